This design comes from an exercise in tuning for small area, a short achievable clock period and few clock cycles on the open sky130 flow, not from production work. RTL that was checked went through simulation tests only; none was proved equivalent to the original. The runs stand in the order in which they began. Some may have run side by side, so a run need not build on the results above it, and the first need not be the original design. Not every run is shown, and edits may drop behaviour that the tests do not exercise. The RTL of runs 1 and 2 was laid out without a check of its function.

--- design/flow/constraint.sdc ---
create_clock -name core_clock -period 14.0 [get_ports {clk}]
set_input_delay 2.8000 -clock core_clock [delete_from_list [all_inputs] [get_ports {clk}]]
set_output_delay 2.8000 -clock core_clock [all_outputs]
set_load 0.01 [all_outputs]
--- design/flow/config.mk ---
export PLATFORM = sky130hd
export DESIGN_NAME = bin_ext_gcd
export DESIGN_NICKNAME = bin_ext_gcd
export VERILOG_FILES = /design/flow/design.v
export SDC_FILE = /design/flow/constraint.sdc
export NUM_CORES = 8
export LEC_CHECK = 0
export CAP_MARGIN = 30
export CORE_MARGIN = 2
export CORE_UTILIZATION = 40
export PLACE_DENSITY = 0.6
export SETUP_SLACK_MARGIN = 0.6
export SLEW_MARGIN = 30
--- design/flow/design.v ---
module bin_ext_gcd #(
  parameter NBITS = 256) (
  input               clk,
  input               rst_n,
  input               enable_p,
  input  [NBITS-1 :0] x,
  input  [NBITS-1 :0] y,
  output [NBITS+2 :0] a,
  output [NBITS+2 :0] b,
  output [NBITS-1 :0] gcd,
  output              done_irq_p
);
localparam CW = NBITS + 3;    
localparam AW = NBITS + 4;    
reg              busy;
reg              done_r;
reg              fin;         
reg              phase;       
reg  [7:0]       k;           
reg  [NBITS-1:0] u;
reg  [NBITS:0]   vs;          
reg              woff;        
reg  [CW-1:0]    Au, Bu, An, Bn;
wire uodd  = u[0];
wire vodd  = vs[0] ^ woff;
wire both_odd = uodd & vodd;
wire eq    = both_odd & (&(u[NBITS-1:1] ^ vs[NBITS-1:1]));
wire selU   = ~phase & (~uodd | vodd);
wire selV   = phase | uodd;
wire tforce = phase | (~uodd & ~vodd);
wire [NBITS:0] opu = selU ? {1'b0, u} : {(NBITS+1){1'b0}};
wire [NBITS:0] opv = selV ? vs : {(NBITS+1){1'b0}};
wire [NBITS:0] s   = opu + opv + {{NBITS{1'b0}}, selV & woff};
wire           t2  = ~tforce & ~s[1];
wire [NBITS:0] res = t2 ? {{2{s[NBITS]}}, s[NBITS:2]} : {s[NBITS], s[NBITS:1]};
wire           dest_v = s[NBITS];
wire [CW-1:0] opa1 = selU ? Au : {CW{1'b0}};
wire [CW-1:0] opa2 = selV ? An : {CW{1'b0}};
wire [CW-1:0] opb1 = selU ? Bu : {CW{1'b0}};
wire [CW-1:0] opb2 = selV ? Bn : {CW{1'b0}};
wire [1:0] alo = opa1[1:0] + opa2[1:0];
wire [1:0] blo = opb1[1:0] + opb2[1:0];
wire       sgna = selU ? Au[CW-1] : An[CW-1];
wire       sgnb = selU ? Bu[CW-1] : Bn[CW-1];
reg  [1:0] m4;
reg        mz, mp1, mp2, mm1;
always @(*) begin
  if (y[0]) begin
    if (t2) m4 = y[1] ? alo : (2'd0 - alo);
    else    m4 = ~alo[0] ? 2'd0 : (sgna ? 2'd1 : 2'd3);
  end else begin
    if (t2) m4 = x[1] ? (2'd0 - blo) : blo;
    else    m4 = ~blo[0] ? 2'd0 : (sgnb ? 2'd3 : 2'd1);
  end
  mz  = (m4 == 2'd0);
  mp1 = (m4 == 2'd1);
  mp2 = (m4 == 2'd2);
  mm1 = (m4 == 2'd3);
end
wire [AW-1:0] yx = {{(AW-NBITS){1'b0}}, y};
wire [AW-1:0] xx = {{(AW-NBITS){1'b0}}, x};
wire [AW-1:0] ta = ({AW{mp1}} & yx) | ({AW{mp2}} & {yx[AW-2:0], 1'b0}) | ({AW{mm1}} & ~yx);
wire [AW-1:0] tb = ({AW{mm1}} & xx) | ({AW{mp1}} & ~xx) | ({AW{mp2}} & ~{xx[AW-2:0], 1'b0});
wire          ia = mm1;
wire          ib = mp1 | mp2;
wire [AW-1:0] a1 = {opa1[CW-1], opa1};
wire [AW-1:0] a2 = {opa2[CW-1], opa2};
wire [AW-1:0] b1 = {opb1[CW-1], opb1};
wire [AW-1:0] b2 = {opb2[CW-1], opb2};
wire [AW-1:0] sa_s = a1 ^ a2 ^ ta;
wire [AW-1:0] sa_c = {(a1[AW-2:0] & a2[AW-2:0]) | (a1[AW-2:0] & ta[AW-2:0]) | (a2[AW-2:0] & ta[AW-2:0]), ia};
wire [AW-1:0] sb_s = b1 ^ b2 ^ tb;
wire [AW-1:0] sb_c = {(b1[AW-2:0] & b2[AW-2:0]) | (b1[AW-2:0] & tb[AW-2:0]) | (b2[AW-2:0] & tb[AW-2:0]), ib};
wire [AW-1:0] sa = sa_s + sa_c;
wire [AW-1:0] sb = sb_s + sb_c;
wire [CW-1:0] ra = t2 ? {sa[AW-1], sa[AW-1:2]} : sa[CW:1];
wire [CW-1:0] rb = t2 ? {sb[AW-1], sb[AW-1:2]} : sb[CW:1];
wire step = busy & ~fin & (phase | ~eq);
always @(posedge clk or negedge rst_n) begin
  if (!rst_n) begin
    busy   <= 1'b0;
    done_r <= 1'b0;
    fin    <= 1'b0;
    phase  <= 1'b0;
    k      <= 8'd0;
  end else begin
    done_r <= 1'b0;
    if (enable_p) begin
      busy  <= 1'b1;
      fin   <= 1'b0;
      phase <= 1'b0;
      k     <= 8'd0;
    end else if (busy) begin
      if (fin) begin
        if (k == 8'd0) begin
          busy   <= 1'b0;
          fin    <= 1'b0;
          done_r <= 1'b1;
        end else begin
          k <= k - 8'd1;
        end
      end else if (phase) begin
        phase <= 1'b0;
        k     <= k + 8'd1;
      end else if (eq) begin
        if (k == 8'd0) begin
          busy   <= 1'b0;
          done_r <= 1'b1;
        end else begin
          fin <= 1'b1;
        end
      end else if (tforce) begin
        phase <= 1'b1;
      end
    end
  end
end
always @(posedge clk) begin
  if (enable_p) begin
    u    <= x;
    vs   <= {1'b1, ~y};
    woff <= 1'b1;
    Au   <= {{(CW-1){1'b0}}, 1'b1};
    Bu   <= {CW{1'b0}};
    An   <= {CW{1'b0}};
    Bn   <= {CW{1'b1}};
  end else if (busy & fin) begin
    if (k != 8'd0) u <= {u[NBITS-2:0], 1'b0};
  end else if (step) begin
    if (dest_v) begin
      vs   <= res;
      woff <= 1'b0;
      An   <= ra;
      Bn   <= rb;
    end else begin
      u    <= res[NBITS-1:0];
      Au   <= ra;
      Bu   <= rb;
    end
  end
end
assign a          = Au;
assign b          = Bu;
assign gcd        = u;
assign done_irq_p = done_r;
endmodule
--- design/flow/run.sh ---
#!/bin/bash
# synth_recipe.tcl (not shown) runs the flow's synth.tcl, then flattens the netlist and writes it again
# the make line also repeats each setting of config.mk as NAME=value (left out here)
make -C /OpenROAD-flow-scripts/flow DESIGN_CONFIG=/design/flow/config.mk WORK_HOME=/design/flow/orfs CLKGATE_MAP_FILE= SYNTH_SCRIPT=/design/flow/synth_recipe.tcl finish
==> results.toml, run 1 <==
[outcome]
outcome = "failed layout checks"
check_fails = "slew limit"

[clock_tree]
cts.repair_timing.setup_buffer_count = 0
clockBufferDepth = 4
htreeDepth = 4
holdBufCountCts = 0
cts_buffers = 205
clk-insertion-delay-late_ps = 1040
cts_tree = "yes"
cts-resized-gates = 0
clkSinkCount = 1562
cts.root.buffer_cell = "clkbuf_16"
clk_transition_reported_paths_ps = 70

[floorplanning]
placeableCoreArea_um2 = 395000
die_w_um = 634
start_util_pct = 40.1
design.die.area_um2 = 402000
io_pins = 1290
core.rowCount = 231
die_height_um = 634

[detailed_routing]
drt_pre_antenna_iters = 9
drc_errors = 0
postRouteAntennaNets = 0
vias = 181000
vias_per_cell = 6.56
post_drt_wl_per_cell_um = 36.5
detail_route.iter0.violations = 26000
postRouteWirelength_mm = 1010

[worst_setup_path]
regToRegStartpoint = "u[0]$_DFFE_PP_"
crit_cells = 34
critical_path_s_slowest_cell = "a31oi_1"
crit_path_end_kind = "register"
crit_path_dat_ps = 12860
cp_common_cell = "a21oi_1"
timing.rr.end = "Bn[202]$_SDFFE_PP1P_"
critical_path.top_delay_family = "compound AO/OA/AOI/OAI gates"
timing.reg2reg.worst_path_depth = 34
crit_buf_inv = 4
timing.reg2reg.setup_slack_ps = 1960
slowest_delay_ps = 790
cp_max_fo = 89
worstSetupStartpointType = "register"
timing_worst_setup_path_type = "register to register"
required_ps = 14820

[timing]
setup_tns_ps = 0
finalWorstPathRequiredPeriod_ps = 12040
setup-violations-final = 0
achievable-frequency_mhz = 83.0
clock-skew-final_ps = 107
slew_violations = 41
rsz0062_at_grt = "false"
relSlewSlack_pct = -4.69
tightest_slew_ps = 1570
min_period_over_period_pct = 86.0
finalHoldViolCount = 0

[global_route]
globalRoute.totalOverflow = 0
grt_start_max_net_pins = 200
grt_first_pass_wirelength_mm = 1360
grt_use_total_pct = 48.1
antenna_found_initial = 205
first_global_vias = 166000

[yosys]
ys_async_sr_fraction_pct = 0.768
yosys_register_bits = 1562
synth-warning-count = 1
synth_nets = 23500
synthesized_area_um2 = 159000
synthesis.area_per_instance_um2 = 7.33
distinct_cell_type_count_of_the_synthesized_netlist = 112
syn-instance-count = 21600
synth.yosys.seq_area_share_pct = 23.0
post_synth_edffs = 512
ys_flop_type = "dfxtp_1"

[cells_and_area]
mostFrequentLayoutCells = "3467 x nand2_1, 2066 x a21oi_1, 1947 x nor2_1, 1597 x o21ai_0, 1288 x clkdlybuf4s50_1"
nets = 23900
area_growth_syn_to_layout_pct = 15.4
layout.cells.non_filler = 27700
drive_gt1_share_pct = 4.79
layout.cells.most_common = "nand2_1"

[worst_hold_path]
worstHoldStart = "An[257]$_SDFFE_PP0P_"
hold_path_depth = 2
capture_endpoint_of_the_worst_hold_path = "An[257]$_SDFFE_PP0P_"
hp-class = "register to register"

[placement]
dpl.hpwl_mm = 833
place.gp.congestion = 1.12
port_buffers = 1289
post_placement_cell_count = 27100

[job]
cap_violations = 0
[worst max-delay path by stage]
stage / from / end
CTS: u[0]$_DFFE_PP_ / Bn[202]$_SDFFE_PP1P_
floorplan: fin$_DFFE_PN0P_ / u[0]$_DFFE_PP_
global route: u[0]$_DFFE_PP_ / Bn[215]$_SDFFE_PP1P_
global placement: vs[0]$_DFFE_PP_ / Au[245]$_SDFFE_PP0P_
detailed placement: x[1] / An[244]$_SDFFE_PP0P_
finish: u[0]$_DFFE_PP_ / Bn[202]$_SDFFE_PP1P_
[per-layer routing]
| layer | vias to the layer above | share of wire (%) | track usage [%] |
|---|---|---|---|
| met3 | 2213 | 13 | 16.2 |
| li1 | 77900 | - | - |
| met4 | 42 | 8.9 | 35.0 |
| met1 | 88900 | 39 | 62.6 |
| met2 | 12200 | 39 | 65.5 |
| met5 | - | 0.054 | 0.556 |
[logic make-up (layout without fill, tap and decap cells)]
kind of cell	after synthesis	in the layout	share of synthesized area [%]
multiplexers	528	528	3.34
other	0	162	0
AND/OR/NAND/NOR	8180	8180	23.3
adder cells (fa/ha/maj)	1307	1307	12.8
AO/OA/AOI/OAI	6524	6524	26.0
buffers and inverters	2609	3217	6.42
flip-flops	1562	1562	23.0
XOR/XNOR	928	928	5.13
[per-stage QoR]
step / hold WS [ps] / utilization (%) / area [um2] / setup WS, ps
floorplan: 415 / - / 159000 / 128
global placement: 432 / 44.4 / 175000 / 610
detailed placement: 431 / 44.4 / 176000 / 2070
CTS: 448 / 46.2 / 183000 / 2240
global route: 468 / 46.3 / 183000 / 1680
finish: 452 / 46.3 / 183000 / 1960
[tightest hold or removal path, stage by stage (launching register included)]
cell,delay [ps]
dfxtp_1,310
nand2_1,50
a21oi_1,50
[Yosys cell counts (all sizes together), types with 298 or more instances]
cell type,count,area (um2)
a211oi,528,3980
ha,785,9820
xnor2,504,4410
o21ai,1657,8300
edfxtp,512,15400
a221oi,329,2910
and2,742,4640
xor2,424,3720
nand2,3470,13000
clkbuf,1103,4140
nor2,1951,7320
dfxtp,1038,20800
inv,1229,4610
nand4,497,3110
a21o,298,2240
fa,522,10500
a21oi,2069,10400
nor2b,304,1900
mux2i,512,5120
nor3,448,2250
[sequential cells by signal (all words and copies together), names as in the netlist, 8 cells and up]
signal  cells
vs        257
Bu        259
Au        259
Bn        259
An        259
k           8
u         256
[cell type report]
type | count | area, um2
fill | 40700 | 212000
multi-input combinational | 17500 | 112000
sequential | 1562 | 36500
timing repair buffer | 1606 | 15600
tap | 5242 | 6560
clock buffer | 262 | 5620
inverter | 1229 | 4640
clock inverter | 120 | 1370
antenna | 162 | 405
Power of run 1 is not shown: default switching activity piles up to over one toggle a cycle in this logic, so the estimate is an artifact.
==> inputs of run 2 (changes only) <==
--- a/design/flow/design.v
+++ b/design/flow/design.v
@@ -23,6 +23,7 @@
 reg  [CW-1:0]    Au, Bu, An, Bn;
-wire uodd  = u[0];
-wire vodd  = vs[0] ^ woff;
+reg              yodd, y1, x1;   
+wire uodd     = u[0];
+wire vodd     = vs[0] ^ woff;
 wire both_odd = uodd & vodd;
-wire eq    = both_odd & (&(u[NBITS-1:1] ^ vs[NBITS-1:1]));
+wire eq       = both_odd & (&(u[NBITS-1:1] ^ vs[NBITS-1:1]));
 wire selU   = ~phase & (~uodd | vodd);
@@ -30,6 +31,11 @@
 wire tforce = phase | (~uodd & ~vodd);
+wire s1_u  = u[1];
+wire s1_v  = vs[1] ^ (vs[0] & woff);
+wire s1_uv = u[1] ^ vs[1] ^ (vs[0] | woff);
+wire s1    = selU ? (selV ? s1_uv : s1_u) : s1_v;
+wire t2    = ~tforce & ~s1;
 wire [NBITS:0] opu = selU ? {1'b0, u} : {(NBITS+1){1'b0}};
 wire [NBITS:0] opv = selV ? vs : {(NBITS+1){1'b0}};
-wire [NBITS:0] s   = opu + opv + {{NBITS{1'b0}}, selV & woff};
-wire           t2  = ~tforce & ~s[1];
+wire [NBITS:0] s;
+skl_add #(.W(NBITS+1)) add_uv (.a(opu), .b(opv), .cin(selV & woff), .s(s));
 wire [NBITS:0] res = t2 ? {{2{s[NBITS]}}, s[NBITS:2]} : {s[NBITS], s[NBITS:1]};
@@ -40,20 +46,30 @@
 wire [CW-1:0] opb2 = selV ? Bn : {CW{1'b0}};
-wire [1:0] alo = opa1[1:0] + opa2[1:0];
-wire [1:0] blo = opb1[1:0] + opb2[1:0];
-wire       sgna = selU ? Au[CW-1] : An[CW-1];
-wire       sgnb = selU ? Bu[CW-1] : Bn[CW-1];
-reg  [1:0] m4;
-reg        mz, mp1, mp2, mm1;
+wire a0 = opa1[0] ^ opa2[0];
+wire a1 = opa1[1] ^ opa2[1] ^ (opa1[0] & opa2[0]);
+wire b0 = opb1[0] ^ opb2[0];
+wire b1 = opb1[1] ^ opb2[1] ^ (opb1[0] & opb2[0]);
+wire sgna = selU ? Au[CW-1] : An[CW-1];
+wire sgnb = selU ? Bu[CW-1] : Bn[CW-1];
+reg mp1, mp2, mm1;
 always @(*) begin
-  if (y[0]) begin
-    if (t2) m4 = y[1] ? alo : (2'd0 - alo);
-    else    m4 = ~alo[0] ? 2'd0 : (sgna ? 2'd1 : 2'd3);
+  mp1 = 1'b0; mp2 = 1'b0; mm1 = 1'b0;
+  if (yodd) begin
+    if (t2) begin
+      mp2 = a1 & ~a0;
+      mp1 = a0 & (a1 ^ y1);
+      mm1 = a0 & ~(a1 ^ y1);
+    end else begin
+      mp1 = a0 & sgna;
+      mm1 = a0 & ~sgna;
+    end
   end else begin
-    if (t2) m4 = x[1] ? (2'd0 - blo) : blo;
-    else    m4 = ~blo[0] ? 2'd0 : (sgnb ? 2'd3 : 2'd1);
+    if (t2) begin
+      mp2 = b1 & ~b0;
+      mp1 = b0 & ~(b1 ^ x1);
+      mm1 = b0 & (b1 ^ x1);
+    end else begin
+      mp1 = b0 & ~sgnb;
+      mm1 = b0 & sgnb;
+    end
   end
-  mz  = (m4 == 2'd0);
-  mp1 = (m4 == 2'd1);
-  mp2 = (m4 == 2'd2);
-  mm1 = (m4 == 2'd3);
 end
@@ -65,12 +81,13 @@
 wire          ib = mp1 | mp2;
-wire [AW-1:0] a1 = {opa1[CW-1], opa1};
-wire [AW-1:0] a2 = {opa2[CW-1], opa2};
-wire [AW-1:0] b1 = {opb1[CW-1], opb1};
-wire [AW-1:0] b2 = {opb2[CW-1], opb2};
-wire [AW-1:0] sa_s = a1 ^ a2 ^ ta;
-wire [AW-1:0] sa_c = {(a1[AW-2:0] & a2[AW-2:0]) | (a1[AW-2:0] & ta[AW-2:0]) | (a2[AW-2:0] & ta[AW-2:0]), ia};
-wire [AW-1:0] sb_s = b1 ^ b2 ^ tb;
-wire [AW-1:0] sb_c = {(b1[AW-2:0] & b2[AW-2:0]) | (b1[AW-2:0] & tb[AW-2:0]) | (b2[AW-2:0] & tb[AW-2:0]), ib};
-wire [AW-1:0] sa = sa_s + sa_c;
-wire [AW-1:0] sb = sb_s + sb_c;
+wire [AW-1:0] a1x = {opa1[CW-1], opa1};
+wire [AW-1:0] a2x = {opa2[CW-1], opa2};
+wire [AW-1:0] b1x = {opb1[CW-1], opb1};
+wire [AW-1:0] b2x = {opb2[CW-1], opb2};
+wire [AW-1:0] sa_s = a1x ^ a2x ^ ta;
+wire [AW-1:0] sa_c = {(a1x[AW-2:0] & a2x[AW-2:0]) | (a1x[AW-2:0] & ta[AW-2:0]) | (a2x[AW-2:0] & ta[AW-2:0]), ia};
+wire [AW-1:0] sb_s = b1x ^ b2x ^ tb;
+wire [AW-1:0] sb_c = {(b1x[AW-2:0] & b2x[AW-2:0]) | (b1x[AW-2:0] & tb[AW-2:0]) | (b2x[AW-2:0] & tb[AW-2:0]), ib};
+wire [AW-1:0] sa, sb;
+skl_add #(.W(AW)) add_a (.a(sa_s), .b(sa_c), .cin(1'b0), .s(sa));
+skl_add #(.W(AW)) add_b (.a(sb_s), .b(sb_c), .cin(1'b0), .s(sb));
 wire [CW-1:0] ra = t2 ? {sa[AW-1], sa[AW-1:2]} : sa[CW:1];
@@ -126,2 +143,5 @@
     Bn   <= {CW{1'b1}};
+    yodd <= y[0];
+    y1   <= y[1];
+    x1   <= x[1];
   end else if (busy & fin) begin
@@ -146 +166,28 @@
 endmodule
+module skl_add #(parameter W = 260) (
+  input  [W-1:0] a,
+  input  [W-1:0] b,
+  input          cin,
+  output [W-1:0] s
+);
+  localparam L = $clog2(W + 1);
+  wire [W:0] G [0:L];
+  wire [W:0] P [0:L];
+  assign G[0] = {a & b, cin};
+  assign P[0] = {a ^ b, 1'b0};
+  genvar l, i;
+  generate
+    for (l = 0; l < L; l = l + 1) begin : lv
+      for (i = 0; i <= W; i = i + 1) begin : bt
+        if ((i >> l) & 1) begin : m
+          assign G[l+1][i] = G[l][i] | (P[l][i] & G[l][((i >> l) << l) - 1]);
+          assign P[l+1][i] = P[l][i] & P[l][((i >> l) << l) - 1];
+        end else begin : p
+          assign G[l+1][i] = G[l][i];
+          assign P[l+1][i] = P[l][i];
+        end
+      end
+    end
+  endgenerate
+  assign s = P[0][W:1] ^ G[L][W-1:0];
+endmodule
--- a/design/flow/config.mk
+++ b/design/flow/config.mk
@@ -12,2 +12,2 @@
 export SETUP_SLACK_MARGIN = 0.6
-export SLEW_MARGIN = 30
+export SLEW_MARGIN = 50
==> run 2 against run 1 <==
  * Now clean on timing, DRC and antenna
  * Worst setup slack improved by 1200 ps
  * Worst hold slack improved by 2.6 ps
  * Non-clock buffer count fell by 102
  * Flip-flop and latch count rose by 3
  * First-iteration DRC count fell by 24%
  * Routed wire length fell by 22%
  * Largest cell class unchanged
  * Highest routed layer unchanged
==> results.toml, run 2 <==
[floorplanning]
design.die.area_um2 = 357000
start_util_pct = 40.3
io_pins = 1290
placeableCoreArea_um2 = 350000
die_height_um = 598
core.rowCount = 217
die_w_um = 598

[timing]
achievable-frequency_mhz = 92.1
min_period_over_period_pct = 77.5
setup-violations-final = 0
relSlewSlack_pct = 37.1
finalWorstPathRequiredPeriod_ps = 10850
finalHoldViolCount = 0
tightest_slew_ps = 941
slew_violations = 0
rsz0062_at_grt = "false"
setup_tns_ps = 0
clock-skew-final_ps = 84.6

[yosys]
ys_flop_type = "dfxtp_1"
synth.yosys.seq_area_share_pct = 25.9
synth-warning-count = 3
yosys_register_bits = 1565
synthDominantCellAreaShare_pct = 14.7
syn-instance-count = 18500
post_synth_edffs = 515
distinct_cell_type_count_of_the_synthesized_netlist = 111
synth_nets = 20300
netlist.top_cell.by_area = "dfxtp_1"
ys_async_sr_fraction_pct = 0.767
synth_common_cells = "2486 x nand2_1, 1746 x a21oi_1, 1641 x nor2_1"
synthMostInstantiatedCell = "nand2_1"
synthesis.area_per_instance_um2 = 7.63
post_synth_main_area_contributors = "dfxtp_1 15%, edfxtp_1 11%, fa_1 7.7%"
synthesized_area_um2 = 141000

[clock_tree]
cts_tree = "yes"
cts.repair_timing.setup_buffer_count = 0
cts.root.buffer_cell = "clkbuf_16"
holdBufCountCts = 0
cts_buffers = 214
clk_transition_reported_paths_ps = 60
cts-resized-gates = 0
clk-insertion-delay-late_ps = 980
clockBufferDepth = 4
clkSinkCount = 1565
htreeDepth = 4

[cells_and_area]
register_area_um2 = 36500
area_growth_syn_to_layout_pct = 16.8
area_of_combinational_cells_with_multiple_inputs_um2 = 95400
final_core_util_pct = 47.1
nets = 20700
mostFrequentLayoutCells = "2477 x nand2_1, 1746 x a21oi_1, 1631 x nor2_1, 1244 x o21ai_0, 1213 x inv_1"
drive_gt1_share_pct = 5.27
fillers = 35300
layout.cells.most_common = "nand2_1"

[global_route]
grt_first_pass_wirelength_mm = 1070
antenna_found_initial = 183
grt_use_total_pct = 42.3
first_global_vias = 135000
grt_start_max_net_pins = 149
globalRoute.totalOverflow = 0

[worst_setup_path]
regToRegStartpoint = "vs[0]$_DFFE_PP_"
crit_path_dat_ps = 11640
timing.reg2reg.worst_path_depth = 35
crit_path_end_kind = "register"
slowest_delay_ps = 580
timing.reg2reg.setup_slack_ps = 3150
required_ps = 14790
worstSetupStartpointType = "register"
timing.rr.end = "Bu[254]$_SDFFE_PP0P_"
timing_worst_setup_path_type = "register to register"
cp_max_fo = 71
critical_path_s_slowest_cell = "buf_4"

[outcome]
outcome = "complete, no violations"

[detailed_routing]
detail_route.iter0.violations = 19800
drt_pre_antenna_iters = 9
postRouteAntennaNets = 0
post_drt_wl_per_cell_um = 33.2
postRouteWirelength_mm = 788
vias_per_cell = 6.31
drc_errors = 0
vias = 150000

[job]
cap_violations = 0

[placement]
dpl.hpwl_mm = 603
port_buffers = 1289
place.gp.congestion = 1.04

[worst_hold_path]
hold_path_depth = 2
worstHoldStart = "An[121]$_SDFFE_PP0P_"
hp-class = "register to register"
capture_endpoint_of_the_worst_hold_path = "An[121]$_SDFFE_PP0P_"
==> run 2: cell types whose count changed after synthesis, sizes merged, moves of 135 or more <==
cell | previous run | this run
a211oi | 528 | 242
a21oi | 2069 | 1748
and2 | 742 | 345
and3 | 76 | 390
mux2i | 512 | 262
nand2 | 3470 | 2486
nand4 | 497 | 175
nor2 | 1951 | 1643
nor2b | 304 | 72
o21ai | 1657 | 1280
o221a | 213 | 9
o22ai | 59 | 366
or3 | 40 | 175
==> run 2: cell families (layout without fill, tap and decap cells) <==
group	Yosys count	count (layout)	share of synthesized area (%)
and+or+nand+nor	6255	6255	20.1
buffers and inverters	2553	3117	6.85
muxes	282	282	2.02
AOI/OAI and AO/OA	5726	5726	25.8
DFF	1565	1565	25.9
other	0	133	0
adders and majority gates	1326	1326	14.7
xor gates and xnor gates	751	751	4.67
==> run 2: per-stage QoR <==
stage | worst slack [ps] | cell area [um2] | std cells | hold WS, ps
after floorplan | 3720 | 141000 | 18500 | 415
after global placement | 2810 | 156000 | 23200 | 434
after detailed placement | 3080 | 157000 | 23200 | 437
after CTS | 3050 | 164000 | 23600 | 449
after global routing | 2840 | 164000 | 23700 | 468
final | 3150 | 165000 | 23800 | 455
==> run 2: how the worst max path moves through the flow <==
stage	startpoint	end	depth (start not counted)	slack, ps
finish	vs[0]$_DFFE_PP_	Bu[254]$_SDFFE_PP0P_	35	3150
global placement	u[0]$_DFFE_PP_	Bu[254]$_SDFFE_PP0P_	30	2810
floorplan	vs[0]$_DFFE_PP_	u[0]$_DFFE_PP_	29	3720
global route	vs[0]$_DFFE_PP_	Bu[254]$_SDFFE_PP0P_	35	2840
detailed placement	phase$_DFFE_PN0P_	Bu[254]$_SDFFE_PP0P_	33	3080
CTS	phase$_DFFE_PN0P_	Bu[254]$_SDFFE_PP0P_	33	3050
==> run 2: final cells by class <==
cell class                      count  area share, %
Sequential cell                  1565           22.2
Antenna cell                      133          0.202
Inverter                         1217           2.80
Tap cell                         4599           3.49
Timing Repair Buffer             1504           8.96
Clock buffer                      306           3.78
Clock inverter                     90          0.623
Multi-Input combinational cell  14300           57.9
==> run 2: critical path, delay by kind of cell (launching register included) <==
family / cells / cell delay (ps)
AOI/OAI and AO/OA: 14 / 4150
adders and majority gates: 5 / 2090
and+or+nand+nor: 7 / 1480
buffers and inverters: 5 / 1350
xor gates and xnor gates: 3 / 830
DFF: 1 / 370
muxes: 1 / 220
==> run 2: layer usage <==
| layer | GRT usage, % | vias to the layer above | share of wire, % |
|---|---|---|---|
| met5 | 0 | - | 0.046 |
| met4 | 41.6 | 48 | 12 |
| met3 | 13.6 | 1906 | 13 |
| met2 | 58.4 | 8578 | 40 |
| met1 | 50.9 | 72700 | 36 |
| li1 | - | 66500 | - |
Power of run 2 is left out for the same reason.
==> inputs of run 3 (changes only) <==
--- a/design/flow/design.v
+++ b/design/flow/design.v
@@ -23,15 +23,42 @@
 reg  [CW-1:0]    Au, Bu, An, Bn;
-reg              yodd, y1, x1;   
-wire uodd     = u[0];
-wire vodd     = vs[0] ^ woff;
-wire both_odd = uodd & vodd;
-wire eq       = both_odd & (&(u[NBITS-1:1] ^ vs[NBITS-1:1]));
-wire selU   = ~phase & (~uodd | vodd);
-wire selV   = phase | uodd;
-wire tforce = phase | (~uodd & ~vodd);
-wire s1_u  = u[1];
-wire s1_v  = vs[1] ^ (vs[0] & woff);
-wire s1_uv = u[1] ^ vs[1] ^ (vs[0] | woff);
-wire s1    = selU ? (selV ? s1_uv : s1_u) : s1_v;
-wire t2    = ~tforce & ~s1;
+reg  [NBITS-1:0] xr, yr;      
+reg              selU, selV, tforce, t2, mp1, mp2, mm1;
+function [6:0] ctl;
+  input ph, u0, u1, v0, v1, wo;
+  input au0, au1, an0, an1, bu0, bu1, bn0, bn1;
+  input sga, sgb;
+  input yo, yb1, xb1;
+  reg uo, vo, su, sv, tf, s1, tt, a0, a1, b0, b1, p1, p2, n1, od;
+  begin
+    uo = u0;
+    vo = v0 ^ wo;
+    su = ~ph & (~uo | vo);
+    sv = ph | uo;
+    tf = ph | (~uo & ~vo);
+    s1 = su ? (sv ? (u1 ^ v1 ^ (v0 | wo)) : u1) : (v1 ^ (v0 & wo));
+    tt = ~tf & ~s1;
+    a0 = (su & au0) ^ (sv & an0);
+    a1 = (su & au1) ^ (sv & an1) ^ (su & au0 & sv & an0);
+    b0 = (su & bu0) ^ (sv & bn0);
+    b1 = (su & bu1) ^ (sv & bn1) ^ (su & bu0 & sv & bn0);
+    if (yo) begin
+      p2 = tt & a1 & ~a0;
+      p1 = tt & a0 & (a1 ^ yb1);
+      n1 = tt & a0 & ~(a1 ^ yb1);
+      od = ~tt & a0;
+      p1 = p1 | (od & sga);
+      n1 = n1 | (od & ~sga);
+    end else begin
+      p2 = tt & b1 & ~b0;
+      p1 = tt & b0 & ~(b1 ^ xb1);
+      n1 = tt & b0 & (b1 ^ xb1);
+      od = ~tt & b0;
+      p1 = p1 | (od & ~sgb);
+      n1 = n1 | (od & sgb);
+    end
+    ctl = {su, sv, tf, tt, p1, p2, n1};
+  end
+endfunction
+wire vodd = vs[0] ^ woff;
+wire eq   = u[0] & vodd & (&(u[NBITS-1:1] ^ vs[NBITS-1:1]));
 wire [NBITS:0] opu = selU ? {1'b0, u} : {(NBITS+1){1'b0}};
@@ -46,33 +73,4 @@
 wire [CW-1:0] opb2 = selV ? Bn : {CW{1'b0}};
-wire a0 = opa1[0] ^ opa2[0];
-wire a1 = opa1[1] ^ opa2[1] ^ (opa1[0] & opa2[0]);
-wire b0 = opb1[0] ^ opb2[0];
-wire b1 = opb1[1] ^ opb2[1] ^ (opb1[0] & opb2[0]);
-wire sgna = selU ? Au[CW-1] : An[CW-1];
-wire sgnb = selU ? Bu[CW-1] : Bn[CW-1];
-reg mp1, mp2, mm1;
-always @(*) begin
-  mp1 = 1'b0; mp2 = 1'b0; mm1 = 1'b0;
-  if (yodd) begin
-    if (t2) begin
-      mp2 = a1 & ~a0;
-      mp1 = a0 & (a1 ^ y1);
-      mm1 = a0 & ~(a1 ^ y1);
-    end else begin
-      mp1 = a0 & sgna;
-      mm1 = a0 & ~sgna;
-    end
-  end else begin
-    if (t2) begin
-      mp2 = b1 & ~b0;
-      mp1 = b0 & ~(b1 ^ x1);
-      mm1 = b0 & (b1 ^ x1);
-    end else begin
-      mp1 = b0 & ~sgnb;
-      mm1 = b0 & sgnb;
-    end
-  end
-end
-wire [AW-1:0] yx = {{(AW-NBITS){1'b0}}, y};
-wire [AW-1:0] xx = {{(AW-NBITS){1'b0}}, x};
+wire [AW-1:0] yx = {{(AW-NBITS){1'b0}}, yr};
+wire [AW-1:0] xx = {{(AW-NBITS){1'b0}}, xr};
 wire [AW-1:0] ta = ({AW{mp1}} & yx) | ({AW{mp2}} & {yx[AW-2:0], 1'b0}) | ({AW{mm1}} & ~yx);
@@ -94,3 +92,19 @@
 wire [CW-1:0] rb = t2 ? {sb[AW-1], sb[AW-1:2]} : sb[CW:1];
-wire step = busy & ~fin & (phase | ~eq);
+wire step    = busy & ~fin & (phase | ~eq);
+wire phase_n = ~phase & tforce;    
+wire [6:0] ctl_u = ctl(phase_n, res[0], res[1], vs[0], vs[1], woff,
+                       ra[0], ra[1], An[0], An[1], rb[0], rb[1], Bn[0], Bn[1],
+                       An[CW-1], Bn[CW-1], yr[0], yr[1], xr[1]);
+wire [6:0] ctl_v = ctl(phase_n, u[0], u[1], res[0], res[1], 1'b0,
+                       Au[0], Au[1], ra[0], ra[1], Bu[0], Bu[1], rb[0], rb[1],
+                       Au[CW-1], Bu[CW-1], yr[0], yr[1], xr[1]);
+wire [6:0] ctl_l = ctl(1'b0, x[0], x[1], ~y[0], ~y[1], 1'b1,
+                       1'b1, 1'b0, 1'b0, 1'b0, 1'b0, 1'b0, 1'b1, 1'b1,
+                       1'b0, 1'b0, y[0], y[1], x[1]);
+always @(posedge clk) begin
+  if (enable_p)
+    {selU, selV, tforce, t2, mp1, mp2, mm1} <= ctl_l;
+  else if (step)
+    {selU, selV, tforce, t2, mp1, mp2, mm1} <= dest_v ? ctl_v : ctl_u;
+end
 always @(posedge clk or negedge rst_n) begin
@@ -143,5 +157,4 @@
     Bn   <= {CW{1'b1}};
-    yodd <= y[0];
-    y1   <= y[1];
-    x1   <= x[1];
+    xr   <= x;
+    yr   <= y;
   end else if (busy & fin) begin
@@ -172,3 +185,3 @@
 );
-  localparam L = $clog2(W + 1);
+  localparam L = 9;             
   wire [W:0] G [0:L];
--- a/design/flow/config.mk
+++ b/design/flow/config.mk
@@ -11,3 +11,3 @@
 export PLACE_DENSITY = 0.6
-export SETUP_SLACK_MARGIN = 0.6
+export SETUP_SLACK_MARGIN = 5
 export SLEW_MARGIN = 50
==> run 3 against run 2 <==
  * Critical path depth fell by 9
  * Count of clock-buffer cells in the layout is 53 higher
  * Global-route usage is 3.1 points lower
  * Worst setup slack improved by 2000 ps
  * Die area grew 8.5%
  * Non-clock buffer count up 35
  * Still clean on timing, DRC and antenna
  * First-iteration DRC count decreased by 2.9%
  * Worst hold slack worse by 14 ps
==> results.toml, run 3 <==
[outcome]
outcome = "complete, no violations"

[placement]
place.gp.congestion = 1.04
post_placement_cell_count = 23400
port_buffers = 1289
dpl.hpwl_mm = 612

[global_route]
grt_use_total_pct = 39.2
antenna_found_initial = 277
first_global_vias = 135000
globalRoute.totalOverflow = 0
grt_start_max_net_pins = 152
grt_first_pass_wirelength_mm = 1070

[worst_setup_path]
worstSetupStartpointType = "register"
critical_path.top_delay_family = "compound AO/OA/AOI/OAI gates"
cp_max_fo = 88
slowest_delay_ps = 550
critical_path_s_slowest_cell = "edfxtp_1"
timing_worst_setup_path_type = "register to register"
cp_common_cell = "buf_4"
required_ps = 14590
crit_path_dat_ps = 9390
crit_path_end_kind = "register"
crit_buf_inv = 6

[yosys]
ys_async_sr_fraction_pct = 0.577
netlist.top_cell.by_area = "edfxtp_1"
synth_nets = 19800
synth_common_cells = "2475 x nand2_1, 1478 x a21oi_1, 1400 x nor2_1"
synth.yosys.seq_area_share_pct = 34.0
post_synth_main_area_contributors = "edfxtp_1 20%, dfxtp_1 14%, fa_1 7.1%"
synthDominantCellAreaShare_pct = 20.2
synth-warning-count = 3
distinct_cell_type_count_of_the_synthesized_netlist = 107
syn-instance-count = 17900
synthesized_area_um2 = 153000
synthMostInstantiatedCell = "nand2_1"
synthesis.area_per_instance_um2 = 8.52
yosys_register_bits = 2081
ys_flop_type = "dfxtp_1"
post_synth_edffs = 1031

[timing]
setup_tns_ps = 0
slew_violations = 0
setup-violations-final = 0
finalWorstPathRequiredPeriod_ps = 8810
clock-skew-final_ps = 79.1
tightest_slew_ps = 900
min_period_over_period_pct = 62.9
finalHoldViolCount = 0
achievable-frequency_mhz = 114
rsz0062_at_grt = "false"
relSlewSlack_pct = 39.8

[floorplanning]
die_w_um = 622
die_height_um = 622
io_pins = 1290
start_util_pct = 40.1
core.rowCount = 227
placeableCoreArea_um2 = 381000
design.die.area_um2 = 387000

[cells_and_area]
nets = 20500
final_core_util_pct = 47.6
register_area_um2 = 52000
layout.cells.most_common = "nand2_1"
mostFrequentLayoutCells = "2463 x nand2_1, 1475 x a21oi_1, 1386 x nor2_1, 1240 x clkdlybuf4s50_1, 1105 x o21ai_0"
area_of_combinational_cells_with_multiple_inputs_um2 = 93400
fillers = 37100
area_growth_syn_to_layout_pct = 18.7
layout.cells.non_filler = 24100
drive_gt1_share_pct = 5.56

[detailed_routing]
detail_route.iter0.violations = 19200
vias_per_cell = 6.19
post_drt_wl_per_cell_um = 32.7
vias = 149000
postRouteWirelength_mm = 789
drt_pre_antenna_iters = 8
drc_errors = 0
postRouteAntennaNets = 0

[worst_hold_path]
hp-class = "register to register"

[clock_tree]
cts.root.buffer_cell = "clkbuf_16"
clockBufferDepth = 4
clk-insertion-delay-late_ps = 970
cts_buffers = 271
holdBufCountCts = 0
htreeDepth = 5
cts_tree = "yes"
clkSinkCount = 2081
clk_transition_reported_paths_ps = 60

[job]
cap_violations = 0
-- run 3: cell count changes after synthesis, moves of 215 or more --
cell      before   now
and2_1       344   910
and3_1       390   103
a21oi_1     1746  1478
clkbuf_1    1182   967
edfxtp_1     515  1031
nor2_1      1641  1400
-- run 3: path summary, 6_finish.rpt --
path,cells past startpoint,slack [ps],endpoint,from
setup / recovery,26,5190,u[37]$_DFFE_PP_,selV$_DFFE_PP_
hold / removal,2,440,An[188]$_SDFFE_PP0P_,An[188]$_SDFFE_PP0P_
setup reg to reg,26,5190,u[37]$_DFFE_PP_,selV$_DFFE_PP_
hold reg to reg,2,440,An[188]$_SDFFE_PP0P_,An[188]$_SDFFE_PP0P_
max in group asynchronous,1,11340,fin$_DFFE_PN0P_,rst_n
min in group asynchronous,1,2220,k[5]$_DFFE_PN0P_,rst_n
-- run 3: metrics by stage --
stage / hold WS, ps / instance area, um2 / setup slack (ps)
floorplan: 415 / 153000 / 108
global placement: 426 / 170000 / 4300
detailed placement: 428 / 171000 / 4570
CTS: 439 / 181000 / 5000
global route: 471 / 181000 / 4980
finish: 441 / 182000 / 5190
-- run 3: worst register-to-register path: stages (launching register included) --
cell and delay, ps:
edfxtp_1 550, buf_4 220, buf_12 230, buf_16 410, and2_1 290, ha_1 300, a21oi_1 150, o21ai_0 160
a221o_1 450, o31ai_2 520, o211a_1 390, o21ai_0 200, a22oi_1 290, a21boi_2 150, o211ai_1 390, nand3_1 300
nand3_1 160, a41o_1 250, nand2_1 80, a21o_1 190, fa_1 530, xnor2_4 280, or3_4 540, buf_4 200
o211ai_1 210, buf_4 400, clkbuf_8 570
-- run 3: routing by layer --
metal / part of all wire, % / routed length [um] / GRT usage [%] / up-vias
met2: 40 / 314000 / 53.7 / 8259
met3: 12 / 98700 / 13.2 / 1634
met5: 0.072 / 570 / 0 / -
met4: 8.2 / 64400 / 27.9 / 84
li1: - / - / - / 65700
met1: 40 / 312000 / 51.1 / 73400
-- run 3: logic make-up after synthesis --
family	count (synthesis)	share of synthesized area, %
flip-flops	2081	34.0
multiplexers	450	3.00
XOR/XNOR	639	3.66
AND/OR/NAND/NOR	6041	18.2
buffers and inverters	2125	5.24
adder cells (fa/ha/maj)	1322	13.5
AO/OA/AOI/OAI	5281	22.4
-- run 3: layout make-up --
class	instances	area share, %
clock buffer	359	4.26
inverter	1064	2.23
multi-input combinational	13700	51.5
clock inverter	138	0.974
timing repair buffer	1539	8.71
tap	5038	3.47
sequential	2081	28.7
antenna	153	0.211
-- run 3: timing repair --
item | in CTS | in global routing
pin swaps | 2 | 1
setup buffers | 0 | 10
setup endpoints to repair | 383 | 830
gates resized for setup | 6 | 22
hold endpoints to repair | 0 | 0
cloned | 1 | 0
Testbench counts for the RTL of run 3, summed over its fixed seeds: cycles 67,681.
Power of run 3 is not shown: the default activity estimate is doubtful for this run.
==> inputs of run 4 (changes only) <==
--- a/design/flow/design.v
+++ b/design/flow/design.v
@@ -21,8 +21,7 @@
 reg  [NBITS:0]   vs;          
-reg              woff;        
 reg  [CW-1:0]    Au, Bu, An, Bn;
 reg  [NBITS-1:0] xr, yr;      
-reg              selU, selV, tforce, t2, mp1, mp2, mm1;
-function [6:0] ctl;
-  input ph, u0, u1, v0, v1, wo;
+reg              sub, shu, shv, selU, selV, tforce, t2, mp1, mp2, mm1;
+function [9:0] ctl;
+  input ph, u0, u1, v0, v1;             
   input au0, au1, an0, an1, bu0, bu1, bn0, bn1;
@@ -30,11 +29,12 @@
   input yo, yb1, xb1;
-  reg uo, vo, su, sv, tf, s1, tt, a0, a1, b0, b1, p1, p2, n1, od;
+  reg su, sv, sb, hu, hv, tf, d1, tt, a0, a1, b0, b1, p1, p2, n1, od;
   begin
-    uo = u0;
-    vo = v0 ^ wo;
-    su = ~ph & (~uo | vo);
-    sv = ph | uo;
-    tf = ph | (~uo & ~vo);
-    s1 = su ? (sv ? (u1 ^ v1 ^ (v0 | wo)) : u1) : (v1 ^ (v0 & wo));
-    tt = ~tf & ~s1;
+    hv = ph | (u0 & ~v0);
+    hu = ~ph & ~u0;
+    sb = ~ph & u0 & v0;
+    tf = ph | (~u0 & ~v0);
+    su = hu | sb;
+    sv = hv | sb;
+    d1 = sb ? (u1 ^ v1) : (hu ? u1 : v1);
+    tt = ~tf & ~d1;
     a0 = (su & au0) ^ (sv & an0);
@@ -58,13 +58,13 @@
     end
-    ctl = {su, sv, tf, tt, p1, p2, n1};
+    ctl = {sb, hu, hv, su, sv, tf, tt, p1, p2, n1};
   end
 endfunction
-wire vodd = vs[0] ^ woff;
-wire eq   = u[0] & vodd & (&(u[NBITS-1:1] ^ vs[NBITS-1:1]));
-wire [NBITS:0] opu = selU ? {1'b0, u} : {(NBITS+1){1'b0}};
-wire [NBITS:0] opv = selV ? vs : {(NBITS+1){1'b0}};
-wire [NBITS:0] s;
-skl_add #(.W(NBITS+1)) add_uv (.a(opu), .b(opv), .cin(selV & woff), .s(s));
-wire [NBITS:0] res = t2 ? {{2{s[NBITS]}}, s[NBITS:2]} : {s[NBITS], s[NBITS:1]};
-wire           dest_v = s[NBITS];
+wire eq = &(u ^ vs[NBITS-1:0]);           
+wire [NBITS:0] s0, s1;
+cmp_add #(.W(NBITS+1)) add_uv (.a({1'b0, u}), .b(vs), .s0(s0), .s1(s1));
+wire           dest_v = s0[NBITS];        
+wire [NBITS-1:0] u_sub = t2 ? {1'b0, s1[NBITS:2]} : s1[NBITS:1];
+wire [NBITS:0]   v_sub = t2 ? {{2{s0[NBITS]}}, s0[NBITS:2]} : {s0[NBITS], s0[NBITS:1]};
+wire [NBITS-1:0] u_sh  = t2 ? {2'b00, u[NBITS-1:2]} : {1'b0, u[NBITS-1:1]};
+wire [NBITS:0]   v_sh  = t2 ? {{2{vs[NBITS]}}, vs[NBITS:2]} : {vs[NBITS], vs[NBITS:1]};
 wire [CW-1:0] opa1 = selU ? Au : {CW{1'b0}};
@@ -93,10 +93,13 @@
 wire step    = busy & ~fin & (phase | ~eq);
-wire phase_n = ~phase & tforce;    
-wire [6:0] ctl_u = ctl(phase_n, res[0], res[1], vs[0], vs[1], woff,
+wire wr_u    = step & (shu | (sub & ~dest_v));    
+wire phase_n = ~phase & tforce;                    
+wire [NBITS-1:0] u_n  = sub ? u_sub : u_sh;        
+wire [NBITS:0]   vs_n = sub ? v_sub : v_sh;        
+wire [9:0] ctl_u = ctl(phase_n, u_n[0], u_n[1], ~vs[0], ~vs[1],
                        ra[0], ra[1], An[0], An[1], rb[0], rb[1], Bn[0], Bn[1],
                        An[CW-1], Bn[CW-1], yr[0], yr[1], xr[1]);
-wire [6:0] ctl_v = ctl(phase_n, u[0], u[1], res[0], res[1], 1'b0,
+wire [9:0] ctl_v = ctl(phase_n, u[0], u[1], ~vs_n[0], ~vs_n[1],
                        Au[0], Au[1], ra[0], ra[1], Bu[0], Bu[1], rb[0], rb[1],
                        Au[CW-1], Bu[CW-1], yr[0], yr[1], xr[1]);
-wire [6:0] ctl_l = ctl(1'b0, x[0], x[1], ~y[0], ~y[1], 1'b1,
+wire [9:0] ctl_l = ctl(1'b0, x[0], x[1], y[0], y[1],
                        1'b1, 1'b0, 1'b0, 1'b0, 1'b0, 1'b0, 1'b1, 1'b1,
@@ -104,6 +107,10 @@
 always @(posedge clk) begin
+  xr <= x;
+  yr <= y;
+end
+always @(posedge clk) begin
   if (enable_p)
-    {selU, selV, tforce, t2, mp1, mp2, mm1} <= ctl_l;
+    {sub, shu, shv, selU, selV, tforce, t2, mp1, mp2, mm1} <= ctl_l;
   else if (step)
-    {selU, selV, tforce, t2, mp1, mp2, mm1} <= dest_v ? ctl_v : ctl_u;
+    {sub, shu, shv, selU, selV, tforce, t2, mp1, mp2, mm1} <= wr_u ? ctl_u : ctl_v;
 end
@@ -152,3 +159,2 @@
     vs   <= {1'b1, ~y};
-    woff <= 1'b1;
     Au   <= {{(CW-1){1'b0}}, 1'b1};
@@ -157,4 +163,2 @@
     Bn   <= {CW{1'b1}};
-    xr   <= x;
-    yr   <= y;
   end else if (busy & fin) begin
@@ -162,11 +166,10 @@
   end else if (step) begin
-    if (dest_v) begin
-      vs   <= res;
-      woff <= 1'b0;
+    if (wr_u) begin
+      u    <= u_n;
+      Au   <= ra;
+      Bu   <= rb;
+    end else begin
+      vs   <= vs_n;
       An   <= ra;
       Bn   <= rb;
-    end else begin
-      u    <= res[NBITS-1:0];
-      Au   <= ra;
-      Bu   <= rb;
     end
@@ -186,21 +189,53 @@
   localparam L = 9;             
-  wire [W:0] G [0:L];
-  wire [W:0] P [0:L];
-  assign G[0] = {a & b, cin};
-  assign P[0] = {a ^ b, 1'b0};
-  genvar l, i;
-  generate
-    for (l = 0; l < L; l = l + 1) begin : lv
-      for (i = 0; i <= W; i = i + 1) begin : bt
-        if ((i >> l) & 1) begin : m
-          assign G[l+1][i] = G[l][i] | (P[l][i] & G[l][((i >> l) << l) - 1]);
-          assign P[l+1][i] = P[l][i] & P[l][((i >> l) << l) - 1];
-        end else begin : p
-          assign G[l+1][i] = G[l][i];
-          assign P[l+1][i] = P[l][i];
+  reg [W:0] g, p, gn, pn;
+  integer l, i, j;
+  always @(*) begin
+    j = 0;
+    g = {a & b, cin};
+    p = {a ^ b, 1'b0};
+    for (l = 0; l < L; l = l + 1) begin
+      gn = g;
+      pn = p;
+      for (i = 0; i <= W; i = i + 1) begin
+        if ((i >> l) & 1) begin
+          j = ((i >> l) << l) - 1;
+          gn[i] = g[i] | (p[i] & g[j]);
+          pn[i] = p[i] & p[j];
         end
       end
-    end
-  endgenerate
-  assign s = P[0][W:1] ^ G[L][W-1:0];
+      g = gn;
+      p = pn;
+    end
+  end
+  assign s = a ^ b ^ g[W-1:0];
 endmodule
+module cmp_add #(parameter W = 257) (
+  input  [W-1:0] a,
+  input  [W-1:0] b,
+  output [W-1:0] s0,
+  output [W-1:0] s1
+);
+  localparam L = 9;             
+  reg [W-1:0] g, p, gn, pn;
+  integer l, i, j;
+  always @(*) begin
+    j = 0;
+    g = a & b;
+    p = a ^ b;
+    for (l = 0; l < L; l = l + 1) begin
+      gn = g;
+      pn = p;
+      for (i = 0; i < W; i = i + 1) begin
+        if ((i >> l) & 1) begin
+          j = ((i >> l) << l) - 1;
+          gn[i] = g[i] | (p[i] & g[j]);
+          pn[i] = p[i] & p[j];
+        end
+      end
+      g = gn;
+      p = pn;
+    end
+  end
+  assign s0 = a ^ b ^ {g[W-2:0], 1'b0};
+  assign s1 = a ^ b ^ {g[W-2:0] | p[W-2:0], 1'b1};
+endmodule
==> design/flow/flow/run.sh (new file) <==
#!/bin/bash
set -euo pipefail
bash standard.sh SETUP_SLACK_MARGIN=8 \
  "BUFFER_PORTS_ARGS=-buffer_cell sky130_fd_sc_hd__buf_1" finish > make_finish.log 2>&1
==> design/flow/standard.sh (new file) <==
#!/bin/bash
# synth_recipe.tcl (not shown) runs the flow's synth.tcl, then flattens the netlist and writes it again
# the make line also repeats each setting of config.mk as NAME=value (left out here)
make -C /OpenROAD-flow-scripts/flow DESIGN_CONFIG=/design/flow/config.mk WORK_HOME=/design/flow/orfs CLKGATE_MAP_FILE= SYNTH_SCRIPT=/design/flow/synth_recipe.tcl "${@:-finish}"
--- a/design/flow/config.mk
+++ b/design/flow/config.mk
@@ -11,3 +11,3 @@
 export PLACE_DENSITY = 0.6
-export SETUP_SLACK_MARGIN = 5
 export SLEW_MARGIN = 50
+export TNS_END_PERCENT = 5
removed: design/flow/run.sh
==> run 4 against run 3 <==
  * Worst hold slack gained 9.9 ps
  * Cell count grew 5.0%
  * Count of clock-buffer cells in the layout grew 24
  * Worst setup slack better by 2700 ps
  * Critical endpoint is now u[181]$_DFFE_PP_
  * Die area rose by 1.7%
  * Final area grew 0.39%
  * Utilization is 0.41 points lower
  * Non-clock buffer count is 236 higher
  * Register-to-register slack better by 2700 ps
  * Via count rose by 6.1%
  * Global-route usage down 0.27 points
==> results.toml, run 4 <==
[worst_setup_path]
critical_path.top_delay_family = "compound AO/OA/AOI/OAI gates"
cp_max_fo = 36
crit_buf_inv = 5
crit_path_dat_ps = 6780
worstSetupStartpointType = "register"
required_ps = 14630
critical_path_s_slowest_cell = "edfxtp_1"
crit_path_end_kind = "register"
cp_common_cell = "buf_4"
crit_path_cell_chain = "ha_1, and4_1, and2_1, a221oi_2, nor3_4, o311ai_2, buf_4, a211oi_4, o311ai_4, nand3_4, a21oi_4, mux2i_4, o21bai_4, o211ai_1, buf_4, buf_12, buf_16, clkbuf_16"
slowest_delay_ps = 520
timing_worst_setup_path_type = "register to register"

[timing]
achievable-frequency_mhz = 163
finalWorstPathRequiredPeriod_ps = 6140
min_period_over_period_pct = 43.9
relSlewSlack_pct = 38.8
clock-skew-final_ps = 66.5
slew_violations = 0
setup_tns_ps = 0
setup-violations-final = 0
rsz0062_at_grt = "true"
finalHoldViolCount = 0
setup_slack_ps = 7860
tightest_slew_ps = 919

[yosys]
synth_common_cells = "2459 x nand2_1, 1748 x a21oi_1, 1650 x nor2_1"
synthMostInstantiatedCell = "nand2_1"
synth.yosys.seq_area_share_pct = 30.2
post_synth_main_area_contributors = "dfxtp_1 20%, edfxtp_1 10%, fa_1 7.0%"
ys_async_sr_fraction_pct = 0.576
ys_flop_type = "dfxtp_1"
synthDominantCellAreaShare_pct = 19.9
synthesized_area_um2 = 155000
yosys_register_bits = 2082
synth-warning-count = 3
synthesis.area_per_instance_um2 = 8.22
synth_nets = 20700
post_synth_edffs = 521
distinct_cell_type_count_of_the_synthesized_netlist = 115
syn-instance-count = 18900
netlist.top_cell.by_area = "dfxtp_1"

[floorplanning]
die_w_um = 627
io_pins = 1290
die_height_um = 627
core.rowCount = 228
design.die.area_um2 = 394000
start_util_pct = 40.3
placeableCoreArea_um2 = 386000

[clock_tree]
clk-insertion-delay-late_ps = 970
clkSinkCount = 2082
clockBufferDepth = 4
cts.root.buffer_cell = "clkbuf_16"
htreeDepth = 5
clk_transition_reported_paths_ps = 60
cts_buffers = 275
cts_tree = "yes"

[placement]
place.gp.congestion = 1.01
port_buffers = 1289
dpl.hpwl_mm = 575
place_area_um2 = 165000
detailedPlace.worstSlack_ps = 6190

[worst_hold_path]
hp-class = "register to register"

[global_route]
globalRoute.totalOverflow = 0
first_global_vias = 141000
grt_first_pass_wirelength_mm = 1090
grt_start_max_net_pins = 116
grt_use_total_pct = 38.9
antenna_found_initial = 248

[cells_and_area]
final_core_util_pct = 47.2
layout.cells.most_common = "nand2_1"
mostFrequentLayoutCells = "2438 x nand2_1, 1695 x a21oi_1, 1612 x nor2_1, 1542 x dfxtp_1, 1105 x buf_1"
fillers = 38100
post-route-cell-area_um2 = 182000
nets = 21500
area_growth_syn_to_layout_pct = 17.2
drive_gt1_share_pct = 9.64

[detailed_routing]
postRouteWirelength_mm = 817
post_drt_wl_per_cell_um = 32.3
vias = 158000
postRouteAntennaNets = 0
detail_route.iter0.violations = 21200
drc_errors = 0
drt_pre_antenna_iters = 7
vias_per_cell = 6.26

[outcome]
outcome = "complete, no violations"

[job]
cap_violations = 0
## run 4: cell count changes after synthesis, sizes merged, moves of 164 or more
cell    before   now
dfxtp     1038  1549
nor2      1401  1653
a21oi     1487  1754
and2       910   418
buf         92   256
edfxtp    1031   521
a211oi     195   376
o21ai     1167   976
## run 4: logic make-up (layout without fill, tap and decap cells)
kind of cell | after synthesis | count (layout) | share of synthesized area, %
AND/OR/NAND/NOR | 6031 | 6032 | 17.3
AO/OA/AOI/OAI | 5655 | 5656 | 23.8
buffers and inverters | 2368 | 3367 | 6.07
flip-flops | 2082 | 2082 | 30.2
adder cells (fa/ha/maj) | 1322 | 1322 | 13.3
XOR/XNOR | 859 | 859 | 4.84
multiplexers | 593 | 593 | 4.55
other | 0 | 217 | 0
## run 4: per-stage QoR
step	std cells	hold slack [ps]
6_report	25300	451
3_5_place_dp	24300	443
3_3_place_gp	24300	439
4_1_cts	25000	451
5_1_grt	25200	471
2_1_floorplan	18900	429
## run 4: metal layers
layer | GRT usage, % | up-vias | wire [um]
met4 | 30.6 | 80 | 76700
met3 | 15.6 | 2109 | 116000
met5 | 0 | - | 608
met1 | 48.7 | 76800 | 307000
met2 | 52.6 | 9778 | 317000
li1 | - | 69600 | -
## run 4: worst min-delay path: cells and delay by family, from the launching register on
family / cells / cell delay, ps
and+or+nand+nor: 1 / 50
AOI/OAI and AO/OA: 1 / 50
DFF: 1 / 300
## run 4: cell type report
cell class | count | area [um2] | area share [%]
inverter | 1089 | 4180 | 2.29
sequential | 2082 | 47000 | 25.8
clock buffer | 383 | 8050 | 4.42
tap | 5175 | 6470 | 3.55
clock inverter | 110 | 1120 | 0.612
timing repair buffer | 1775 | 12400 | 6.83
multi-input combinational | 14500 | 102000 | 56.2
timing repair inverter | 10 | 130 | 0.0714
antenna | 217 | 543 | 0.298
## run 4: repair_timing
| item | in CTS | in global routing |
|---|---|---|
| pin swaps | 57 | 96 |
| hold buffers | 0 | 0 |
| gates cloned | 65 | 32 |
| setup buffers | 95 | 61 |
| setup endpoints to repair | 1529 | 1080 |
| resized for setup | 411 | 335 |
## run 4: final timing paths
path	slack, ps	from	endpoint	depth (start not counted)
hold reg to reg	450	An[66]$_SDFFE_PP0P_	An[66]$_SDFFE_PP0P_	2
setup reg to reg	7860	u[17]$_DFFE_PP_	u[181]$_DFFE_PP_	18
hold / removal	450	An[66]$_SDFFE_PP0P_	An[66]$_SDFFE_PP0P_	2
min in group asynchronous	1770	rst_n	done_r$_DFF_PN0_	1
max in group asynchronous	11940	rst_n	fin$_DFFE_PN0P_	1
setup / recovery	7860	u[17]$_DFFE_PP_	u[181]$_DFFE_PP_	18
Testbench counts for the RTL of run 4, summed over its fixed seeds: cycles 67,681.
Power of run 4 is not shown: the default activity estimate is doubtful for this run.
==> inputs of run 5 (changes only) <==
--- a/design/flow/design.v
+++ b/design/flow/design.v
@@ -20,4 +20,5 @@
 reg  [NBITS-1:0] u;
-reg  [NBITS:0]   vs;          
+reg  [NBITS-1:0] vs;          
 reg  [CW-1:0]    Au, Bu, An, Bn;
+reg              ninit;       
 reg  [NBITS-1:0] xr, yr;      
@@ -61,14 +62,15 @@
 endfunction
-wire eq = &(u ^ vs[NBITS-1:0]);           
 wire [NBITS:0] s0, s1;
-cmp_add #(.W(NBITS+1)) add_uv (.a({1'b0, u}), .b(vs), .s0(s0), .s1(s1));
-wire           dest_v = s0[NBITS];        
+cmp_add #(.W(NBITS+1)) add_uv (.a({1'b0, u}), .b({1'b1, vs}), .s0(s0), .s1(s1), .pall());
+wire           gt, eq;
+cmp4 #(.W(NBITS)) cmp_uv (.u(u), .vs(vs), .gt(gt), .eq(eq));
+wire           dest_v = ~gt;              
 wire [NBITS-1:0] u_sub = t2 ? {1'b0, s1[NBITS:2]} : s1[NBITS:1];
-wire [NBITS:0]   v_sub = t2 ? {{2{s0[NBITS]}}, s0[NBITS:2]} : {s0[NBITS], s0[NBITS:1]};
+wire [NBITS-1:0] v_sub = t2 ? {s0[NBITS], s0[NBITS:2]} : s0[NBITS:1];
 wire [NBITS-1:0] u_sh  = t2 ? {2'b00, u[NBITS-1:2]} : {1'b0, u[NBITS-1:1]};
-wire [NBITS:0]   v_sh  = t2 ? {{2{vs[NBITS]}}, vs[NBITS:2]} : {vs[NBITS], vs[NBITS:1]};
+wire [NBITS-1:0] v_sh  = t2 ? {2'b11, vs[NBITS-1:2]} : {1'b1, vs[NBITS-1:1]};
 wire [CW-1:0] opa1 = selU ? Au : {CW{1'b0}};
-wire [CW-1:0] opa2 = selV ? An : {CW{1'b0}};
+wire [CW-1:0] opa2 = (selV & ~ninit) ? An : {CW{1'b0}};
 wire [CW-1:0] opb1 = selU ? Bu : {CW{1'b0}};
-wire [CW-1:0] opb2 = selV ? Bn : {CW{1'b0}};
+wire [CW-1:0] opb2 = selV ? (ninit ? {CW{1'b1}} : Bn) : {CW{1'b0}};
 wire [AW-1:0] yx = {{(AW-NBITS){1'b0}}, yr};
@@ -96,6 +98,10 @@
 wire [NBITS-1:0] u_n  = sub ? u_sub : u_sh;        
-wire [NBITS:0]   vs_n = sub ? v_sub : v_sh;        
+wire [NBITS-1:0] vs_n = sub ? v_sub : v_sh;        
+wire [1:0] an_lo = ninit ? 2'b00 : An[1:0];
+wire [1:0] bn_lo = ninit ? 2'b11 : Bn[1:0];
+wire       an_sg = ~ninit & An[CW-1];
+wire       bn_sg = ninit | Bn[CW-1];
 wire [9:0] ctl_u = ctl(phase_n, u_n[0], u_n[1], ~vs[0], ~vs[1],
-                       ra[0], ra[1], An[0], An[1], rb[0], rb[1], Bn[0], Bn[1],
-                       An[CW-1], Bn[CW-1], yr[0], yr[1], xr[1]);
+                       ra[0], ra[1], an_lo[0], an_lo[1], rb[0], rb[1], bn_lo[0], bn_lo[1],
+                       an_sg, bn_sg, yr[0], yr[1], xr[1]);
 wire [9:0] ctl_v = ctl(phase_n, u[0], u[1], ~vs_n[0], ~vs_n[1],
@@ -158,7 +164,6 @@
     u    <= x;
-    vs   <= {1'b1, ~y};
+    vs   <= ~y;
     Au   <= {{(CW-1){1'b0}}, 1'b1};
     Bu   <= {CW{1'b0}};
-    An   <= {CW{1'b0}};
-    Bn   <= {CW{1'b1}};
+    ninit <= 1'b1;
   end else if (busy & fin) begin
@@ -172,2 +177,3 @@
       vs   <= vs_n;
+      ninit <= 1'b0;
       An   <= ra;
@@ -215,3 +221,4 @@
   output [W-1:0] s0,
-  output [W-1:0] s1
+  output [W-1:0] s1,
+  output         pall           
 );
@@ -240,2 +247,25 @@
   assign s1 = a ^ b ^ {g[W-2:0] | p[W-2:0], 1'b1};
-endmodule
+  assign pall = p[W-2];
+endmodule
+module cmp4 #(parameter W = 256) (
+  input  [W-1:0] u,
+  input  [W-1:0] vs,
+  output         gt,
+  output         eq
+);
+  reg [W-1:0] g, e;
+  integer l, i;
+  always @(*) begin
+    g = u & vs;               
+    e = u ^ vs;               
+    for (l = 1; (W >> (2 * l)) > 0; l = l + 1) begin
+      for (i = 0; i < (W >> (2 * l)); i = i + 1) begin
+        g[i] = g[4*i+3] | (e[4*i+3] & g[4*i+2]) | (e[4*i+3] & e[4*i+2] & g[4*i+1])
+             | (e[4*i+3] & e[4*i+2] & e[4*i+1] & g[4*i]);
+        e[i] = e[4*i+3] & e[4*i+2] & e[4*i+1] & e[4*i];
+      end
+    end
+  end
+  assign gt = g[0];
+  assign eq = e[0];
+endmodule
--- a/design/flow/config.mk
+++ b/design/flow/config.mk
@@ -9,4 +9,5 @@
 export CORE_MARGIN = 2
-export CORE_UTILIZATION = 40
-export PLACE_DENSITY = 0.6
+export CORE_UTILIZATION = 55
+export CTS_BUF_LIST = sky130_fd_sc_hd__clkbuf_8
+export PLACE_DENSITY = 0.7
 export SLEW_MARGIN = 50
==> run 5 against run 4 <==
  * Still clean
  * Register-to-register slack got worse by 260 ps
  * Fmax decreased by 4.1%
  * Area after synthesis decreased by 0.48%
  * Cell count decreased by 11%
  * Synthesized cell count decreased by 7.9%
==> results.toml, run 5 <==
[yosys]
synthesized_area_um2 = 155000
combinational_family_with_the_most_area_after_synthesis = "compound AO/OA/AOI/OAI gates"
yosys.area_share.adder_pct = 13.3
synthesis.area_per_instance_um2 = 8.88
netlist.top_cell.by_area = "edfxtp_1"
syn-instance-count = 17400
post_synth_main_area_contributors = "edfxtp_1 20%, dfxtp_1 13%, fa_1 7.0%"
synth.yosys.seq_area_share_pct = 33.7
synth_compound_area_share_pct = 23.3
share_of_synthesized_area_spent_on_multiplexers_pct = 4.35
yosys_register_bits = 2082
distinct_cell_type_count_of_the_synthesized_netlist = 102
synth-warning-count = 4
synth-xor-area-share_pct = 4.44
synth_nets = 19300
synthDominantCellAreaShare_pct = 20.2
post_synth_edffs = 1039
synthMostInstantiatedCell = "nand2_1"
post_synth_and_or_nand_nor_area_fraction_pct = 16.4
ys_flop_type = "edfxtp_1"
synth_common_cells = "2154 x nand2_1, 1420 x a21oi_1, 1261 x nor2_1"
ys_async_sr_fraction_pct = 0.576

[worst_setup_path]
crit_path_dat_ps = 7320
slowest_delay_ps = 710
timing.reg2reg.setup_slack_ps = 7600
crit_path_cell_chain = "ha_1, inv_1, fa_1, nor2b_1, o21ai_0, a21oi_1, o21ai_0, a21o_1, a21oi_1, buf_4, o21ai_4, a21oi_1, buf_4, nor3_4, o21ai_0, xor2_1, mux2i_1, mux2i_1, a221o_1"
cp_max_fo = 11
crit_path_end_kind = "register"
worstSetupStartpointType = "register"
critical_path_s_slowest_cell = "mux2i_1"
required_ps = 14910
timing_worst_setup_path_type = "register to register"

[cells_and_area]
mostFrequentLayoutCells = "2131 x nand2_1, 1387 x a21oi_1, 1229 x nor2_1, 1151 x buf_1, 1039 x edfxtp_1"
drive_gt1_share_pct = 9.79
register_area_um2 = 52200
area_growth_syn_to_layout_pct = 14.0
area_of_combinational_cells_with_multiple_inputs_um2 = 97300
post-route-cell-area_um2 = 176000
nets = 20200
layout.cells.most_common = "nand2_1"
fillers = 24500

[global_route]
grt_use_total_pct = 49.9
grt_first_pass_wirelength_mm = 1020
antenna_found_initial = 155
first_global_vias = 139000
globalRoute.totalOverflow = 0
grt_start_max_net_pins = 136

[detailed_routing]
vias_per_cell = 6.80
postRouteWirelength_mm = 746
post_drt_wl_per_cell_um = 33.0
drc_errors = 0
drt_pre_antenna_iters = 9
postRouteAntennaNets = 0
vias = 153000
detail_route.iter0.violations = 21700

[floorplanning]
die_w_um = 534
design.die.area_um2 = 286000
start_util_pct = 55.3
die_height_um = 534
core.rowCount = 194
io_pins = 1290
placeableCoreArea_um2 = 280000

[timing]
setup_tns_ps = 0
min_period_over_period_pct = 45.7
clock-skew-final_ps = 89.4
rsz0062_at_grt = "true"
slew_violations = 0
tightest_slew_ps = 961
achievable-frequency_mhz = 156
relSlewSlack_pct = 36.0
smallest_hold_slack_ps = 464
finalHoldViolCount = 0
finalWorstPathRequiredPeriod_ps = 6400
setup-violations-final = 0

[placement]
port_buffers = 1289
dpl.hpwl_mm = 536
place_area_um2 = 163000
place.gp.congestion = 1.06

[clock_tree]
htreeDepth = 5
cts.root.buffer_cell = "clkbuf_8"
holdBufCountCts = 0
clockBufferDepth = 4
cts_buffers = 380
clkSinkCount = 2082
cts_tree = "yes"
clk_transition_reported_paths_ps = 60
clk-insertion-delay-late_ps = 1180

[outcome]
outcome = "complete, no violations"

[worst_hold_path]
hp-class = "register to register"

[job]
cap_violations = 0
## run 5: through the flow
step | instances | setup WS [ps] | utilization (%)
finish | 22600 | 7600 | 63.1
global route | 22400 | 7540 | 63.0
CTS | 22400 | 7860 | 62.5
detailed placement | 21500 | 6130 | 58.3
global placement | 21500 | 5820 | 57.9
floorplan | 17400 | 112 | -
## run 5: metal layers
| metal | wire [um] | part of all wire [%] | global-route usage (%) |
|---|---|---|---|
| met5 | 284 | 0.038 | 0 |
| met4 | 74900 | 10 | 41.0 |
| met2 | 285000 | 38 | 66.2 |
| met1 | 256000 | 34 | 59.9 |
| met3 | 130000 | 17 | 25.2 |
## run 5: kinds of logic after synthesis
family,Yosys count
flops,2082
xor+xnor,785
simple gates,5472
mux,536
buf+inv,1849
fa+ha+maj,1322
compound gates,5372
## run 5: worst paths after layout
| path | start | end | cells after the start |
|---|---|---|---|
| setup / recovery | u[0]$_DFFE_PP_ | u[195]$_DFFE_PP_ | 19 |
| hold / removal | Bu[25]$_SDFFE_PP0P_ | Bu[25]$_SDFFE_PP0P_ | 2 |
| setup reg to reg | u[0]$_DFFE_PP_ | u[195]$_DFFE_PP_ | 19 |
| hold reg to reg | Bu[25]$_SDFFE_PP0P_ | Bu[25]$_SDFFE_PP0P_ | 2 |
| max in group asynchronous | rst_n | fin$_DFFE_PN0P_ | 1 |
| min in group asynchronous | rst_n | k[4]$_DFFE_PN0P_ | 1 |
## run 5: timing repair
item / CTS / global route
gates resized for setup: 301 / 120
endpoints found under the hold margin: 0 / 0
pin swaps: 88 / 47
gates cloned: 52 / 8
endpoints found under the setup margin: 1796 / 1230
setup buffers: 88 / 37
## run 5: area by class of cell
cell class                      count  area share [%]
Antenna cell                      149           0.211
Sequential cell                  2082            29.6
Clock inverter                    244           0.918
Timing Repair inverter              6          0.0341
Inverter                          711            1.55
Clock buffer                      467            3.64
Tap cell                         3724            2.64
Timing Repair Buffer             1689            6.24
Multi-Input combinational cell  13500            55.2
## run 5: worst max-delay path, delay by kind of cell (launching register included)
kind	cells	cell delay (ps)
XOR/XNOR	1	190
AO/OA/AOI/OAI	9	2850
buffers and inverters	3	620
AND/OR/NAND/NOR	2	510
adder cells (fa/ha/maj)	2	560
multiplexers	2	920
flip-flops	1	510
Testbench counts for the RTL of run 5, summed over its fixed seeds: cycles 67,681.
Power of run 5 is not shown: the default activity estimate is doubtful for this run.
==> inputs of run 6 (changes only) <==
--- a/design/flow/design.v
+++ b/design/flow/design.v
@@ -24,3 +24,3 @@
 reg  [NBITS-1:0] xr, yr;      
-reg              sub, shu, shv, selU, selV, tforce, t2, mp1, mp2, mm1;
+reg              sub, shu, shv, selU, gVa, gVo, tforce, t2, mp1, mp2, mm1;
 function [9:0] ctl;
@@ -72,5 +72,5 @@
 wire [CW-1:0] opa1 = selU ? Au : {CW{1'b0}};
-wire [CW-1:0] opa2 = (selV & ~ninit) ? An : {CW{1'b0}};
+wire [CW-1:0] opa2 = gVa ? An : {CW{1'b0}};
 wire [CW-1:0] opb1 = selU ? Bu : {CW{1'b0}};
-wire [CW-1:0] opb2 = selV ? (ninit ? {CW{1'b1}} : Bn) : {CW{1'b0}};
+wire [CW-1:0] opb2 = ({CW{gVa}} & Bn) | {CW{gVo}};
 wire [AW-1:0] yx = {{(AW-NBITS){1'b0}}, yr};
@@ -99,2 +99,9 @@
 wire [NBITS-1:0] vs_n = sub ? v_sub : v_sh;        
+function [10:0] gv;
+  input [9:0] c;
+  input       ni;
+  begin
+    gv = {c[9:6], c[5] & ~ni, c[5] & ni, c[4:0]};
+  end
+endfunction
 wire [1:0] an_lo = ninit ? 2'b00 : An[1:0];
@@ -118,5 +125,5 @@
   if (enable_p)
-    {sub, shu, shv, selU, selV, tforce, t2, mp1, mp2, mm1} <= ctl_l;
+    {sub, shu, shv, selU, gVa, gVo, tforce, t2, mp1, mp2, mm1} <= gv(ctl_l, 1'b1);
   else if (step)
-    {sub, shu, shv, selU, selV, tforce, t2, mp1, mp2, mm1} <= wr_u ? ctl_u : ctl_v;
+    {sub, shu, shv, selU, gVa, gVo, tforce, t2, mp1, mp2, mm1} <= wr_u ? gv(ctl_u, ninit) : gv(ctl_v, 1'b0);
 end
==> run 6 against run 5 <==
  * Still clean on timing, DRC and antenna
  * Clock skew is 17 ps lower
  * Global-route usage increased by 1.8 points
  * Worst hold slack improved by 3.9 ps
  * Critical path type unchanged
  * Non-clock buffer count shrank 5
  * Cell count grew 0.84%
  * Area after synthesis is 1.2% lower
  * Fmax up 2.7%
  * Critical endpoint is now vs[190]$_DFFE_PP_
  * Routed wire length up 3.5%
  * Highest routed layer unchanged
  * Largest cell class unchanged
  * First-iteration DRC count is 9.0% higher
  * Utilization grew 0.65 points
==> results.toml, run 6 <==
[outcome]
outcome = "complete, no violations"

[yosys]
post_synth_and_or_nand_nor_area_fraction_pct = 15.6
synthMostInstantiatedCell = "nand2_1"
netlist.top_cell.by_area = "edfxtp_1"
synth_compound_area_share_pct = 23.0
synth_common_cells = "2317 x nand2_1, 1621 x a21oi_1, 1267 x nor2_1"
post_synth_main_area_contributors = "edfxtp_1 20%, dfxtp_1 14%, fa_1 7.1%"
yosys_register_bits = 2083
synth_nets = 19200
ys_async_sr_fraction_pct = 0.576
yosys.area_share.adder_pct = 13.5
synthesis.area_per_instance_um2 = 8.79
syn-instance-count = 17400
synthesized_area_um2 = 153000
combinational_family_with_the_most_area_after_synthesis = "compound AO/OA/AOI/OAI gates"
share_of_synthesized_area_spent_on_multiplexers_pct = 4.09
synth-xor-area-share_pct = 4.52
post_synth_edffs = 1039
synth.yosys.seq_area_share_pct = 34.1
synth-warning-count = 4
distinct_cell_type_count_of_the_synthesized_netlist = 109
synthDominantCellAreaShare_pct = 20.4
ys_flop_type = "edfxtp_1"

[worst_setup_path]
crit_path_end_kind = "register"
cp_max_fo = 8
slowest_delay_ps = 550
crit_path_dat_ps = 7200
required_ps = 14960
critical_path.top_delay_family = "compound AO/OA/AOI/OAI gates"
crit_buf_inv = 3
critical_path_s_slowest_cell = "edfxtp_1"
crit_path_cell_chain = "ha_1, inv_1, fa_1, nor2b_1, o21ai_0, nand2b_1, a21bo_2, o2bb2ai_1, buf_4, a21o_1, inv_2, nor2_2, o21ai_4, nand2_2, a21o_1, a21oi_1, o21ai_0, xor2_1, mux4_2, o21a_1"
worstSetupStartpointType = "register"
timing_worst_setup_path_type = "register to register"

[placement]
dpl.hpwl_mm = 556
port_buffers = 1289
place.gp.congestion = 1.08

[detailed_routing]
vias = 155000
drt_pre_antenna_iters = 10
postRouteWirelength_mm = 772
post_drt_wl_per_cell_um = 33.9
detail_route.iter0.violations = 23600
vias_per_cell = 6.81
postRouteAntennaNets = 0
drc_errors = 0

[worst_hold_path]
hp-class = "register to register"

[floorplanning]
die_height_um = 531
placeableCoreArea_um2 = 276000
start_util_pct = 55.3
core.rowCount = 193
io_pins = 1290
design.die.area_um2 = 282000
die_w_um = 531

[clock_tree]
clk-insertion-delay-late_ps = 1200
cts_buffers = 382
holdBufCountCts = 0
clockBufferDepth = 4
htreeDepth = 5
clkSinkCount = 2083
clk_transition_reported_paths_ps = 70
cts_tree = "yes"
cts.root.buffer_cell = "clkbuf_8"

[cells_and_area]
mostFrequentLayoutCells = "2303 x nand2_1, 1557 x a21oi_1, 1237 x nor2_1, 1124 x buf_1, 1082 x inv_1"
fillers = 24100
layout.cells.most_common = "nand2_1"
drive_gt1_share_pct = 10.0
nets = 20200
area_growth_syn_to_layout_pct = 15.2

[timing]
min_period_over_period_pct = 44.6
clock-skew-final_ps = 72.0
relSlewSlack_pct = 36.1
setup_tns_ps = 0
finalHoldViolCount = 0
tightest_slew_ps = 959
setup-violations-final = 0
slew_violations = 0
rsz0062_at_grt = "true"
finalWorstPathRequiredPeriod_ps = 6240
achievable-frequency_mhz = 160

[job]
cap_violations = 0

[global_route]
grt_start_max_net_pins = 133
grt_use_total_pct = 51.7
grt_first_pass_wirelength_mm = 1040
antenna_found_initial = 285
first_global_vias = 137000
globalRoute.totalOverflow = 0
-- run 6: cell types whose count changed after synthesis, moves of 116 or more --
cell      delta
a21o_1     +126
a21oi_1    +201
a221oi_1   +116
and2_1     -244
inv_1      +257
nand2_1    +163
o211ai_1   -131
o21a_1     -211
o21ai_0    -204
-- run 6: logic make-up (layout without fill, tap and decap cells) --
family	Yosys count	in the layout
simple gates	5312	5312
compound gates	5243	5243
buf+inv	2089	3380
flops	2083	2083
fa+ha+maj	1322	1322
xor+xnor	790	790
mux	556	556
other cells	0	359
-- run 6: stage by stage --
step | cell area [um2] | instances | setup slack, ps | hold WS [ps] | utilization, %
2_1_floorplan | 153000 | 17400 | 2590 | 484 | -
3_3_place_gp | 160000 | 21500 | 5690 | 453 | 57.9
3_5_place_dp | 161000 | 21500 | 6020 | 458 | 58.3
4_1_cts | 173000 | 22300 | 7850 | 467 | 62.7
5_1_grt | 176000 | 22500 | 7650 | 480 | 63.5
6_report | 176000 | 22800 | 7760 | 467 | 63.7
-- run 6: tightest hold or removal path: cells and delay by family (launching register included) --
kind             cells  cell delay, ps
AO/OA/AOI/OAI        1              50
AND/OR/NAND/NOR      1              50
flip-flops           1             320
-- run 6: what timing repair did --
item | in CTS | in global routing
gates resized for setup | 322 | 248
setup endpoints to repair | 1598 | 1537
cloned | 68 | 14
setup buffers | 76 | 30
pin swaps | 40 | 35
-- run 6: layer usage --
| layer | global-route usage [%] | share of wire (%) |
|---|---|---|
| met1 | 61.7 | 34 |
| met2 | 66.1 | 38 |
| met3 | 26.3 | 18 |
| met4 | 47.7 | 11 |
| met5 | 1.16 | 0.080 |
-- run 6: area by class of cell --
| class | count | area (um2) | area share (%) |
|---|---|---|---|
| multi-input combinational | 13200 | 95000 | 53.9 |
| sequential | 2083 | 52200 | 29.6 |
| timing repair buffer | 1684 | 11400 | 6.45 |
| clock buffer | 475 | 6540 | 3.71 |
| tap | 3705 | 4640 | 2.63 |
| inverter | 971 | 3730 | 2.12 |
| clock inverter | 240 | 1690 | 0.957 |
| antenna | 359 | 898 | 0.510 |
| timing repair inverter | 10 | 121 | 0.0689 |
-- run 6: path summary, 6_finish.rpt --
kind / from / to / slack, ps / cells after the start
max: u[0]$_DFFE_PP_ / vs[190]$_DFFE_PP_ / 7760 / 20
min: Bu[11]$_SDFFE_PP0P_ / Bu[11]$_SDFFE_PP0P_ / 470 / 2
max reg2reg: u[0]$_DFFE_PP_ / vs[190]$_DFFE_PP_ / 7760 / 20
min reg2reg: Bu[11]$_SDFFE_PP0P_ / Bu[11]$_SDFFE_PP0P_ / 470 / 2
max in group asynchronous: rst_n / k[0]$_DFFE_PN0P_ / 12250 / 1
min in group asynchronous: rst_n / k[2]$_DFFE_PN0P_ / 1500 / 1
Testbench counts for the RTL of run 6, summed over its fixed seeds: cycles 67,681.
Power of run 6 is not shown: the default activity estimate is doubtful for this run.
==> inputs of run 7 (changes only) <==
--- a/design/flow/config.mk
+++ b/design/flow/config.mk
@@ -9,5 +9,4 @@
 export CORE_MARGIN = 2
-export CORE_UTILIZATION = 55
-export CTS_BUF_LIST = sky130_fd_sc_hd__clkbuf_8
-export PLACE_DENSITY = 0.7
+export CORE_UTILIZATION = 40
+export PLACE_DENSITY = 0.6
 export SLEW_MARGIN = 50
==> run 7 against run 6 <==
  * Critical path type unchanged
  * Non-clock buffer count increased by 87
  * Synthesized cell count unchanged
  * Cell count increased by 4.7%
  * Clock skew increased by 5.7 ps
==> results.toml, run 7 <==
[floorplanning]
die_height_um = 622
core.rowCount = 227
start_util_pct = 40.1
placeableCoreArea_um2 = 381000
design.die.area_um2 = 387000
io_pins = 1290
die_w_um = 622

[clock_tree]
cts.root.buffer_cell = "clkbuf_16"
clk_transition_reported_paths_ps = 70
clkSinkCount = 2083
htreeDepth = 5
clk-insertion-delay-late_ps = 960
holdBufCountCts = 0
cts_buffers = 272
cts_tree = "yes"
clockBufferDepth = 4

[yosys]
ys_flop_type = "edfxtp_1"
post_synth_main_area_contributors = "edfxtp_1 20%, dfxtp_1 14%, fa_1 7.1%"
synthesis.area_per_instance_um2 = 8.79
netlist.top_cell.by_area = "edfxtp_1"
ys_async_sr_fraction_pct = 0.576
post_synth_edffs = 1039
syn-instance-count = 17400
synth_common_cells = "2317 x nand2_1, 1621 x a21oi_1, 1267 x nor2_1"
synthMostInstantiatedCell = "nand2_1"
distinct_cell_type_count_of_the_synthesized_netlist = 109
yosys_register_bits = 2083
synth-warning-count = 4
synth.yosys.seq_area_share_pct = 34.1
synthesized_area_um2 = 153000
synth_nets = 19200
synthDominantCellAreaShare_pct = 20.4

[timing]
setup_tns_ps = 0
finalHoldViolCount = 0
tightest_slew_ps = 906
rsz0062_at_grt = "true"
setup-violations-final = 0
clock-skew-final_ps = 77.7
finalWorstPathRequiredPeriod_ps = 6160
min_period_over_period_pct = 44.0
achievable-frequency_mhz = 162
slew_violations = 0
relSlewSlack_pct = 39.6

[global_route]
grt_first_pass_wirelength_mm = 1080
first_global_vias = 136000
grt_use_total_pct = 39.2
antenna_found_initial = 251
globalRoute.totalOverflow = 0
grt_start_max_net_pins = 116

[worst_setup_path]
required_ps = 14830
crit_path_end_kind = "register"
slowest_delay_ps = 610
crit_path_cell_chain = "buf_4, buf_6, bufbuf_16, and2_1, fa_1, ha_1, o211ai_1, o31ai_4, nand3_4, a2111o_1, a2111o_2, a21o_4, buf_12, a21oi_4, buf_12, nor3_4, or4_4, a21oi_4, a21o_4, buf_6, a31oi_1, o311a_1, a21o_1"
cp_max_fo = 16
regToRegStartpoint = "selU$_DFFE_PP_"
critical_path.top_delay_family = "compound AO/OA/AOI/OAI gates"
worstSetupStartpointType = "register"
timing.reg2reg.setup_slack_ps = 7840
timing_worst_setup_path_type = "register to register"
timing.reg2reg.worst_path_depth = 23
crit_cells = 23
critical_path_s_slowest_cell = "a2111o_2"
crit_buf_inv = 6
crit_path_dat_ps = 6990
timing.rr.end = "Bu[257]$_SDFFE_PP0P_"

[placement]
port_buffers = 1289
place.gp.congestion = 1.04
dpl.hpwl_mm = 583

[cells_and_area]
fillers = 37100
final_core_util_pct = 47.3
layout.cells.most_common = "nand2_1"
drive_gt1_share_pct = 10.4
area_growth_syn_to_layout_pct = 18.0
nets = 20200
mostFrequentLayoutCells = "2297 x nand2_1, 1559 x a21oi_1, 1234 x nor2_1, 1079 x buf_1, 1039 x edfxtp_1"

[worst_hold_path]
hp-class = "register to register"
hold_path_depth = 2
worstHoldStart = "Bu[183]$_SDFFE_PP0P_"
capture_endpoint_of_the_worst_hold_path = "Bu[183]$_SDFFE_PP0P_"

[detailed_routing]
vias = 151000
post_drt_wl_per_cell_um = 33.8
drc_errors = 0
postRouteAntennaNets = 0
vias_per_cell = 6.34
postRouteWirelength_mm = 805
detail_route.iter0.violations = 20700
drt_pre_antenna_iters = 12

[outcome]
outcome = "complete, no violations"

[job]
cap_violations = 0
[run 7: logic make-up (layout without fill, tap and decap cells)]
group,after synthesis,count (layout),synth area share (%)
flip-flops,2083,2083,34.1
buffers and inverters,2089,3251,5.19
adder cells (fa/ha/maj),1322,1322,13.5
AO/OA/AOI/OAI,5243,5243,23.0
AND/OR/NAND/NOR,5312,5314,15.6
XOR/XNOR,790,790,4.52
other,0,219,0
multiplexers,556,556,4.09
[run 7: cell type report]
cell class | count | area, um2 | area share [%]
multi-input cells | 13200 | 95700 | 53.0
flip-flops and latches | 2083 | 52200 | 28.9
repair buffers | 1771 | 12700 | 7.03
clock buffers | 379 | 7740 | 4.29
well taps | 5038 | 6300 | 3.49
inverters | 971 | 3740 | 2.07
clock inverters | 121 | 1500 | 0.829
diodes | 219 | 548 | 0.304
repair inverters | 9 | 148 | 0.0818
[run 7: what timing repair did]
| action | 4_1_cts | 5_1_grt |
|---|---|---|
| cloned | 68 | 25 |
| setup buffers | 91 | 70 |
| gates resized for setup | 350 | 361 |
| pin swaps | 53 | 74 |
| setup endpoints to repair | 1596 | 1100 |
[run 7: worst reg2reg max path, delay by kind of cell, from the launching register on]
kind	cells	cell delay (ps)
and+or+nand+nor	4	880
DFF	1	410
adders and majority gates	2	800
buffers and inverters	6	1020
AOI/OAI and AO/OA	11	2910
[run 7: how the worst max path moves through the flow]
stage,end,start,slack [ps]
3_5_place_dp,Au[255]$_SDFFE_PP0P_,mm1$_DFFE_PP_,5480
3_3_place_gp,Au[168]$_SDFFE_PP0P_,mm1$_DFFE_PP_,5320
2_1_floorplan,An[0]$_DFFE_PP_,enable_p,2590
6_report,Bu[257]$_SDFFE_PP0P_,selU$_DFFE_PP_,7840
4_1_cts,Au[211]$_SDFFE_PP0P_,mm1$_DFFE_PP_,7850
5_1_grt,Au[120]$_SDFFE_PP0P_,mp2$_DFFE_PP_,7730
[run 7: metrics by stage]
stage               cell area (um2)  hold WS, ps  cells  setup WS [ps]
finish                       181000          470  23800           7840
global route                 180000          485  23700           7730
CTS                          177000          470  23500           7850
detailed placement           163000          461  22800           5480
global placement             162000          455  22800           5320
floorplan                    153000          484  17400           2590
[run 7: layer usage]
| metal | GRT usage, % | part of all wire, % | vias up |
|---|---|---|---|
| li1 | - | - | 65100 |
| met1 | 47.6 | 36 | 73500 |
| met2 | 53.3 | 39 | 9828 |
| met3 | 16.4 | 15 | 2271 |
| met4 | 33.5 | 10 | 150 |
| met5 | 0 | 0.13 | - |
Power of run 7 is not shown: the default activity estimate is doubtful for this run.
==> inputs of run 8 (changes only) <==
==> design/flow/flow/run.sh (replaced) <==
#!/bin/bash
set -euo pipefail
bash standard.sh SETUP_SLACK_MARGIN=9 \
  "BUFFER_PORTS_ARGS=-buffer_cell sky130_fd_sc_hd__buf_1" finish > make_finish.log 2>&1
--- a/design/flow/config.mk
+++ b/design/flow/config.mk
@@ -9,4 +9,5 @@
 export CORE_MARGIN = 2
-export CORE_UTILIZATION = 40
-export PLACE_DENSITY = 0.6
+export CORE_UTILIZATION = 45
+export CTS_BUF_LIST = sky130_fd_sc_hd__clkbuf_8
+export PLACE_DENSITY = 0.65
 export SLEW_MARGIN = 50
==> run 8 against run 7 <==
  * Count of clock-buffer cells in the layout increased by 88
  * Utilization increased by 8.0 points
  * Die area decreased by 11%
  * Via count increased by 3.9%
  * Routed wire length increased by 2.3%
  * Fmax increased by 0.25%
  * Worst setup slack improved by 16 ps
  * Largest cell class unchanged
  * Non-clock buffer count increased by 369
  * Cell count increased by 0.73%
==> results.toml, run 8 <==
[outcome]
outcome = "complete, no violations"

[global_route]
grt_start_max_net_pins = 123
grt_first_pass_wirelength_mm = 1100
first_global_vias = 141000
grt_use_total_pct = 45.1
globalRoute.totalOverflow = 0
antenna_found_initial = 301

[detailed_routing]
postRouteAntennaNets = 0
vias = 157000
drc_errors = 0
detail_route.iter0.violations = 22000
postRouteWirelength_mm = 823
vias_per_cell = 6.54
drt_pre_antenna_iters = 10
post_drt_wl_per_cell_um = 34.3

[yosys]
synthMostInstantiatedCell = "nand2_1"
post_synth_edffs = 1039
synth.yosys.seq_area_share_pct = 34.1
synthDominantCellAreaShare_pct = 20.4
post_synth_main_area_contributors = "edfxtp_1 20%, dfxtp_1 14%, fa_1 7.1%"
synthesis.area_per_instance_um2 = 8.79
netlist.top_cell.by_area = "edfxtp_1"
synth_common_cells = "2317 x nand2_1, 1621 x a21oi_1, 1267 x nor2_1"
ys_async_sr_fraction_pct = 0.576
syn-instance-count = 17400
synth-warning-count = 4
distinct_cell_type_count_of_the_synthesized_netlist = 109
ys_flop_type = "edfxtp_1"
yosys_register_bits = 2083
synth_nets = 19200
synthesized_area_um2 = 153000

[cells_and_area]
layout.cells.most_common = "nand2_1"
area_growth_syn_to_layout_pct = 22.5
mostFrequentLayoutCells = "2273 x nand2_1, 1491 x a21oi_1, 1205 x nor2_1, 1110 x buf_1, 1064 x inv_1"
drive_gt1_share_pct = 15.7
final_core_util_pct = 55.3
nets = 20700
fillers = 31100

[floorplanning]
design.die.area_um2 = 345000
io_pins = 1290
die_height_um = 587
core.rowCount = 214
placeableCoreArea_um2 = 339000
start_util_pct = 45.1
die_w_um = 587

[worst_setup_path]
worstSetupStartpoint = "mp1$_DFFE_PP_"
regToRegStartpoint = "mp1$_DFFE_PP_"
timing.reg2reg.setup_slack_ps = 7860
cp_common_cell = "buf_6"
timing.reg2reg.worst_path_depth = 31
crit_path_end_kind = "register"
required_ps = 15150
critical_path_s_slowest_cell = "edfxtp_1"
cp_max_fo = 6
crit_path_dat_ps = 7290
timing_worst_setup_path_type = "register to register"
critPathCapture = "Au[247]$_SDFFE_PP0P_"
slowest_delay_ps = 460
timing.rr.end = "Au[247]$_SDFFE_PP0P_"
worstSetupStartpointType = "register"

[clock_tree]
cts.root.buffer_cell = "clkbuf_8"
clk-insertion-delay-late_ps = 1230
cts_tree = "yes"
clockBufferDepth = 4
htreeDepth = 5
cts_buffers = 392
clk_transition_reported_paths_ps = 70
clkSinkCount = 2083

[placement]
detailedPlace.worstSlack_ps = 5810
port_buffers = 1289
place.gp.congestion = 1.04
dpl.hpwl_mm = 577

[timing]
achievable-frequency_mhz = 163
slew_violations = 0
finalWorstPathRequiredPeriod_ps = 6140
min_period_over_period_pct = 43.9
setup-violations-final = 0
setup_tns_ps = 0
rsz0062_at_grt = "true"
tightest_slew_ps = 914
finalHoldViolCount = 0
clock-skew-final_ps = 113
relSlewSlack_pct = 39.1
setup_slack_ps = 7860

[job]
cap_violations = 0

[worst_hold_path]
hp-class = "register to register"
==> run 8: logic make-up after synthesis <==
family / synth area share, %
multiplexers: 4.09
buffers and inverters: 5.19
AND/OR/NAND/NOR: 15.6
XOR/XNOR: 4.52
AO/OA/AOI/OAI: 23.0
flip-flops: 34.1
adder cells (fa/ha/maj): 13.5
==> run 8: area by class of cell <==
cell class              count  area (um2)  share of cell area (%)
clock inverters           264        1920                    1.02
flip-flops and latches   2083       52200                    27.8
repair inverters           13         191                   0.102
clock buffers             467        6430                    3.43
diodes                    292         731                   0.390
well taps                4536        5680                    3.03
repair buffers           2140       16500                    8.78
multi-input cells       13200      100000                    53.4
inverters                 971        3740                    2.00
==> run 8: critical path: cells and delay by family (launching register included) <==
| kind | cells | cell delay (ps) |
|---|---|---|
| flops | 1 | 460 |
| compound gates | 9 | 1450 |
| buf+inv | 14 | 2030 |
| simple gates | 6 | 1300 |
| fa+ha+maj | 2 | 770 |
==> run 8: how the worst min path moves through the flow <==
stage	slack, ps	end	cells after the start	from
floorplan	480	Bu[157]$_SDFFE_PP0P_	2	Bu[157]$_SDFFE_PP0P_
global route	480	Bu[113]$_SDFFE_PP0P_	2	Bu[113]$_SDFFE_PP0P_
CTS	470	Bu[235]$_SDFFE_PP0P_	2	Bu[235]$_SDFFE_PP0P_
finish	470	Au[151]$_SDFFE_PP0P_	2	Au[151]$_SDFFE_PP0P_
detailed placement	460	Bu[235]$_SDFFE_PP0P_	2	Bu[235]$_SDFFE_PP0P_
global placement	450	Bu[101]$_SDFFE_PP0P_	2	Bu[101]$_SDFFE_PP0P_
==> run 8: per-layer routing <==
layer	wire (um)	track usage, %	up-vias
met5	1210	0.581	-
met4	82300	37.4	134
met3	142000	24.2	2801
met2	315000	59.8	11600
met1	283000	53.0	76000
li1	-	-	66300
==> run 8: what timing repair did <==
item / CTS / global route
hold buffers: 0 / 0
resized for setup: 1161 / 533
cloned: 109 / 16
setup buffers: 327 / 198
pin swaps: 275 / 233
endpoints found under the setup margin: 2437 / 2454
==> run 8: stage by stage <==
step                      instance area, um2  std cells  hold slack (ps)
after global routing                  187000      23800              483
final                                 187000      24000              467
after global placement                161000      22300              452
after floorplan                       153000      17400              484
after CTS                             182000      23500              468
after detailed placement              162000      22300              461
Power of run 8 is not shown: the default activity estimate is doubtful for this run.
==> inputs of run 9 (changes only) <==
--- a/design/flow/design.v
+++ b/design/flow/design.v
@@ -201,24 +201,44 @@
 );
-  localparam L = 9;             
-  reg [W:0] g, p, gn, pn;
-  integer l, i, j;
+  localparam NG = (W + 3) / 4;   
+  localparam L  = 7;             
+  reg [4*NG-1:0] g, p, c;
+  reg [NG-1:0]   gg, gp, tg, tp, ng, np;
+  reg [NG:0]     cg;             
+  integer l, i, q;
   always @(*) begin
-    j = 0;
-    g = {a & b, cin};
-    p = {a ^ b, 1'b0};
+    g = {{(4*NG-W){1'b0}}, a & b};
+    p = {{(4*NG-W){1'b0}}, a ^ b};
+    for (i = 0; i < NG; i = i + 1) begin
+      gg[i] = g[4*i+3] | (p[4*i+3] & g[4*i+2]) | (p[4*i+3] & p[4*i+2] & g[4*i+1])
+            | (p[4*i+3] & p[4*i+2] & p[4*i+1] & g[4*i]);
+      gp[i] = p[4*i+3] & p[4*i+2] & p[4*i+1] & p[4*i];
+    end
+    tg = gg;
+    tp = gp;
+    q = 0;
     for (l = 0; l < L; l = l + 1) begin
-      gn = g;
-      pn = p;
-      for (i = 0; i <= W; i = i + 1) begin
+      ng = tg;
+      np = tp;
+      for (i = 0; i < NG; i = i + 1) begin
         if ((i >> l) & 1) begin
-          j = ((i >> l) << l) - 1;
-          gn[i] = g[i] | (p[i] & g[j]);
-          pn[i] = p[i] & p[j];
+          q = ((i >> l) << l) - 1;
+          ng[i] = tg[i] | (tp[i] & tg[q]);
+          np[i] = tp[i] & tp[q];
         end
       end
-      g = gn;
-      p = pn;
+      tg = ng;
+      tp = np;
+    end
+    cg[0] = cin;
+    for (i = 0; i < NG; i = i + 1)
+      cg[i+1] = tg[i] | (tp[i] & cin);
+    for (i = 0; i < NG; i = i + 1) begin
+      c[4*i]   = cg[i];
+      c[4*i+1] = g[4*i] | (p[4*i] & cg[i]);
+      c[4*i+2] = g[4*i+1] | (p[4*i+1] & g[4*i]) | (p[4*i+1] & p[4*i] & cg[i]);
+      c[4*i+3] = g[4*i+2] | (p[4*i+2] & g[4*i+1]) | (p[4*i+2] & p[4*i+1] & g[4*i])
+               | (p[4*i+2] & p[4*i+1] & p[4*i] & cg[i]);
     end
   end
-  assign s = a ^ b ^ g[W-1:0];
+  assign s = a ^ b ^ c[W-1:0];
 endmodule
@@ -231,26 +251,54 @@
 );
-  localparam L = 9;             
-  reg [W-1:0] g, p, gn, pn;
-  integer l, i, j;
+  localparam NG = (W + 3) / 4;
+  localparam L  = 7;
+  reg [4*NG-1:0] g, p, c0, c1;
+  reg [NG-1:0]   gg, gp, tg, tp, ng, np;
+  reg [NG:0]     cg0, cg1;
+  integer l, i, q;
   always @(*) begin
-    j = 0;
-    g = a & b;
-    p = a ^ b;
+    g = {{(4*NG-W){1'b0}}, a & b};
+    p = {{(4*NG-W){1'b0}}, a ^ b};
+    for (i = 0; i < NG; i = i + 1) begin
+      gg[i] = g[4*i+3] | (p[4*i+3] & g[4*i+2]) | (p[4*i+3] & p[4*i+2] & g[4*i+1])
+            | (p[4*i+3] & p[4*i+2] & p[4*i+1] & g[4*i]);
+      gp[i] = p[4*i+3] & p[4*i+2] & p[4*i+1] & p[4*i];
+    end
+    tg = gg;
+    tp = gp;
+    q = 0;
     for (l = 0; l < L; l = l + 1) begin
-      gn = g;
-      pn = p;
-      for (i = 0; i < W; i = i + 1) begin
+      ng = tg;
+      np = tp;
+      for (i = 0; i < NG; i = i + 1) begin
         if ((i >> l) & 1) begin
-          j = ((i >> l) << l) - 1;
-          gn[i] = g[i] | (p[i] & g[j]);
-          pn[i] = p[i] & p[j];
+          q = ((i >> l) << l) - 1;
+          ng[i] = tg[i] | (tp[i] & tg[q]);
+          np[i] = tp[i] & tp[q];
         end
       end
-      g = gn;
-      p = pn;
+      tg = ng;
+      tp = np;
+    end
+    cg0[0] = 1'b0;
+    cg1[0] = 1'b1;
+    for (i = 0; i < NG; i = i + 1) begin
+      cg0[i+1] = tg[i];
+      cg1[i+1] = tg[i] | tp[i];
+    end
+    for (i = 0; i < NG; i = i + 1) begin
+      c0[4*i]   = cg0[i];
+      c0[4*i+1] = g[4*i] | (p[4*i] & cg0[i]);
+      c0[4*i+2] = g[4*i+1] | (p[4*i+1] & g[4*i]) | (p[4*i+1] & p[4*i] & cg0[i]);
+      c0[4*i+3] = g[4*i+2] | (p[4*i+2] & g[4*i+1]) | (p[4*i+2] & p[4*i+1] & g[4*i])
+                | (p[4*i+2] & p[4*i+1] & p[4*i] & cg0[i]);
+      c1[4*i]   = cg1[i];
+      c1[4*i+1] = g[4*i] | (p[4*i] & cg1[i]);
+      c1[4*i+2] = g[4*i+1] | (p[4*i+1] & g[4*i]) | (p[4*i+1] & p[4*i] & cg1[i]);
+      c1[4*i+3] = g[4*i+2] | (p[4*i+2] & g[4*i+1]) | (p[4*i+2] & p[4*i+1] & g[4*i])
+                | (p[4*i+2] & p[4*i+1] & p[4*i] & cg1[i]);
     end
   end
-  assign s0 = a ^ b ^ {g[W-2:0], 1'b0};
-  assign s1 = a ^ b ^ {g[W-2:0] | p[W-2:0], 1'b1};
-  assign pall = p[W-2];
+  assign s0 = a ^ b ^ c0[W-1:0];
+  assign s1 = a ^ b ^ c1[W-1:0];
+  assign pall = &p[W-2:0];
 endmodule
==> design/flow/flow/run.sh (replaced) <==
#!/bin/bash
set -euo pipefail
bash standard.sh SETUP_SLACK_MARGIN=8 \
  "BUFFER_PORTS_ARGS=-buffer_cell sky130_fd_sc_hd__buf_1" finish > make_finish.log 2>&1
--- a/design/flow/config.mk
+++ b/design/flow/config.mk
@@ -9,5 +9,4 @@
 export CORE_MARGIN = 2
-export CORE_UTILIZATION = 45
-export CTS_BUF_LIST = sky130_fd_sc_hd__clkbuf_8
-export PLACE_DENSITY = 0.65
+export CORE_UTILIZATION = 40
+export PLACE_DENSITY = 0.6
 export SLEW_MARGIN = 50
==> run 9 against run 8 <==
  * Die area grew 11%
  * Synthesized cell count shrank 3.1%
  * First-iteration DRC count shrank 29%
  * Flip-flop and latch count is the same
  * Sequential share of layout area grew 1.4 points
  * Critical endpoint is now Au[254]$_SDFFE_PP0P_
  * Largest cell class unchanged
==> results.toml, run 9 <==
[outcome]
outcome = "complete, no violations"

[clock_tree]
clkSinkCount = 2083
cts_buffers = 269
cts.root.buffer_cell = "clkbuf_16"
cts_tree = "yes"
clk-insertion-delay-late_ps = 960
clk_transition_reported_paths_ps = 60
htreeDepth = 5
holdBufCountCts = 0
clockBufferDepth = 4

[yosys]
synthMostInstantiatedCell = "nand2_1"
synthesis.area_per_instance_um2 = 8.98
distinct_cell_type_count_of_the_synthesized_netlist = 107
synthesized_area_um2 = 151000
yosys.area_share.adder_pct = 16.7
ys_async_sr_fraction_pct = 0.576
ys_flop_type = "edfxtp_1"
post_synth_and_or_nand_nor_area_fraction_pct = 14.9
synth_compound_area_share_pct = 21.5
post_synth_main_area_contributors = "edfxtp_1 21%, dfxtp_1 14%, fa_1 10%"
synthDominantCellAreaShare_pct = 20.6
yosys_register_bits = 2083
synth.yosys.seq_area_share_pct = 34.5
syn-instance-count = 16800
synth-xor-area-share_pct = 4.25
synth_nets = 18900
synth-warning-count = 4
synth_common_cells = "2106 x nand2_1, 1613 x nor2_1, 1566 x a21oi_1"
combinational_family_with_the_most_area_after_synthesis = "compound AO/OA/AOI/OAI gates"
post_synth_edffs = 1039
share_of_synthesized_area_spent_on_multiplexers_pct = 3.25
netlist.top_cell.by_area = "edfxtp_1"

[worst_setup_path]
timing.reg2reg.worst_path_depth = 25
regToRegStartpoint = "selU$_DFFE_PP_"
crit_path_dat_ps = 7130
cp_max_fo = 34
timing_worst_setup_path_type = "register to register"
timing.rr.end = "Au[254]$_SDFFE_PP0P_"
required_ps = 14810
timing.reg2reg.setup_slack_ps = 7680
worstSetupStartpointType = "register"
crit_path_end_kind = "register"

[floorplanning]
io_pins = 1290
placeableCoreArea_um2 = 376000
die_w_um = 619
start_util_pct = 40.2
design.die.area_um2 = 383000
core.rowCount = 225
die_height_um = 619

[timing]
finalHoldViolCount = 0
finalWorstPathRequiredPeriod_ps = 6320
slew_violations = 0
relSlewSlack_pct = 44.3
achievable-frequency_mhz = 158
clock-skew-final_ps = 65.5
setup-violations-final = 0
min_period_over_period_pct = 45.1
tightest_slew_ps = 836
setup_slack_ps = 7680
rsz0062_at_grt = "true"

[job]
cap_violations = 0

[global_route]
grt_use_total_pct = 35.9
globalRoute.totalOverflow = 0
global_route.usage.met2_pct = 55.3
gr-usage-met1_pct = 39.8
first_global_vias = 135000
groute.layer.met3.usage_pct = 9.19
antenna_found_initial = 112
grt_start_max_net_pins = 119
grt-busiest-layer = "met2"
grt_first_pass_wirelength_mm = 990

[placement]
port_buffers = 1289
place.gp.congestion = 1.01
detailedPlace.worstSlack_ps = 5670
dpl.hpwl_mm = 510
place_area_um2 = 161000

[detailed_routing]
postRouteWirelength_mm = 722
detail_route.iter0.violations = 15600
drc_errors = 0
vias_per_cell = 6.14
post_drt_wl_per_cell_um = 31.2
vias = 142000
drt_pre_antenna_iters = 6
postRouteAntennaNets = 0

[cells_and_area]
nets = 19900
layout.cells.most_common = "nand2_1"
area_growth_syn_to_layout_pct = 18.0
mostFrequentLayoutCells = "2085 x nand2_1, 1585 x nor2_1, 1520 x a21oi_1, 1265 x buf_1, 1039 x edfxtp_1"
drive_gt1_share_pct = 9.75
post-route-cell-area_um2 = 178000

[worst_hold_path]
capture_endpoint_of_the_worst_hold_path = "Bu[215]$_SDFFE_PP0P_"
hp-class = "register to register"
hold_path_depth = 2
worstHoldStart = "Bu[215]$_SDFFE_PP0P_"
==> run 9: cell types whose count changed after synthesis, sizes merged, moves of 76 or more <==
cell / previous run / this run
a22o: 133 / 25
fa: 543 / 776
inv: 967 / 855
mux2i: 378 / 229
nand2: 2317 / 2107
nor2: 1268 / 1615
o21ai: 737 / 827
o221ai: 200 / 276
o22ai: 196 / 104
xor2: 296 / 178
==> run 9: area by class of cell <==
type                            instances  area [um2]
Inverter                              860        3340
Antenna cell                           91         228
Tap cell                             4994        6250
Multi-Input combinational cell      12800       94400
Clock buffer                          369        7780
Sequential cell                      2083       52200
Timing Repair Buffer                 1799       12800
Fill cell                           36500      198000
Clock inverter                        124        1400
Timing Repair inverter                  7        85.1
==> run 9: logic make-up after synthesis <==
family,Yosys count
compound gates,4959
fa+ha+maj,1555
xor+xnor,734
mux,444
flops,2083
simple gates,5145
buf+inv,1929
==> run 9: worst max path at each step <==
stage	start	end	slack (ps)	cells past startpoint
2_1_floorplan	enable_p	An[0]$_DFFE_PP_	-1930	5
3_3_place_gp	mp1$_DFFE_PP_	Au[250]$_SDFFE_PP0P_	4990	25
3_5_place_dp	mm1$_DFFE_PP_	Au[230]$_SDFFE_PP0P_	5670	25
4_1_cts	selU$_DFFE_PP_	Bu[255]$_SDFFE_PP0P_	7820	24
5_1_grt	selU$_DFFE_PP_	Au[254]$_SDFFE_PP0P_	7620	25
6_report	selU$_DFFE_PP_	Au[254]$_SDFFE_PP0P_	7680	25
==> run 9: repair_timing <==
item	4_1_cts	5_1_grt
resized for setup	376	282
endpoints found under the hold margin	0	0
pin swaps	73	82
setup endpoints to repair	1368	1389
buffers inserted	106	86
gates cloned	67	28
==> run 9: critical path, stage by stage (launching register included) <==
cell and delay, ps:
edfxtp_1 480, buf_4 200, buf_16 160, buf_16 260, bufbuf_16 340, and2_1 200
fa_1 480, ha_1 380, and4_2 300, nand2_1 130, nor2_1 150, nand3_2 170
nor3_1 240, nand4_1 250, nor4_2 360, a211o_2 250, a21oi_2 90, buf_6 150
buf_4 140, buf_4 130, o21bai_2 180, inv_1 80, fa_2 540, nor2_1 50
a21o_1 200, o21a_1 180
==> run 9: stage by stage <==
step	util [%]	instances	setup TNS, ps	hold WS (ps)
after floorplan	-	16800	-1380490	484
after global placement	42.6	22200	0	453
after detailed placement	42.9	22300	0	457
after CTS	46.6	23000	0	465
after global routing	47.4	23100	0	488
final	47.4	23200	0	466
==> run 9: layer usage <==
layer,vias up,part of all wire (%)
met4,56,12
met5,-,0.062
li1,62500,-
met2,7506,44
met1,70200,34
met3,2019,10
Testbench counts for the RTL of run 9, summed over its fixed seeds: cycles 67,681.
Power of run 9 is not shown: the default activity estimate is doubtful for this run.
==> inputs of run 10 (changes only) <==
--- a/design/flow/design.v
+++ b/design/flow/design.v
@@ -63,6 +63,5 @@
 wire [NBITS:0] s0, s1;
-cmp_add #(.W(NBITS+1)) add_uv (.a({1'b0, u}), .b({1'b1, vs}), .s0(s0), .s1(s1), .pall());
-wire           gt, eq;
-cmp4 #(.W(NBITS)) cmp_uv (.u(u), .vs(vs), .gt(gt), .eq(eq));
-wire           dest_v = ~gt;              
+wire           eq;                        
+cmp_add #(.W(NBITS+1)) add_uv (.a({1'b0, u}), .b({1'b1, vs}), .s0(s0), .s1(s1), .pall(eq));
+wire           dest_v = s0[NBITS];        
 wire [NBITS-1:0] u_sub = t2 ? {1'b0, s1[NBITS:2]} : s1[NBITS:1];
@@ -201,44 +200,24 @@
 );
-  localparam NG = (W + 3) / 4;   
-  localparam L  = 7;             
-  reg [4*NG-1:0] g, p, c;
-  reg [NG-1:0]   gg, gp, tg, tp, ng, np;
-  reg [NG:0]     cg;             
-  integer l, i, q;
+  localparam L = 9;             
+  reg [W:0] g, p, gn, pn;
+  integer l, i, j;
   always @(*) begin
-    g = {{(4*NG-W){1'b0}}, a & b};
-    p = {{(4*NG-W){1'b0}}, a ^ b};
-    for (i = 0; i < NG; i = i + 1) begin
-      gg[i] = g[4*i+3] | (p[4*i+3] & g[4*i+2]) | (p[4*i+3] & p[4*i+2] & g[4*i+1])
-            | (p[4*i+3] & p[4*i+2] & p[4*i+1] & g[4*i]);
-      gp[i] = p[4*i+3] & p[4*i+2] & p[4*i+1] & p[4*i];
-    end
-    tg = gg;
-    tp = gp;
-    q = 0;
+    j = 0;
+    g = {a & b, cin};
+    p = {a ^ b, 1'b0};
     for (l = 0; l < L; l = l + 1) begin
-      ng = tg;
-      np = tp;
-      for (i = 0; i < NG; i = i + 1) begin
+      gn = g;
+      pn = p;
+      for (i = 0; i <= W; i = i + 1) begin
         if ((i >> l) & 1) begin
-          q = ((i >> l) << l) - 1;
-          ng[i] = tg[i] | (tp[i] & tg[q]);
-          np[i] = tp[i] & tp[q];
+          j = ((i >> l) << l) - 1;
+          gn[i] = g[i] | (p[i] & g[j]);
+          pn[i] = p[i] & p[j];
         end
       end
-      tg = ng;
-      tp = np;
-    end
-    cg[0] = cin;
-    for (i = 0; i < NG; i = i + 1)
-      cg[i+1] = tg[i] | (tp[i] & cin);
-    for (i = 0; i < NG; i = i + 1) begin
-      c[4*i]   = cg[i];
-      c[4*i+1] = g[4*i] | (p[4*i] & cg[i]);
-      c[4*i+2] = g[4*i+1] | (p[4*i+1] & g[4*i]) | (p[4*i+1] & p[4*i] & cg[i]);
-      c[4*i+3] = g[4*i+2] | (p[4*i+2] & g[4*i+1]) | (p[4*i+2] & p[4*i+1] & g[4*i])
-               | (p[4*i+2] & p[4*i+1] & p[4*i] & cg[i]);
-    end
-  end
-  assign s = a ^ b ^ c[W-1:0];
+      g = gn;
+      p = pn;
+    end
+  end
+  assign s = a ^ b ^ g[W-1:0];
 endmodule
@@ -251,76 +230,26 @@
 );
-  localparam NG = (W + 3) / 4;
-  localparam L  = 7;
-  reg [4*NG-1:0] g, p, c0, c1;
-  reg [NG-1:0]   gg, gp, tg, tp, ng, np;
-  reg [NG:0]     cg0, cg1;
-  integer l, i, q;
+  localparam L = 9;             
+  reg [W-1:0] g, p, gn, pn;
+  integer l, i, j;
   always @(*) begin
-    g = {{(4*NG-W){1'b0}}, a & b};
-    p = {{(4*NG-W){1'b0}}, a ^ b};
-    for (i = 0; i < NG; i = i + 1) begin
-      gg[i] = g[4*i+3] | (p[4*i+3] & g[4*i+2]) | (p[4*i+3] & p[4*i+2] & g[4*i+1])
-            | (p[4*i+3] & p[4*i+2] & p[4*i+1] & g[4*i]);
-      gp[i] = p[4*i+3] & p[4*i+2] & p[4*i+1] & p[4*i];
-    end
-    tg = gg;
-    tp = gp;
-    q = 0;
+    j = 0;
+    g = a & b;
+    p = a ^ b;
     for (l = 0; l < L; l = l + 1) begin
-      ng = tg;
-      np = tp;
-      for (i = 0; i < NG; i = i + 1) begin
+      gn = g;
+      pn = p;
+      for (i = 0; i < W; i = i + 1) begin
         if ((i >> l) & 1) begin
-          q = ((i >> l) << l) - 1;
-          ng[i] = tg[i] | (tp[i] & tg[q]);
-          np[i] = tp[i] & tp[q];
+          j = ((i >> l) << l) - 1;
+          gn[i] = g[i] | (p[i] & g[j]);
+          pn[i] = p[i] & p[j];
         end
       end
-      tg = ng;
-      tp = np;
-    end
-    cg0[0] = 1'b0;
-    cg1[0] = 1'b1;
-    for (i = 0; i < NG; i = i + 1) begin
-      cg0[i+1] = tg[i];
-      cg1[i+1] = tg[i] | tp[i];
-    end
-    for (i = 0; i < NG; i = i + 1) begin
-      c0[4*i]   = cg0[i];
-      c0[4*i+1] = g[4*i] | (p[4*i] & cg0[i]);
-      c0[4*i+2] = g[4*i+1] | (p[4*i+1] & g[4*i]) | (p[4*i+1] & p[4*i] & cg0[i]);
-      c0[4*i+3] = g[4*i+2] | (p[4*i+2] & g[4*i+1]) | (p[4*i+2] & p[4*i+1] & g[4*i])
-                | (p[4*i+2] & p[4*i+1] & p[4*i] & cg0[i]);
-      c1[4*i]   = cg1[i];
-      c1[4*i+1] = g[4*i] | (p[4*i] & cg1[i]);
-      c1[4*i+2] = g[4*i+1] | (p[4*i+1] & g[4*i]) | (p[4*i+1] & p[4*i] & cg1[i]);
-      c1[4*i+3] = g[4*i+2] | (p[4*i+2] & g[4*i+1]) | (p[4*i+2] & p[4*i+1] & g[4*i])
-                | (p[4*i+2] & p[4*i+1] & p[4*i] & cg1[i]);
-    end
-  end
-  assign s0 = a ^ b ^ c0[W-1:0];
-  assign s1 = a ^ b ^ c1[W-1:0];
-  assign pall = &p[W-2:0];
+      g = gn;
+      p = pn;
+    end
+  end
+  assign s0 = a ^ b ^ {g[W-2:0], 1'b0};
+  assign s1 = a ^ b ^ {g[W-2:0] | p[W-2:0], 1'b1};
+  assign pall = p[W-2];
 endmodule
-module cmp4 #(parameter W = 256) (
-  input  [W-1:0] u,
-  input  [W-1:0] vs,
-  output         gt,
-  output         eq
-);
-  reg [W-1:0] g, e;
-  integer l, i;
-  always @(*) begin
-    g = u & vs;               
-    e = u ^ vs;               
-    for (l = 1; (W >> (2 * l)) > 0; l = l + 1) begin
-      for (i = 0; i < (W >> (2 * l)); i = i + 1) begin
-        g[i] = g[4*i+3] | (e[4*i+3] & g[4*i+2]) | (e[4*i+3] & e[4*i+2] & g[4*i+1])
-             | (e[4*i+3] & e[4*i+2] & e[4*i+1] & g[4*i]);
-        e[i] = e[4*i+3] & e[4*i+2] & e[4*i+1] & e[4*i];
-      end
-    end
-  end
-  assign gt = g[0];
-  assign eq = e[0];
-endmodule
==> run 10 against run 9 <==
  * Still clean on timing, DRC and antenna
  * Area after synthesis grew 1.7%
  * Cell count grew 3.6%
  * Non-clock buffer count shrank 36
  * Final area grew 0.91%
  * Routed wire length grew 9.3%
  * Sequential share of layout area shrank 0.26 points
  * Flip-flop and latch count is the same
  * Worst hold slack lost 2.9 ps
  * Synthesized cell count grew 4.2%
  * Register-to-register slack gained 80 ps
  * Largest cell class unchanged
  * Highest routed layer unchanged
==> results.toml, run 10 <==
[floorplanning]
placeableCoreArea_um2 = 383000
core.rowCount = 227
die_w_um = 624
start_util_pct = 40.2
die_height_um = 624
io_pins = 1290
design.die.area_um2 = 390000

[timing]
relSlewSlack_pct = 43.5
slew_violations = 0
rsz0062_at_grt = "true"
tightest_slew_ps = 846
clock-skew-final_ps = 69.0
finalHoldViolCount = 0
smallest_hold_slack_ps = 463
min_period_over_period_pct = 44.6
finalWorstPathRequiredPeriod_ps = 6240
setup-violations-final = 0
achievable-frequency_mhz = 160

[clock_tree]
cts.root.buffer_cell = "clkbuf_16"
cts_tree = "yes"
clkSinkCount = 2083
clk_transition_reported_paths_ps = 70
holdBufCountCts = 0
htreeDepth = 5
clockBufferDepth = 4
cts_buffers = 272
clk-insertion-delay-late_ps = 980

[job]
cap_violations = 0

[yosys]
distinct_cell_type_count_of_the_synthesized_netlist = 100
synth_nets = 19400
ys_async_sr_fraction_pct = 0.576
post_synth_edffs = 1039
yosys_register_bits = 2083
ys_flop_type = "edfxtp_1"
post_synth_main_area_contributors = "edfxtp_1 20%, dfxtp_1 13%, fa_1 7.1%"
synthMostInstantiatedCell = "nand2_1"
netlist.top_cell.by_area = "edfxtp_1"
syn-instance-count = 17600
synth.yosys.seq_area_share_pct = 33.9
synth-warning-count = 3
synthDominantCellAreaShare_pct = 20.3
synthesized_area_um2 = 154000
synth_common_cells = "2165 x nand2_1, 1583 x a21oi_1, 1454 x nor2_1"
synthesis.area_per_instance_um2 = 8.76

[global_route]
antenna_found_initial = 204
first_global_vias = 137000
globalRoute.totalOverflow = 0
grt_start_max_net_pins = 108
grt_first_pass_wirelength_mm = 1070
grt_use_total_pct = 38.4

[cells_and_area]
mostFrequentLayoutCells = "2147 x nand2_1, 1545 x a21oi_1, 1426 x nor2_1, 1158 x buf_1, 1039 x edfxtp_1"
register_area_um2 = 52200
layout.cells.most_common = "nand2_1"
fillers = 37400
area_growth_syn_to_layout_pct = 17.1
drive_gt1_share_pct = 9.41
nets = 20300
area_of_combinational_cells_with_multiple_inputs_um2 = 96100

[outcome]
outcome = "complete, no violations"

[placement]
dpl.hpwl_mm = 573
place.gp.congestion = 1.01
port_buffers = 1289

[detailed_routing]
drt_pre_antenna_iters = 8
postRouteAntennaNets = 0
postRouteWirelength_mm = 790
post_drt_wl_per_cell_um = 32.9
vias = 151000
drc_errors = 0
vias_per_cell = 6.28
detail_route.iter0.violations = 18800

[worst_setup_path]
crit_path_end_kind = "register"
crit_path_dat_ps = 7090
critical_path.top_delay_family = "compound AO/OA/AOI/OAI gates"
slowest_delay_ps = 650
required_ps = 14850
worstSetupStartpointType = "register"
critical_path_s_slowest_cell = "or4_4"
worstSetupStartpoint = "mp1$_DFFE_PP_"
cp_max_fo = 6
regToRegStartpoint = "mp1$_DFFE_PP_"
timing_worst_setup_path_type = "register to register"
crit_buf_inv = 8

[worst_hold_path]
worstHoldStart = "Bu[181]$_SDFFE_PP0P_"
hp-class = "register to register"
==> run 10: changes by cell type after synthesis, moves of 88 or more <==
cell,change
and3_1,+108
clkbuf_1,+99
fa_1,-233
nor2_1,-159
o221ai_1,-88
xor2_1,+128
==> run 10: tightest hold or removal path, cell delays in order (launching register included) <==
cell and delay [ps]:
dfxtp_1 320, nand2_1 50, a21oi_1 50
==> run 10: layout make-up <==
type	instances	area share, %
Inverter	923	1.97
Clock inverter	102	0.634
Clock buffer	399	4.51
Antenna cell	279	0.388
Timing Repair Buffer	1763	6.61
Multi-Input combinational cell	13400	53.4
Tap cell	5038	3.50
Timing Repair inverter	6	0.0445
Sequential cell	2083	29.0
==> run 10: cell families (layout without fill, tap and decap cells) <==
logic type | Yosys count | after routing | synth area share, %
compound gates | 5357 | 5357 | 23.2
xor+xnor | 844 | 844 | 4.81
mux | 529 | 529 | 3.93
other cells | 0 | 279 | 0
buf+inv | 2073 | 3193 | 5.11
fa+ha+maj | 1322 | 1322 | 13.4
flops | 2083 | 2083 | 33.9
simple gates | 5357 | 5361 | 15.6
==> run 10: final timing paths <==
kind	slack [ps]	end	cells after the start
min in group asynchronous	1740	k[5]$_DFFE_PN0P_	1
setup / recovery	7760	Bu[171]$_SDFFE_PP0P_	25
max in group asynchronous	11960	fin$_DFFE_PN0P_	1
hold / removal	460	Bu[181]$_SDFFE_PP0P_	2
setup reg to reg	7760	Bu[171]$_SDFFE_PP0P_	25
hold reg to reg	460	Bu[181]$_SDFFE_PP0P_	2
==> run 10: per-stage QoR <==
stage,instance area [um2],std cells,setup slack (ps),TNS [ps],utilization (%)
6_report,180000,24000,7760,0,47.1
2_1_floorplan,154000,17600,-25.3,-6480,-
3_5_place_dp,164000,23000,5650,0,42.9
5_1_grt,180000,23900,7630,0,47.0
4_1_cts,177000,23700,7840,0,46.4
3_3_place_gp,163000,23000,4980,0,42.6
==> run 10: what timing repair did <==
item	CTS	global route
pin swaps	46	47
gates resized for setup	311	237
setup buffers	87	33
endpoints found under the setup margin	1924	1344
cloned	60	18
==> run 10: routing by layer <==
metal	share of wire (%)	vias up	GRT usage [%]	wire, um
li1	-	65800	-	-
met1	36	73700	45.1	284000
met2	42	8901	55.4	329000
met3	12	2245	13.4	98000
met4	9.9	96	33.9	78300
met5	0.079	-	0	624
Testbench counts for the RTL of run 10, summed over its fixed seeds: cycles 67,681.
Power of run 10 is not shown: the default activity estimate is doubtful for this run.
==> inputs of run 11 (changes only) <==
--- a/design/flow/design.v
+++ b/design/flow/design.v
@@ -25,2 +25,3 @@
 reg              sub, shu, shv, selU, gVa, gVo, tforce, t2, mp1, mp2, mm1;
+reg              kp1, kn1, kn2;
 function [9:0] ctl;
@@ -63,5 +64,5 @@
 wire [NBITS:0] s0, s1;
-wire           eq;                        
-cmp_add #(.W(NBITS+1)) add_uv (.a({1'b0, u}), .b({1'b1, vs}), .s0(s0), .s1(s1), .pall(eq));
-wire           dest_v = s0[NBITS];        
+cmp_add #(.W(NBITS+1)) add_uv (.a({1'b0, u}), .b({1'b1, vs}), .s0(s0), .s1(s1), .pall());
+wire           gt, eq;
+cmp4 #(.W(NBITS)) cmp_uv (.u(u), .vs(vs), .gt(gt), .eq(eq));
 wire [NBITS-1:0] u_sub = t2 ? {1'b0, s1[NBITS:2]} : s1[NBITS:1];
@@ -77,5 +78,5 @@
 wire [AW-1:0] ta = ({AW{mp1}} & yx) | ({AW{mp2}} & {yx[AW-2:0], 1'b0}) | ({AW{mm1}} & ~yx);
-wire [AW-1:0] tb = ({AW{mm1}} & xx) | ({AW{mp1}} & ~xx) | ({AW{mp2}} & ~{xx[AW-2:0], 1'b0});
+wire [AW-1:0] tb = ({AW{kp1}} & xx) | ({AW{kn1}} & ~xx) | ({AW{kn2}} & ~{xx[AW-2:0], 1'b0});
 wire          ia = mm1;
-wire          ib = mp1 | mp2;
+wire          ib = kn1 | kn2;
 wire [AW-1:0] a1x = {opa1[CW-1], opa1};
@@ -93,4 +94,6 @@
 wire [CW-1:0] rb = t2 ? {sb[AW-1], sb[AW-1:2]} : sb[CW:1];
-wire step    = busy & ~fin & (phase | ~eq);
-wire wr_u    = step & (shu | (sub & ~dest_v));    
+reg              r_sub, r_shu, r_shv, r_shvp;
+wire wr_u    = (r_sub & gt) | (r_shu & ~eq);                    
+wire wr_v    = (r_sub & ~gt & ~eq) | r_shvp | (r_shv & ~eq);     
+wire step    = wr_u | wr_v;
 wire phase_n = ~phase & tforce;                    
@@ -98,2 +101,24 @@
 wire [NBITS-1:0] vs_n = sub ? v_sub : v_sh;        
+function [2:0] ctlk;
+  input ph, u0, u1, v0, v1;
+  input au0, au1, an0, an1, bu0, bu1, bn0, bn1;
+  input sga, sgb;
+  input yo, yb1, xb1;
+  reg       su, sv, tt;
+  reg [1:0] as, bs, k4;
+  begin
+    su = ph ? 1'b0 : (~u0 | v0);
+    sv = ph | u0;
+    tt = ~ph & (u0 | v0) & ~((u0 & v0) ? (u1 ^ v1) : (u0 ? v1 : u1));
+    as = (su ? {au1, au0} : 2'd0) + (sv ? {an1, an0} : 2'd0);
+    bs = (su ? {bu1, bu0} : 2'd0) + (sv ? {bn1, bn0} : 2'd0);
+    if (tt)
+      k4 = yo ? (yb1 ? 2'd0 - as : as) : (xb1 ? bs : 2'd0 - bs);
+    else if (yo)
+      k4 = as[0] ? (sga ? 2'd3 : 2'd1) : 2'd0;
+    else
+      k4 = bs[0] ? (sgb ? 2'd1 : 2'd3) : 2'd0;
+    ctlk = {k4 == 2'd1, k4 == 2'd3, k4 == 2'd2};
+  end
+endfunction
 function [10:0] gv;
@@ -122,7 +147,57 @@
 end
+wire [2:0] ck_u = ctlk(phase_n, u_n[0], u_n[1], ~vs[0], ~vs[1],
+                      ra[0], ra[1], an_lo[0], an_lo[1], rb[0], rb[1], bn_lo[0], bn_lo[1],
+                      an_sg, bn_sg, yr[0], yr[1], xr[1]);
+wire [2:0] ck_v = ctlk(phase_n, u[0], u[1], ~vs_n[0], ~vs_n[1],
+                      Au[0], Au[1], ra[0], ra[1], Bu[0], Bu[1], rb[0], rb[1],
+                      Au[CW-1], Bu[CW-1], yr[0], yr[1], xr[1]);
+wire [2:0] ck_l = ctlk(1'b0, x[0], x[1], y[0], y[1],
+                      1'b1, 1'b0, 1'b0, 1'b0, 1'b0, 1'b0, 1'b1, 1'b1,
+                      1'b0, 1'b0, y[0], y[1], x[1]);
+wire [2:0] ck_n = enable_p ? ck_l : step ? (wr_u ? ck_u : ck_v) : {kp1, kn1, kn2};
+wire [10:0] ctl_n = enable_p ? gv(ctl_l, 1'b1)
+                  : step ? (wr_u ? gv(ctl_u, ninit) : gv(ctl_v, 1'b0))
+                  : {sub, shu, shv, selU, gVa, gVo, tforce, t2, mp1, mp2, mm1};
+wire last    = k == 8'd0;
+reg         busy_n, fin_n, phase_nx, done_n;
+reg  [7:0]  k_n;
+always @(*) begin
+  busy_n   = busy;
+  done_n   = 1'b0;
+  fin_n    = fin;
+  phase_nx = phase;
+  k_n      = k;
+  if (enable_p) begin
+    busy_n   = 1'b1;
+    fin_n    = 1'b0;
+    phase_nx = 1'b0;
+    k_n      = 8'd0;
+  end else if (busy) begin
+    if (fin) begin
+      if (last) begin
+        busy_n = 1'b0;
+        done_n = 1'b1;
+        fin_n  = 1'b0;
+      end else begin
+        k_n = k - 8'd1;
+      end
+    end else if (phase) begin
+      phase_nx = 1'b0;
+      k_n      = k + 8'd1;
+    end else if (eq) begin
+      if (last) begin
+        busy_n = 1'b0;
+        done_n = 1'b1;
+      end else begin
+        fin_n  = 1'b1;
+      end
+    end else if (tforce) begin
+      phase_nx = 1'b1;
+    end
+  end
+end
+wire run_n = busy_n & ~fin_n;
 always @(posedge clk) begin
-  if (enable_p)
-    {sub, shu, shv, selU, gVa, gVo, tforce, t2, mp1, mp2, mm1} <= gv(ctl_l, 1'b1);
-  else if (step)
-    {sub, shu, shv, selU, gVa, gVo, tforce, t2, mp1, mp2, mm1} <= wr_u ? gv(ctl_u, ninit) : gv(ctl_v, 1'b0);
+  {sub, shu, shv, selU, gVa, gVo, tforce, t2, mp1, mp2, mm1} <= ctl_n;
+  {kp1, kn1, kn2} <= ck_n;
 end
@@ -135,32 +210,16 @@
     k      <= 8'd0;
+    r_sub  <= 1'b0;
+    r_shu  <= 1'b0;
+    r_shv  <= 1'b0;
+    r_shvp <= 1'b0;
   end else begin
-    done_r <= 1'b0;
-    if (enable_p) begin
-      busy  <= 1'b1;
-      fin   <= 1'b0;
-      phase <= 1'b0;
-      k     <= 8'd0;
-    end else if (busy) begin
-      if (fin) begin
-        if (k == 8'd0) begin
-          busy   <= 1'b0;
-          fin    <= 1'b0;
-          done_r <= 1'b1;
-        end else begin
-          k <= k - 8'd1;
-        end
-      end else if (phase) begin
-        phase <= 1'b0;
-        k     <= k + 8'd1;
-      end else if (eq) begin
-        if (k == 8'd0) begin
-          busy   <= 1'b0;
-          done_r <= 1'b1;
-        end else begin
-          fin <= 1'b1;
-        end
-      end else if (tforce) begin
-        phase <= 1'b1;
-      end
-    end
+    busy   <= busy_n;
+    done_r <= done_n;
+    fin    <= fin_n;
+    phase  <= phase_nx;
+    k      <= k_n;
+    r_sub  <= run_n & ctl_n[10];
+    r_shu  <= run_n & ctl_n[9];
+    r_shv  <= run_n & ctl_n[8] & ~phase_nx;
+    r_shvp <= run_n & ctl_n[8] & phase_nx;
   end
@@ -176,3 +235,3 @@
     if (k != 8'd0) u <= {u[NBITS-2:0], 1'b0};
-  end else if (step) begin
+  end else begin
     if (wr_u) begin
@@ -181,3 +240,4 @@
       Bu   <= rb;
-    end else begin
+    end
+    if (wr_v) begin
       vs   <= vs_n;
@@ -255 +315,23 @@
 endmodule
+module cmp4 #(parameter W = 256) (
+  input  [W-1:0] u,
+  input  [W-1:0] vs,
+  output         gt,
+  output         eq
+);
+  reg [W-1:0] g, e;
+  integer l, i;
+  always @(*) begin
+    g = u & vs;               
+    e = u ^ vs;               
+    for (l = 1; (W >> (2 * l)) > 0; l = l + 1) begin
+      for (i = 0; i < (W >> (2 * l)); i = i + 1) begin
+        g[i] = g[4*i+3] | (e[4*i+3] & g[4*i+2]) | (e[4*i+3] & e[4*i+2] & g[4*i+1])
+             | (e[4*i+3] & e[4*i+2] & e[4*i+1] & g[4*i]);
+        e[i] = e[4*i+3] & e[4*i+2] & e[4*i+1] & e[4*i];
+      end
+    end
+  end
+  assign gt = g[0];
+  assign eq = e[0];
+endmodule
==> run 11 against run 10 <==
  * Flip-flop and latch count up 8
  * Largest cell class unchanged
  * Sequential share of layout area is 0.24 points lower
  * Global-route usage shrank 0.32 points
  * Still clean on timing, DRC and antenna
  * Final area grew 1.2%
  * Critical path depth shrank 11
  * Non-clock buffer count shrank 71
  * Via count is 2.5% higher
  * Register-to-register slack gained 90 ps
  * Area after synthesis rose by 2.2%
==> results.toml, run 11 <==
[worst_setup_path]
crit_path_end_kind = "register"
crit_path_cell_chain = "ha_1, nand4_1, or3_1, or2_2, nor2_4, nand2_2, a2111o_1, and3b_1, a221oi_4, a211oi_1, o221ai_1, xor2_1, a221oi_1, a21oi_1"
worstSetupStartpoint = "u[137]$_DFFE_PP_"
required_ps = 14690
regToRegStartpoint = "u[137]$_DFFE_PP_"
timing_worst_setup_path_type = "register to register"
cp_max_fo = 9
slowest_delay_ps = 640
timing.rr.end = "u[233]$_DFFE_PP_"
timing.reg2reg.worst_path_depth = 14
critical_path_s_slowest_cell = "or3_1"
timing.reg2reg.setup_slack_ps = 7850
worstSetupStartpointType = "register"
crit_path_dat_ps = 6840

[floorplanning]
design.die.area_um2 = 398000
die_w_um = 631
core.rowCount = 230
io_pins = 1290
placeableCoreArea_um2 = 392000
start_util_pct = 40.1
die_height_um = 631

[detailed_routing]
drc_errors = 0
postRouteAntennaNets = 0
vias = 154000
vias_per_cell = 6.30
drt_pre_antenna_iters = 10
detail_route.iter0.violations = 19400
post_drt_wl_per_cell_um = 32.5
postRouteWirelength_mm = 797

[clock_tree]
htreeDepth = 5
cts_tree = "yes"
clk_transition_reported_paths_ps = 60
cts_buffers = 270
clockBufferDepth = 4
cts.root.buffer_cell = "clkbuf_16"
clkSinkCount = 2091
clk-insertion-delay-late_ps = 990

[cells_and_area]
area_of_combinational_cells_with_multiple_inputs_um2 = 98500
register_area_um2 = 52400
area_growth_syn_to_layout_pct = 15.9
nets = 20700
layout.cells.most_common = "nand2_1"
fillers = 38600
mostFrequentLayoutCells = "2291 x nand2_1, 1596 x a21oi_1, 1327 x nor2_1, 1151 x buf_1, 1040 x edfxtp_1"
drive_gt1_share_pct = 8.86

[yosys]
ys_flop_type = "edfxtp_1"
post_synth_main_area_contributors = "edfxtp_1 20%, dfxtp_1 13%, fa_1 6.9%"
distinct_cell_type_count_of_the_synthesized_netlist = 119
synth_nets = 19900
combinational_family_with_the_most_area_after_synthesis = "compound AO/OA/AOI/OAI gates"
yosys.area_share.adder_pct = 13.2
synthesis.area_per_instance_um2 = 8.71
synth-xor-area-share_pct = 4.36
synthDominantCellAreaShare_pct = 19.9
post_synth_edffs = 1040
synth.yosys.seq_area_share_pct = 33.3
synth_compound_area_share_pct = 23.9
synth_common_cells = "2308 x nand2_1, 1633 x a21oi_1, 1352 x nor2_1"
share_of_synthesized_area_spent_on_multiplexers_pct = 3.69
syn-instance-count = 18100
synth-warning-count = 4
post_synth_and_or_nand_nor_area_fraction_pct = 16.3
netlist.top_cell.by_area = "edfxtp_1"
yosys_register_bits = 2091
ys_async_sr_fraction_pct = 0.765
synthesized_area_um2 = 157000
synthMostInstantiatedCell = "nand2_1"

[timing]
tightest_slew_ps = 877
finalWorstPathRequiredPeriod_ps = 6150
slew_violations = 0
rsz0062_at_grt = "true"
achievable-frequency_mhz = 163
setup-violations-final = 0
relSlewSlack_pct = 41.5
setup_tns_ps = 0
min_period_over_period_pct = 43.9
finalHoldViolCount = 0
clock-skew-final_ps = 86.3

[worst_hold_path]
worstHoldStart = "Bu[119]$_SDFFE_PP0P_"
hold_path_depth = 2
hp-class = "register to register"
capture_endpoint_of_the_worst_hold_path = "Bu[119]$_SDFFE_PP0P_"

[placement]
port_buffers = 1289
place.gp.congestion = 0.983
dpl.hpwl_mm = 576

[global_route]
first_global_vias = 141000
antenna_found_initial = 204
grt_use_total_pct = 38.1
grt_start_max_net_pins = 137
globalRoute.totalOverflow = 0
grt_first_pass_wirelength_mm = 1090

[outcome]
outcome = "complete, no violations"

[job]
cap_violations = 0
## run 11: layer usage
layer / track usage [%] / routed length (um)
met2: 54.9 / 330000
met4: 36.3 / 87700
met3: 11.8 / 91400
met1: 44.7 / 286000
met5: 0 / 796
## run 11: cells by family (layout without fill, tap and decap cells)
| logic type | Yosys count | after routing |
|---|---|---|
| fa+ha+maj | 1327 | 1327 |
| simple gates | 5632 | 5634 |
| compound gates | 5574 | 5577 |
| buf+inv | 2169 | 3151 |
| xor+xnor | 781 | 781 |
| mux | 484 | 484 |
| other cells | 0 | 254 |
| flops | 2091 | 2091 |
## run 11: cell type report
type                    instances  area share [%]
flip-flops and latches       2091            28.7
clock buffers                 377            4.36
clock inverters               118           0.802
multi-input cells           13800            54.1
repair buffers               1692            6.05
inverters                     955            2.03
diodes                        254           0.349
repair inverters                9          0.0487
well taps                    5220            3.58
## run 11: critical path: cells and delay by family (launching register included)
family                   cells  cell delay (ps)
adder cells (fa/ha/maj)      1              450
flip-flops                   1              490
AND/OR/NAND/NOR              6             2500
AO/OA/AOI/OAI                6             2270
XOR/XNOR                     1              180
## run 11: timing repair
item | in CTS | in global routing
setup endpoints to repair | 1928 | 1362
hold buffers | 0 | 0
gates resized for setup | 215 | 194
pin swaps | 25 | 64
cloned | 52 | 13
setup buffers | 64 | 56
## run 11: how the worst max path moves through the flow
stage                                 to  slack [ps]  cells past startpoint
global placement    Au[172]$_SDFFE_PP0P_        5640                     16
CTS                     u[214]$_DFFE_PP_        7860                     17
global route        Bu[170]$_SDFFE_PP0P_        7730                     19
detailed placement  Bu[255]$_SDFFE_PP0P_        6120                     23
finish                  u[233]$_DFFE_PP_        7850                     14
floorplan                An[0]$_DFFE_PP_        6690                      4
## run 11: metrics by stage
stage | hold slack [ps] | cells | utilization, % | worst slack [ps] | area, um2
after floorplan | 437 | 18100 | - | 6690 | 157000
after global placement | 453 | 23500 | 42.3 | 5640 | 166000
after detailed placement | 458 | 23600 | 42.7 | 6120 | 167000
after CTS | 466 | 24200 | 45.8 | 7860 | 180000
after global routing | 485 | 24400 | 46.4 | 7730 | 182000
final | 467 | 24500 | 46.5 | 7850 | 182000
Testbench counts for the RTL of run 11, summed over its fixed seeds: cycles 67,681.
Power of run 11 is not shown: the default activity estimate is doubtful for this run.

## static timing again, ports no longer ideal
How much do the figures lean on ideal ports? The routed layouts below were timed once more, with nothing changed but the port constraints.
Step 1 sets driving cells, clkbuf_16 on the clock port and buf_2 on the other inputs (assumed; they add their load-dependent delay and slew).
Step 2, shift: input delay + t, output delay - t, t = (earliest + latest rising clock arrival at the registers) / 2. This alone moves slack from input paths to output paths.
a / b / c = ideal ports / drivers / drivers and shift; a / b = the first two.
| run | t (ns) | slack for setup (ns) | clock arrival spread, ns | slew at the worst register clock pin (ns) | cell pins on the clock port's net |
|---|---|---|---|---|---|
| run 1 | 1.110 | 1.959 / 1.959 / 1.713 | 0.107 / 0.107 | 0.08 / 0.08 | 1 |
| run 2 | 1.067 | 3.147 / 3.147 / 3.147 | 0.085 / 0.084 | 0.07 / 0.07 | 1 |
| run 3 | 1.054 | 5.194 / 5.194 / 5.194 | 0.079 / 0.079 | 0.07 / 0.07 | 1 |
| run 4 | 1.055 | 7.858 / 7.858 / 7.460 | 0.067 / 0.066 | 0.07 / 0.07 | 1 |
| run 5 | 1.248 | 7.596 / 7.596 / 7.394 | 0.089 / 0.089 | 0.07 / 0.07 | 1 |
| run 6 | 1.277 | 7.762 / 7.762 / 7.243 | 0.072 / 0.072 | 0.08 / 0.08 | 1 |
| run 7 | 1.039 | 7.840 / 7.840 / 7.290 | 0.077 / 0.078 | 0.07 / 0.07 | 1 |
| run 8 | 1.304 | 7.856 / 7.856 / 7.298 | 0.113 / 0.112 | 0.07 / 0.07 | 1 |
| run 9 | 1.046 | 7.682 / 7.682 / 7.292 | 0.069 / 0.069 | 0.07 / 0.07 | 1 |
| run 10 | 1.074 | 7.762 / 7.762 / 7.176 | 0.069 / 0.069 | 0.07 / 0.07 | 1 |
| run 11 | 1.071 | 7.851 / 7.851 / 7.268 | 0.087 / 0.086 | 0.07 / 0.07 | 1 |
For run 10, which loses most, drivers alone change the setup slack by 0.000 ns; drivers and shift together by -0.586 ns.
